Context: an optimization exercise on an open-source flow, tuned for small area. The choices shown serve that exercise and are no tape-out recipe. RTL that was checked went through simulation tests only; none was proved equivalent to the original. Runs are listed by start time; runs that overlapped did not see each other's results, and the first one shown may already differ from the original design. The series may have gaps, and a smaller design here may also do less where the tests do not look. For run 3, only the layout was checked, not whether the RTL still works. In runs 5 to 7 the design's own scripts or RTL, not TritonCTS, make the clock network. The flow treats the clock pin as an ideal source. Dropping or thinning the clock tree relies on that and would not hold on a real chip. Power figures rest on the tool's default switching activity, not on a simulated workload.

File: flow/design.v
module ALU(
	input [7:0] A,
	input [7:0] B,
	input [2:0] ALUOp,
	output reg [7:0] resultado,
	output zero,
	output eq
);
		always @(*) begin
			case(ALUOp)
				3'b000: resultado = A + B;
				3'b001: resultado = A - B;	
				3'b010: resultado = A & B; 
				3'b011: resultado = A | B;
				3'b100: resultado = A;
				default: resultado = 8'b0000_0000;
			endcase
		end
		assign zero = (resultado == 8'b0000_0000);
		assign eq = (A == B);
endmodule
module BancoRegistrador(
	input clk,
	input write,
	input reset,
	input	[1:0] reg_dest,  
	input [7:0] wrData,
	output [7:0] regA_out,
	output [7:0] regB_out
);
	reg [7:0] regA;
	reg [7:0] regB;
	assign regA_out = regA;
	assign regB_out = regB;
	always @(posedge clk) begin
		if(reset)begin
			regA <= 8'b0000_0000;
			regB <= 8'b0000_0000;
		end else begin
			if(write)begin
				case (reg_dest)
                2'b00: regA <= wrData;   
                2'b01: regB <= wrData;   
                default: ;  
            endcase
			end
		end
	end
endmodule 
module Controle(
	input [3:0] opcode,
	output reg [2:0] ALUOp,
	output reg LoadA,
	output reg LoadB,
	output reg MemRead,
	output reg MemWrite,
	output reg BranchZero,
	output reg BranchEQ,
	output reg UseImmediate
);
	always @(*)begin 
		 LoadA = 0;
		 LoadB = 0;
		 MemRead = 0;
		 MemWrite = 0;
		 BranchZero = 0;
		 BranchEQ   = 0;
		 UseImmediate = 0;
		 ALUOp = 3'b000;
		case(opcode)
			4'b0000: begin  
				ALUOp = 3'b000;
				LoadA = 1;
			end
			4'b0001: begin  
				ALUOp = 3'b001;
				LoadA = 1;
			end
			4'b0010: begin  
            MemRead = 1;
            LoadA = 1;
        end
		  4'b0011: begin  
            MemWrite = 1;
        end
		  4'b0100: begin  
				MemRead = 1;
				LoadB = 1;
		  end
		  4'b0101: begin  
			MemWrite = 1;
		  end
			4'b0110: begin  
            UseImmediate = 1;
            LoadA = 1;
            ALUOp = 3'b100; 
        end
		  4'b0111: begin  
            BranchZero = 1;
        end
		  4'b1000: begin  
            ALUOp = 3'b010;
				LoadA = 1;
        end
			4'b1001: begin  
            ALUOp = 3'b011;
            LoadA = 1;
        end
		  4'b1010: begin  
            BranchEQ = 1;
        end
		endcase	
	end 
endmodule 
module Mux2x1(
	input [7:0] in_0, 
	input [7:0] in_1,
	input sel,
	output reg [7:0] out
);
	always @(*) begin 
		out = (sel) ? in_1 : in_0;
	end
endmodule 
module ProgramCounter(
	input clk,
	input reset,
	input [7:0] data_in,
	output reg [7:0] data_out
);
	always @(posedge clk) begin
		if(reset) begin 
			data_out <= 8'b0000_0000;
		end else begin 
			data_out <= data_in;
		end
	end
endmodule 
module Ram ( 
	input clk,
	input reset,
	input MemWrite,
	input MemRead,
	input [7:0] Address,
	input [7:0] WriteData,
	output reg [7:0] MemData_out
);
	integer k;
	reg [7:0] memoria_dados[0:32];
	always @(posedge clk) begin
        if (reset) begin
            for (k = 0; k < 33; k = k + 1) begin
                memoria_dados[k] <= 8'b0000_0000;
            end
        end else begin
            if (MemWrite) begin
                memoria_dados[Address] <= WriteData;
            end
        end
    end
	 always @(*) begin
        if (MemRead) begin
            if (Address <= 8'd32)
                MemData_out = memoria_dados[Address];
            else
                MemData_out = 8'b0000_0000;
        end else begin
            MemData_out = 8'b0000_0000;
        end
    end
endmodule 
module SomadorPC(
	input [7:0] PC_endereco,
	output reg [7:0] next_endereco
);
	always @(*) begin
		next_endereco = PC_endereco + 8'b0000_0001;
	end
endmodule 
module mux_write_reg_data (
    input UseImmediate,
    input [7:0] immediate_ext,
    input MemRead,
    input [7:0]ram_data_out,
    input [7:0] alu_result,
    output reg [7:0] write_reg_data
);
    always @(*) begin
        if(UseImmediate)begin 
            write_reg_data = immediate_ext;
        end else if(MemRead) begin
            write_reg_data = ram_data_out;
        end else 
            write_reg_data = alu_result;
    end
endmodule
module cpu_top(
	input clk,
	input reset,
	input [7:0] instr,  
	output [7:0] debug_alu_result,
	output [7:0] debug_PC
);
	wire [7:0] PC_out;
	wire [7:0] PC_next;
	wire [7:0] PC_incremented;
	wire [7:0] instrucao;
	wire [7:0] immediate_ext;
	wire [3:0] opcode;
	wire [3:0] imediato;
	wire [2:0] ALUOp;
	wire LoadA, LoadB;
	wire MemRead, MemWrite;
	wire UseImmediate;
	wire BranchZero;
	wire BranchEQ;
	wire [7:0] regA;
	wire [7:0] regB;
	wire [7:0] alu_result;
	wire alu_zero;
	wire alu_eq;
	wire [7:0] ram_data_out;
	wire write_enable;
	wire [1:0] reg_dest;
	wire [7:0] write_reg_data;
	wire [7:0] ram_write_data;
	wire branch_taken;
	assign opcode = instrucao[7:4];
	assign imediato = instrucao[3:0];
	assign immediate_ext = {4'b0000, imediato};  
	assign debug_alu_result = alu_result;
	assign debug_PC = PC_out;
	Controle UC (
		.opcode(opcode),
		.ALUOp(ALUOp),
		.LoadA(LoadA),
		.LoadB(LoadB),
		.MemRead(MemRead),
		.MemWrite(MemWrite),
		.BranchZero(BranchZero),
		.BranchEQ(BranchEQ),
		.UseImmediate(UseImmediate)
	);
	assign instrucao = instr;
	assign write_enable = LoadA | LoadB;
	assign reg_dest = (LoadA) ? 2'b00 :
                     (LoadB) ? 2'b01 : 2'b00;
	mux_write_reg_data mux_reg_data(
		.UseImmediate(UseImmediate),
		.immediate_ext(immediate_ext),
		.MemRead(MemRead),
		.ram_data_out(ram_data_out),
		.alu_result(alu_result),
		.write_reg_data(write_reg_data)
	);
	BancoRegistrador registradores (
		.clk(clk),
      .write(write_enable),
      .reset(reset),
      .reg_dest(reg_dest),	
      .wrData(write_reg_data),
      .regA_out(regA),
      .regB_out(regB)
	);
	ALU alu (
		.A(regA),
		.B(regB),
		.ALUOp(ALUOp),
		.resultado(alu_result),
		.zero(alu_zero),
		.eq(alu_eq)
	);
   assign ram_write_data = alu_result;
	Ram RAM (
        .clk(clk),
        .reset(reset),
        .MemWrite(MemWrite), 
        .MemRead(MemRead),
        .Address(immediate_ext),    
        .WriteData(ram_write_data),
        .MemData_out(ram_data_out)
    );
	 assign branch_taken =
        (BranchZero && alu_zero) ||
        (BranchEQ   && alu_eq);
    Mux2x1 mux_pc (
        .in_0(PC_incremented),
        .in_1(immediate_ext),
        .sel(branch_taken),
        .out(PC_next)
    );
    SomadorPC ADD_PC (
        .PC_endereco(PC_out),
        .next_endereco(PC_incremented)
    );
    ProgramCounter PC (
        .clk(clk),
        .reset(reset),
        .data_in(PC_next),
        .data_out(PC_out)
    );
endmodule 
File: flow/run.sh
#!/bin/bash
# synth_recipe.tcl (not shown) runs the flow's synth.tcl, then flattens the netlist and writes it again
# the make line also repeats each setting of config.mk as NAME=value (left out here)
make -C /OpenROAD-flow-scripts/flow DESIGN_CONFIG=/design/flow/config.mk WORK_HOME=/design/flow/orfs CLKGATE_MAP_FILE= SYNTH_SCRIPT=/design/flow/synth_recipe.tcl finish
File: flow/config.mk
export PLATFORM = sky130hd
export DESIGN_NAME = cpu_top
export DESIGN_NICKNAME = cpu_top
export VERILOG_FILES = /design/flow/design.v
export SDC_FILE = /design/flow/constraint.sdc
export NUM_CORES = 4
export LEC_CHECK = 0
export ABC_AREA = 1
export CAP_MARGIN = 20
export CORE_MARGIN = 2
export CORE_UTILIZATION = 40
export SLEW_MARGIN = 20
File: flow/constraint.sdc
create_clock -name core_clock -period 10.0 [get_ports {clk}]
set_input_delay 2.0000 -clock core_clock [delete_from_list [all_inputs] [get_ports {clk}]]
set_output_delay 2.0000 -clock core_clock [all_outputs]
set_load 0.01 [all_outputs]
==> summary.txt, run 1 <==
Power and ir drop
  • Net Sw Frac: approximately 28%
  • LEAKAGE: 4.005 nW
  • Comb pwr share: between 10% and 20%
  • Psw: 0.4348 mW
  • Reg power frac: a little under half
  • Worst VDD drop: approximately 0.00012 V
  • Clock share of power: between 40% and 50%
  • Cell-internal power: between 1 and 1.5 mW
  • Pwr dens: ~170 mW/mm2

Critical path
  • Critical Path End Type: primary output
  • RR Endpoint: PC.data_out[3]
  • Critical path class: in2out
  • Critical-path top delay cell: clkdlybuf4s50_1
  • Crit path max-delay family: buffers and inverters
  • CP Cell Sequence: clkdlybuf4s50_1, inv_2, nand2_1, nor2_4, nor2_4, nand3_1, nand3_2, clkdlybuf4s50_1
  • CP Launch Type: input pin
  • Critical path depth: 8
  • Max Fanout on Critical Path: 19
  • Critical path arrival: 4.71 ns
  • Crit path from: instr[4]
  • Worst flop-to-flop path startpoint: registradores.regA[2]
  • Critical path data required time: approximately 8.0 ns
  • Worst-case reg-to-reg path depth: 15
  • R2r setup slk: roughly 7 ns
  • CP Buf/Inv Count: 3
  • CP max stage delay: between 0.6 and 0.7 ns

Min path
  • Type of the tightest min-delay check: reg2reg
  • Worst Hold Launch: PC.data_out[4]
  • WHS Endpoint: PC.data_out[4]
  • Hold path depth: 2

Clocking
  • Post-cts resize count: 0
  • CTS tree: done
  • CTS buffer count: 17
  • Clock Sinks: ~150
  • Setup bufs post-CTS: 0
  • Clock Latency Late Sink: about 0.44 ns
  • # hold bufs at CTS: 0
  • Clk buf depth: 2
  • H-tree depth: 4
  • CTS root buf: clkbuf_16
  • Clock Pin Slew Worst Setup and Hold Paths: 0.06 ns

Floorplanning
  • Core footprint: approximately 0.020 mm2
  • Die ar.: roughly 0.021 mm2
  • Top-level I/O count: 26
  • Width of the die: approximately 150 um
  • Initial core utilization: between 40% and 50%
  • Die Height: 145.9 um
  • Rows: 51

GRT
  • Largest net degree at the start of global routing: 36
  • First-pass GRT wire length: ~35 mm
  • Total gr overflow: 0
  • Total Routing Usage GR: 21.80%
  • Initial antenna violation count: 0
  • Vias in the first global route: between 6000 and 7000

Yosys
  • Yosys cell types: 40
  • Synth Instances: roughly 930
  • Number of flops mapped to enable cells by yosys: between 100 and 150
  • Ys flop type: edfxtp_1
  • Cell area after synthesis: between 0.008 and 0.009 mm2
  • Synthesized net count: just under 1000
  • Synth Warn #: 8
  • Sequential area share after synthesis: a little over half
  • Synth Area per Inst: slightly below 9 um2
  • Yosys reg bits: around 150
  • Async SR Flop Fraction: 0%

Detailed routing
  • Initial DRC count: about 600
  • Vias: 6407
  • Routed WL: 22.43 mm
  • DRC viols: 0
  • 1st-pass router iterations: 6
  • Routed Antenna Nets: 0
  • Via/cell ratio: about 5.3
  • WL/cell: 18.42 um

Placement
  • Placer Congestion: between 0.9 and 1
  • Number of I/O port buffers: 25
  • DP HPWL: roughly 16 mm
  • Cell Area, Placed: roughly 0.0085 mm2
  • # placed instances: 1187

Cells and area
  • Nets@finish: about 980
  • Commonest non-fill, non-tap cells in the layout: 190 x nand2_1, 149 x nor2_1, 147 x inv_1
  • Share of layout cells above drive strength 1: under 10%
  • Area Growth Syn to Fin: 12.78%
  • Commonest non-fill, non-tap cell in the layout: nand2_1
  • Post-route insts no fill: between 1000 and 1500
  • Final Instance Area: a little over 0.009 mm2
  • # diodes: 0

Timing
  • Clock Skews: 0.01619 ns
  • Worst rel slew slack: between 50% and 60%
  • Max Clock Freq: around 0.15 GHz
  • Worst hold-check slack: a little over 0.5 ns
  • Unrepaired setup endpoints after global routing: false
  • TNS Setup: 0 ns
  • Endpoints failing hold: 0
  • Worst-Margin Slew: about 0.75 ns
  • Tmin final: between 6 and 7 ns
  • Pins over their slew limit: 0
  • Final period util: between 60% and 70%
  • # setup viols final: 0

Job
  • Max-cap violation count: 0

Outcome
  • Status: no timing/DRC/antenna violations
[per-stage QoR]
step           worst slack, ns  util (%)  total power [mW]
2_1_floorplan            4.896         -            0.8598
3_3_place_gp             3.380     43.39            0.9352
3_5_place_dp             3.318     43.39            0.9355
4_1_cts                  3.300     46.32             1.572
5_1_grt                  3.137     46.34             1.620
6_report                 3.291     46.34             1.570
[metal layers]
layer	track usage, %	vias to the layer above	part of all wire [%]
met4	8.824	0	2.9
met5	0	-	0
li1	-	3074	-
met3	3.354	41	6.7
met1	29.03	3058	43
met2	35.73	234	47
[cell families after synthesis]
group                    synth area share [%]
XOR/XNOR                               0.6529
AO/OA/AOI/OAI                           8.875
adder cells (fa/ha/maj)                 4.228
AND/OR/NAND/NOR                         23.38
buffers and inverters                   9.154
flip-flops                              53.71
[how the worst max path moves through the flow]
stage	endpoint	slack (ns)
after global placement	debug_alu_result[5]	3.38
after floorplan	debug_alu_result[7]	4.90
after global routing	debug_alu_result[7]	3.14
final	debug_alu_result[5]	3.29
after CTS	debug_alu_result[5]	3.30
after detailed placement	debug_alu_result[5]	3.32
[cell type report]
class / count / area [um2]
inverter: 155 / 581.8
tap: 265 / 331.6
clock buffer: 17 / 425.4
multi-input combinational: 587 / 2993
clock inverter: 14 / 150.1
fill: 1936 / 10510
sequential: 152 / 4324
timing repair buffer: 28 / 272.8
[flip-flops by register name, summed over array words and instances, names as in the netlist]
register,count
registradores.regA,8
PC.data_out,8
registradores.regB,8
RAM.memoria_dados,128
[synth_stat cells, types with 8 or more instances]
cell       count  area [um2]
nor2_1       149       559.3
a21oi_1       38       190.2
o21ai_0       20       100.1
ha_1          24       300.3
nand3_1       54       270.3
buf_2         13       65.06
dfxtp_1       24       480.5
nand2_1      190       713.2
edfxtp_1     128        3844
clkbuf_1      14       52.55
nand4_1       14       87.58
inv_1        147       551.8
o22ai_1       27       168.9
o2111ai_1      8       70.07
[power groups by stage]
stage / sequential (mW) / combinational (mW) / clock [mW]
detailed placement: 0.735 / 0.201 / 0
global route: 0.724 / 0.222 / 0.674
floorplan: 0.731 / 0.129 / 0
finish: 0.721 / 0.202 / 0.646
CTS: 0.722 / 0.201 / 0.649
global placement: 0.734 / 0.201 / 0
[tightest hold or removal path, cell delays in order (launching register included)]
cell     delay [ns]
dfxtp_1        0.33
nand2_1        0.07
a21oi_1        0.06
==> inputs of run 2 (changes only) <==
==> flow/design.v (replaced) <==
module cpu_top(
	input clk,
	input reset,
	input [7:0] instr,
	output [7:0] debug_alu_result,
	output [7:0] debug_PC
);
	reg [7:0] pc, ra, rb;
	reg [7:0] mem [0:15];
	wire [3:0] op  = instr[7:4];
	wire [3:0] imm = instr[3:0];
	wire is_sub = (op == 4'd1);
	wire is_ldc = (op == 4'd6);
	wire is_and = (op == 4'd8);
	wire is_or  = (op == 4'd9);
	wire [7:0] sum = ra + rb;
	reg  [7:0] alu;
	always @(*) begin
		if (is_sub)      alu = ra - rb;
		else if (is_ldc) alu = ra;
		else if (is_and) alu = ra & rb;
		else if (is_or)  alu = ra | rb;
		else             alu = sum;
	end
	assign debug_alu_result = alu;
	assign debug_PC = pc;
	wire [7:0] rd = mem[imm];
	wire load_a = (op == 4'd0) | is_sub | (op == 4'd2) | is_ldc | is_and | is_or;
	wire load_b = (op == 4'd4);
	wire store  = (op == 4'd3) | (op == 4'd5);
	wire taken  = ((op == 4'd7) & (sum == 8'd0)) | ((op == 4'd10) & (ra == rb));
	wire [7:0] wa = (op == 4'd2) ? rd : is_ldc ? {4'd0, imm} : alu;
	integer k;
	always @(posedge clk) begin
		if (reset) begin
			pc <= 8'd0;
			ra <= 8'd0;
			rb <= 8'd0;
			for (k = 0; k < 16; k = k + 1) mem[k] <= 8'd0;
		end else begin
			pc <= taken ? {4'd0, imm} : pc + 8'd1;
			if (load_a) ra <= wa;
			if (load_b) rb <= rd;
			if (store) mem[imm] <= sum;
		end
	end
endmodule
==> run 2 against run 1 <==
Against the previous run:
- non-clock buffer count unchanged
- area after synthesis decreased by 1.2%
- register-to-register slack about the same
- critical path depth increased by 2
- critical path type unchanged
- largest cell class unchanged
- highest routed layer unchanged
==> summary.txt, run 2 <==
Outcome
  • Status: no timing/DRC/antenna violations

GRT
  • First-pass GRT wire length: 32.12 mm (-8.6%)
  • Vias in the first global route: 5894 (-6.3%)
  • Initial antenna violation count: 0 (unchanged)
  • Total Routing Usage GR: 19.82% (-2.0 points)
  • Largest net degree at the start of global routing: 37 (+2.8%)
  • Total gr overflow: 0 (unchanged)

Critical path
  • CP Buf/Inv Count: 4 (+1)
  • Critical path data required time: 8.00 ns (about the same)
  • Max Fanout on Critical Path: 14 (-5)
  • CP Cell Sequence: clkdlybuf4s50_1, nand2_1, nor2_1, inv_1, o21ai_0, inv_1, nand2_1, nand2_1, nand2_1, clkdlybuf4s50_1
  • Critical path class: in2out
  • Critical Path End Type: primary output
  • Critical Path Most Common Cell: nand2_1
  • CP Launch Type: input pin
  • Critical path arrival: 4.50 ns (-0.21 ns)
  • CP max stage delay: 0.68 ns (+0.02 ns)
  • Critical-path top delay cell: nor2_1
  • Crit path max-delay family: buffers and inverters
  • R2r setup slk: 7.04 ns (about the same)

Yosys
  • Post-Synth XOR/XNOR Area: 1.541% (+0.89 points)
  • Cell area after synthesis: 0.007956 mm2 (-1.2%)
  • Sequential area share after synthesis: 54.35% (+0.63 points)
  • Synth area leaders: edfxtp_1 48%, nand2_1 9.6%, nor2_1 8.4%
  • Synth Area per Inst: 9.198 um2 (+5.8%)
  • Largest family of logic cells by synthesized area: simple AND/OR/NAND/NOR gates
  • Mux contribution to synthesized area: 0% (unchanged)
  • Synth Instances: 865 (-6.6%)
  • Leading area contributor after synthesis: edfxtp_1
  • Ys flop type: edfxtp_1
  • Synth Warn #: 1 (-7)
  • Adder-cell area share of the yosys netlist: 4.277% (+0.050 points)
  • Synth top cells by count: 204 x nand2_1, 179 x nor2_1, 128 x edfxtp_1
  • Number of flops mapped to enable cells by yosys: 128 (unchanged)
  • Yosys cell types: 46 (+15%)
  • Yosys reg bits: 152 (unchanged)
  • Top-area cell type share of the netlist area: 48.31% (+0.56 points)
  • Top-count cell post-synth: nand2_1
  • Synth Area in Compound Gates: 10.57% (+1.7 points)
  • Synthesized net count: 901 (-6.3%)
  • Synth Area in Simple Gates: 22.90% (-0.48 points)
  • Async SR Flop Fraction: 0% (unchanged)

Timing
  • # setup viols final: 0 (unchanged)
  • Pins over their slew limit: 0 (unchanged)
  • TNS Setup: 0 ns (unchanged)
  • Worst hold-check slack: 0.5418 ns (+0.03381 ns)
  • Min setup slack post-route: 3.503 ns (+0.2121 ns)
  • Tmin final: 6.497 ns (-0.2120 ns)
  • Unrepaired setup endpoints after global routing: false
  • Clock Skews: 0.008114 ns (-0.008072 ns)
  • Final period util: 64.97% (-2.1 points)
  • Worst rel slew slack: 30.01% (-20 points)
  • Worst-Margin Slew: 1.050 ns (+0.3030 ns)
  • Max Clock Freq: 0.1539 GHz (+3.3%)
  • Endpoints failing hold: 0 (unchanged)

Cells and area
  • Commonest non-fill, non-tap cell in the layout: nand2_1
  • Max reg flops: 128 (unchanged)
  • Final Instance Area: 0.008920 mm2 (-1.8%)
  • Top reg by flops: mem
  • Commonest non-fill, non-tap cells in the layout: 204 x nand2_1, 179 x nor2_1, 128 x edfxtp_1
  • Post-route insts no fill: 1157 (-5.0%)
  • # diodes: 0 (unchanged)
  • Nets@finish: 915 (-6.3%)
  • Share of layout cells above drive strength 1: 6.726% (+0.12 points)
  • Area Growth Syn to Fin: 12.11%

Clocking
  • CTS tree: done
  • Clock Sinks: 152 (unchanged)
  • CTS root buf: clkbuf_16
  • Clock Pin Slew Worst Setup and Hold Paths: 0.06 ns (about the same)
  • # hold bufs at CTS: 0 (unchanged)
  • Clock Latency Late Sink: 0.42 ns (-0.02 ns)
  • Clk buf depth: 2 (unchanged)
  • Setup bufs post-CTS: 0 (unchanged)
  • H-tree depth: 4 (unchanged)
  • CTS buffer count: 17 (unchanged)
  • Post-cts resize count: 0 (unchanged)

Placement
  • # placed instances: 1125 (-5.2%)
  • Placement Setup Slack: 3.514 ns (+0.1967 ns)
  • DP HPWL: 13.31 mm (-17%)
  • Number of I/O port buffers: 25 (unchanged)
  • Placer Congestion: 0.9024 (-0.15%)
  • Cell Area, Placed: 0.008328 mm2 (-2.0%)

Floorplanning
  • Rows: 51 (unchanged)
  • Top-level I/O count: 26 (unchanged)
  • Die ar.: 0.02104 mm2 (-1.1%)
  • Die Height: 145.0 um (-0.57%)
  • Initial core utilization: 40.88% (-0.21 points)
  • Width of the die: 145.0 um (-0.57%)
  • Core footprint: 0.01946 mm2 (-0.65%)

Detailed routing
  • WL/cell: 17.52 um (-4.9%)
  • Initial DRC count: 499 (-18%)
  • DRC viols: 0 (unchanged)
  • Routed Antenna Nets: 0 (unchanged)
  • Via/cell ratio: 5.199 (-1.2%)
  • Vias: 6015 (-6.1%)
  • Routed WL: 20.27 mm (-9.6%)
  • 1st-pass router iterations: 5 (-1)

Power and ir drop
  • LEAKAGE: 3.561 nW (-11%)
  • Pwr dens: 175.9 mW/mm2 (+1.7%)
  • Worst VDD drop: 0.0001445 V (+24%)

Job
  • Max-cap violation count: 0 (unchanged)

Min path
  • Type of the tightest min-delay check: reg2reg
run 2: cell types whose count changed after synthesis, sizes merged, moves of 8 or more:
cell,before,now
inv,154,70
a22oi,7,64
nor2,158,187
nand3,60,32
o22ai,27,1
a21oi,39,28
nand2,195,205
nand4,14,5
o2111ai,8,0
o21ai,22,30
run 2: worst paths after layout:
check | startpoint | to | cells after the start
min | pc[7] | pc[7] | 2
max reg2reg | ra[2] | pc[2] | 13
max | instr[7] | debug_alu_result[6] | 10
min reg2reg | pc[7] | pc[7] | 2
run 2: kinds of logic (layout without fill, tap and decap cells):
kind of cell	Yosys count	count (layout)
XOR/XNOR	11	11
flip-flops	152	152
adder cells (fa/ha/maj)	26	26
AND/OR/NAND/NOR	441	441
buffers and inverters	106	133
AO/OA/AOI/OAI	129	129
run 2: area by class of cell:
type                            instances  area (um2)
Fill cell                            1869       10540
Multi-Input combinational cell        607        3126
Inverter                               73       274.0
Clock buffer                           22       474.2
Clock inverter                         10       117.6
Sequential cell                       152        4324
Tap cell                              265       331.6
Timing Repair Buffer                   28       272.8
run 2: power by group:
part	internal (mW)	switching, mW	total [mW]
clock network	0.389	0.259	0.648
registers	0.709	0.0121	0.721
logic	0.0595	0.140	0.199
run 2: worst reg2reg max path, cell delays in order (launching register included):
cell and delay [ns]:
dfxtp_1 0.45, inv_1 0.07, ha_1 0.44, nand3_1 0.16, nand3_2 0.13, nand2_1 0.11
nand2_1 0.05, nand2_1 0.06, and2_1 0.81, nand3_4 0.23, nand2_1 0.16, nand2_1 0.07
nand2_1 0.06, nor2_1 0.04
run 2: metal layers:
metal  up-vias  global-route usage [%]  part of all wire (%)
met1      2896                   26.54                    45
li1       2935                       -                     -
met2       157                   33.29                    49
met5         -                       0                     0
met4         0                   5.297                   1.6
met3        27                   3.491                   4.7
run 2: metrics by stage:
stage               utilization, %  power (mW)
floorplan                        -      0.8631
global placement             42.79      0.9323
detailed placement           42.79      0.9336
CTS                          45.83       1.575
global route                 45.83       1.624
finish                       45.83       1.569
==> inputs of run 3 (changes only) <==
==> flow/design.v (replaced) <==
module cpu_top(
	input clk,
	input reset,
	input [7:0] instr,
	output [7:0] debug_alu_result,
	output [7:0] debug_PC
);
	reg [7:0] pc, ra, rb;
	reg [7:0] mem [0:15];
	wire [3:0] op  = instr[7:4];
	wire [3:0] imm = instr[3:0];
	wire is_sub = (op == 4'd1);
	wire is_lda = (op == 4'd2);
	wire is_ldb = (op == 4'd4);
	wire is_ldc = (op == 4'd6);
	wire is_jmp = (op == 4'd7);
	wire is_and = (op == 4'd8);
	wire is_or  = (op == 4'd9);
	wire is_beq = (op == 4'd10);
	wire store  = (op == 4'd3) | (op == 4'd5);
	wire arith  = (op == 4'd0) | is_sub | is_and | is_or;
	wire [7:0] bx = rb ^ {8{is_sub}};
	wire [7:0] s = ra + bx + {7'd0, is_sub};
	wire [7:0] lg = is_ldc ? ra : is_and ? (ra & rb) : (ra | rb);
	wire [7:0] alu = (is_ldc | is_and | is_or) ? lg : s;
	assign debug_alu_result = alu;
	assign debug_PC = pc;
	wire taken = (is_jmp & (s == 8'd0)) | (is_beq & (ra == rb));
	wire sel_rd  = ~reset & (is_lda | is_ldb);
	wire sel_alu = ~reset & (arith | store);
	wire sel_imm = ~reset & is_ldc;
	wire [7:0] rd = mem[imm];
	wire [7:0] wd = ({8{sel_rd}} & rd) | ({8{sel_alu}} & alu) | ({8{sel_imm}} & {4'd0, imm});
	integer k;
	always @(posedge clk) begin
		for (k = 0; k < 16; k = k + 1)
			if (reset | (store & (imm == k))) mem[k] <= wd;
		if (reset | arith | is_lda | is_ldc) ra <= wd;
		if (reset | is_ldb) rb <= wd;
		if (reset) pc <= 8'd0;
		else pc <= taken ? {4'd0, imm} : pc + 8'd1;
	end
endmodule
==> flow/flow/run.sh (new file) <==
#!/bin/bash
# Own flow: the standard layout (standard.sh) with
#  - synthesis: abc mapping script area.abc instead of abc_area.script, and no
#    adder extraction (abc maps the adders itself)
#  - port buffers: buf_1
#  - CTS: no dummy loads, small clock buffers, larger sink clusters
set -euo pipefail
W=$(pwd)
F=$W/flow
export FLOW_SYNTH_TCL=$W/synth_recipe.tcl
export MY_ABC_SCRIPT=$F/area.abc
bash standard.sh \
  SYNTH_SCRIPT=$F/my_synth.tcl \
  ADDER_MAP_FILE= \
  "BUFFER_PORTS_ARGS=-buffer_cell sky130_fd_sc_hd__buf_1" \
  "CTS_ARGS=-sink_clustering_enable -repair_clock_nets -dont_use_dummy_load -buf_list {sky130_fd_sc_hd__clkbuf_4 sky130_fd_sc_hd__clkbuf_8} -sink_clustering_size 30 -sink_clustering_max_diameter 100" \
  finish > $W/make.log 2>&1
==> flow/flow/area.abc (new file) <==
strash; dch -f; amap; topo
==> flow/flow/my_synth.tcl (new file) <==
proc abc {args} {
  set i [lsearch -exact $args -script]
  if {$i >= 0} {
    lset args [expr {$i + 1}] $::env(MY_ABC_SCRIPT)
  }
  yosys abc {*}$args
}
source $::env(FLOW_SYNTH_TCL)
==> flow/standard.sh (new file) <==
#!/bin/bash
# synth_recipe.tcl (not shown) runs the flow's synth.tcl, then flattens the netlist and writes it again
# the make line also repeats each setting of config.mk as NAME=value (left out here)
make -C /OpenROAD-flow-scripts/flow DESIGN_CONFIG=/design/flow/config.mk WORK_HOME=/design/flow/orfs CLKGATE_MAP_FILE= SYNTH_SCRIPT=/design/flow/synth_recipe.tcl "${@:-finish}"
removed: flow/run.sh
==> run 3 against run 2 <==
Against the previous run:
- power fell by 19%
- global-route usage decreased by 1.3 points
- largest power group unchanged
- still clean
- largest cell class unchanged
- core utilization grew 0.47 points
- clock skew is 0.018 ns higher
- setup slack worse by 0.86 ns
- critical path depth is 5 higher
==> summary.txt, run 3 <==
Outcome
  • Status: no timing/DRC/antenna violations

Cells and area
  • Commonest non-fill, non-tap cell in the layout: edfxtp_1
  • # diodes: 0 (unchanged)
  • Top reg by flops: mem
  • Area Growth Syn to Fin: 12.58%
  • Max reg flops: 128 (unchanged)
  • Nets@finish: 560 (-39%)
  • Commonest non-fill, non-tap cells in the layout: 144 x edfxtp_1, 55 x nand2_1, 41 x nor2_1
  • Final Instance Area: 0.007064 mm2 (-21%)
  • FILL cells: 1377 (-26%)
  • Share of layout cells above drive strength 1: 8.029% (+1.3 points)
  • Post-route insts no fill: 759 (-34%)

Placement
  • Placer Congestion: 0.8809 (-2.4%)
  • Number of I/O port buffers: 25 (unchanged)
  • Cell Area, Placed: 0.006820 mm2 (-18%)
  • DP HPWL: 10.10 mm (-24%)
  • # placed instances: 742 (-34%)
  • Placement Setup Slack: 2.778 ns (-0.7359 ns)

Detailed routing
  • Vias: 4319 (-28%)
  • 1st-pass router iterations: 5 (unchanged)
  • DRC viols: 0 (unchanged)
  • Initial DRC count: 409 (-18%)
  • Via/cell ratio: 5.690 (+9.5%)
  • Routed Antenna Nets: 0 (unchanged)
  • WL/cell: 19.53 um (+11%)
  • Routed WL: 14.82 mm (-27%)

Floorplanning
  • Die Height: 129.2 um (-11%)
  • Rows: 45 (-12%)
  • Initial core utilization: 41.12% (+0.24 points)
  • Core footprint: 0.01526 mm2 (-22%)
  • Die ar.: 0.01670 mm2 (-21%)
  • Width of the die: 129.2 um (-11%)
  • Top-level I/O count: 26 (unchanged)

Timing
  • TNS Setup: 0 ns (unchanged)
  • Min setup slack post-route: 2.647 ns (-0.8554 ns)
  • Tmin final: 7.353 ns (+0.8554 ns)
  • Unrepaired setup endpoints after global routing: false
  • # setup viols final: 0 (unchanged)
  • Pins over their slew limit: 0 (unchanged)
  • Final period util: 73.53% (+8.6 points)
  • Endpoints failing hold: 0 (unchanged)
  • Worst-Margin Slew: 0.9893 ns (-0.06055 ns)
  • Worst rel slew slack: 34.05% (+4.0 points)
  • Clock Skews: 0.02566 ns (+0.01754 ns)
  • Max Clock Freq: 0.1360 GHz (-12%)

Clocking
  • CTS buffer count: 17 (unchanged)
  • # hold bufs at CTS: 0 (unchanged)
  • Clock Latency Late Sink: 0.44 ns (+0.02 ns)
  • H-tree depth: 4 (unchanged)
  • Clock Sinks: 152 (unchanged)
  • Post-cts resize count: 0 (unchanged)
  • Clock Pin Slew Worst Setup and Hold Paths: 0.07 ns (about the same)
  • Clk buf depth: 2 (unchanged)
  • CTS root buf: clkbuf_8
  • CTS tree: done
  • Setup bufs post-CTS: 0 (unchanged)

Power and ir drop
  • Worst VDD drop: 0.00007677 V (-47%)
  • LEAKAGE: 2.370 nW (-33%)
  • Pwr dens: 179.6 mW/mm2 (+2.1%)

Yosys
  • Synth Area per Inst: 13.05 um2 (+42%)
  • Yosys reg bits: 152 (unchanged)
  • Number of flops mapped to enable cells by yosys: 144 (+13%)
  • Synth Warn #: 2 (+1)
  • Synth top cells by count: 144 x edfxtp_1, 55 x nand2_1, 41 x nor2_1
  • Top-area cell type share of the netlist area: 68.91% (+21 points)
  • Leading area contributor after synthesis: edfxtp_1
  • Ys flop type: edfxtp_1
  • Synth area leaders: edfxtp_1 69%, a22oi_1 3.6%, nand2_1 3.3%
  • Yosys cell types: 30 (-35%)
  • Async SR Flop Fraction: 0% (unchanged)
  • Cell area after synthesis: 0.006275 mm2 (-21%)
  • Top-count cell post-synth: edfxtp_1
  • Synth Instances: 481 (-44%)
  • Synthesized net count: 491 (-46%)
  • Sequential area share after synthesis: 71.47% (+17 points)

GRT
  • First-pass GRT wire length: 22.51 mm (-30%)
  • Total Routing Usage GR: 18.53% (-1.3 points)
  • Largest net degree at the start of global routing: 22 (-41%)
  • Vias in the first global route: 4102 (-30%)
  • Initial antenna violation count: 0 (unchanged)
  • Total gr overflow: 0 (unchanged)

Critical path
  • Critical path class: in2out
  • Critical Path End Type: primary output
  • CP Launch Type: input pin
  • Critical path data required time: 8.00 ns (about the same)
  • R2r setup slk: 6.74 ns (-0.30 ns)
  • Max Fanout on Critical Path: 11 (-3)
  • Critical path arrival: 5.35 ns (+0.85 ns)

Job
  • Max-cap violation count: 0 (unchanged)

Min path
  • Type of the tightest min-delay check: reg2reg
==> run 3: cell count changes after synthesis, sizes merged, moves of 24 or more <==
| cell | before | now |
|---|---|---|
| nand3 | 32 | 7 |
| a22oi | 64 | 30 |
| clkinv | 3 | 38 |
| ha | 24 | 0 |
| nor2 | 187 | 41 |
| inv | 70 | 0 |
| nand2 | 205 | 55 |
==> run 3: worst max-delay path: stages <==
cell and delay, ns:
buf_1 0.10, or2_0 0.27, nor2_1 0.32, clkinv_1 0.33, o21ai_0 0.34, nand2_1 0.11, o21ai_0 0.11, nor2_1 0.11
o22ai_1 0.27, nor4_1 0.08, a2111oi_0 0.53, o21ai_0 0.23, o22ai_1 0.26, clkinv_1 0.13, buf_1 0.14
==> run 3: kinds of logic after synthesis <==
logic type	share of synthesized area, %
AND/OR/NAND/NOR	10.31
flip-flops	71.47
buffers and inverters	2.273
AO/OA/AOI/OAI	15.95
==> run 3: layout make-up <==
| class | count | area [um2] | area share [%] |
|---|---|---|---|
| inverter | 38 | 142.6 | 2.019 |
| tap | 211 | 264.0 | 3.737 |
| sequential | 152 | 4484 | 63.48 |
| clock buffer | 17 | 234.0 | 3.312 |
| timing repair buffer | 50 | 281.5 | 3.985 |
| multi-input combinational | 291 | 1658 | 23.47 |
==> run 3: metrics by stage <==
step           total power [mW]  hold slack, ns  utilization, %
2_1_floorplan            0.8847          0.5048               -
3_3_place_gp             0.9447          0.4566           44.70
3_5_place_dp             0.9493          0.4769           44.70
4_1_cts                   1.274          0.4907           46.23
5_1_grt                   1.317          0.5260           46.30
6_report                  1.269          0.4819           46.30
==> run 3: per-layer routing <==
metal | global-route usage, % | routed length, um
met1 | 25.16 | 6623
met2 | 29.75 | 7012
met3 | 4.170 | 926
met4 | 6.202 | 258
met5 | 0 | 0
==> run 3: final timing paths <==
check,to,from,cells after the start
max,debug_alu_result[7],instr[6],15
min reg2reg,pc[7],pc[7],1
max reg2reg,pc[3],rb[4],15
min,pc[7],pc[7],1
==> run 3: where the power goes <==
part	leakage (nW)	internal, mW	switching [mW]
clock network	0.122	0.150	0.181
registers	1.55	0.763	0.0200
logic	0.694	0.0447	0.110
==> inputs of run 4 (changes only) <==
==> flow/design.v (replaced) <==
module cpu_top(
	input clk,
	input reset,
	input [7:0] instr,
	output [7:0] debug_alu_result,
	output [7:0] debug_PC
);
	reg [7:0] pc, ra, rb;
	reg [127:0] mem;
	wire [3:0] op  = instr[7:4];
	wire [3:0] imm = instr[3:0];
	wire is_sub = (op == 4'd1);
	wire is_lda = (op == 4'd2);
	wire is_ldb = (op == 4'd4);
	wire is_ldc = (op == 4'd6);
	wire is_jmp = (op == 4'd7);
	wire is_and = (op == 4'd8);
	wire is_or  = (op == 4'd9);
	wire is_beq = (op == 4'd10);
	wire store  = (op == 4'd3) | (op == 4'd5);
	wire arith  = (op == 4'd0) | is_sub | is_and | is_or;
	wire [7:0] bx = rb ^ {8{is_sub}};
	wire [7:0] p = ra ^ bx;
	wire [7:0] g = ra & bx;
	wire [8:0] c;
	assign c[0] = is_sub;
	genvar i;
	generate for (i = 0; i < 8; i = i + 1) begin : carry
		assign c[i+1] = g[i] | (p[i] & c[i]);
	end endgenerate
	wire [7:0] s = p ^ c[7:0];
	wire [7:0] lg = is_ldc ? ra : is_and ? (ra & rb) : (ra | rb);
	wire [7:0] alu = (is_ldc | is_and | is_or) ? lg : s;
	assign debug_alu_result = alu;
	assign debug_PC = pc;
	wire taken = (is_jmp & ~|s) | (is_beq & ~|p);
	wire [3:0] lo = 4'd1 << imm[1:0];
	wire [3:0] hi = 4'd1 << imm[3:2];
	wire [3:0] hi_rd = hi & {4{~reset & (is_lda | is_ldb)}};
	wire [3:0] hi_st = hi & {4{store}};
	wire sel_alu = ~reset & (arith | store);
	wire sel_imm = ~reset & is_ldc;
	reg [7:0] wd;
	integer k;
	always @(*) begin
		wd = ({8{sel_alu}} & alu) | ({8{sel_imm}} & {4'd0, imm});
		for (k = 0; k < 16; k = k + 1)
			wd = wd | ({8{lo[k % 4] & hi_rd[k / 4]}} & mem[k*8 +: 8]);
	end
	always @(posedge clk) begin
		for (k = 0; k < 16; k = k + 1)
			if (reset | (lo[k % 4] & hi_st[k / 4])) mem[k*8 +: 8] <= wd;
		if (reset | arith | is_lda | is_ldc) ra <= wd;
		if (reset | is_ldb) rb <= wd;
		if (reset) pc <= 8'd0;
		else pc <= taken ? {4'd0, imm} : pc + 8'd1;
	end
endmodule
==> flow/flow/run.sh (replaced) <==
#!/bin/bash
# Own flow: the standard layout (standard.sh) with
#  - synthesis: abc mapping script area.abc (area-only mapping) instead of
#    abc_area.script, and no adder extraction (abc maps the adders itself);
#    registers are mapped before abc and are the same as the standard synthesis's
#  - port buffers: buf_1
#  - CTS: no dummy loads, clkbuf_8 clock buffers
# All tool output goes to make.log in the work folder (ORFS also keeps per-step
# logs under orfs/logs).
set -euo pipefail
W=$(pwd)
F=$W/flow
export FLOW_SYNTH_TCL=$W/synth_recipe.tcl
export MY_ABC_SCRIPT=$F/area.abc
bash standard.sh \
  SYNTH_SCRIPT=$F/my_synth.tcl \
  ADDER_MAP_FILE= \
  "BUFFER_PORTS_ARGS=-buffer_cell sky130_fd_sc_hd__buf_1" \
  "CTS_ARGS=-sink_clustering_enable -repair_clock_nets -dont_use_dummy_load -buf_list sky130_fd_sc_hd__clkbuf_8" \
  finish > $W/make.log 2>&1
==> flow/flow/area.abc (replaced) <==
strash; dc2; dch -f; amap; topo
--- a/flow/config.mk
+++ b/flow/config.mk
@@ -6,7 +6,8 @@
 export NUM_CORES = 4
 export LEC_CHECK = 0
 export ABC_AREA = 1
-export CAP_MARGIN = 20
+export CAP_MARGIN = 0
 export CORE_MARGIN = 2
 export CORE_UTILIZATION = 40
-export SLEW_MARGIN = 20
+export GPL_TIMING_DRIVEN = 0
+export SLEW_MARGIN = 0
==> run 4 against run 3 <==
Against the previous run:
- synthesized cell count decreased by 9.1%
- core utilization shrank 1.6 points
- first-iteration DRC count is 24% higher
- sequential share of layout area grew 3.2 points
- non-clock buffer count down 17
- hold slack got worse by 0.0035 ns
- critical endpoint unchanged
- largest cell class unchanged
- largest power group unchanged
- highest routed layer unchanged
==> summary.txt, run 4 <==
Power and ir drop
  • Net Sw Frac: 23.89% (-0.62 points)
  • Worst VDD drop: 0.00009882 V (+29%)
  • Clock share of power: 27.3% (+1.3 points)
  • Psw: 0.2956 mW (-4.9%)
  • Reg power frac: 63.1% (+1.3 points)
  • Comb pwr share: 9.6% (-2.6 points)
  • Cell-internal power: 0.9417 mW (-1.7%)
  • LEAKAGE: 2.231 nW (-5.9%)
  • Pwr dens: 184.0 mW/mm2 (+2.5%)

Clocking
  • Setup bufs post-CTS: 0 (unchanged)
  • H-tree depth: 4 (unchanged)
  • CTS buffer count: 17 (unchanged)
  • Post-cts resize count: 0 (unchanged)
  • Clock Latency Late Sink: 0.45 ns (about the same)
  • # hold bufs at CTS: 0 (unchanged)
  • Clock Pin Slew Worst Setup and Hold Paths: 0.06 ns (about the same)
  • CTS tree: done
  • Clock Sinks: 152 (unchanged)
  • Clk buf depth: 2 (unchanged)
  • CTS root buf: clkbuf_8

Yosys
  • Sequential area share after synthesis: 73.74% (+2.3 points)
  • Synthesized net count: 447 (-9.0%)
  • Leading area contributor after synthesis: edfxtp_1
  • Yosys cell types: 28 (-6.7%)
  • Top-area cell type share of the netlist area: 71.11% (+2.2 points)
  • Cell area after synthesis: 0.006081 mm2 (-3.1%)
  • Async SR Flop Fraction: 0% (unchanged)
  • Synth top cells by count: 144 x edfxtp_1, 49 x nor2_1, 44 x o21ai_0
  • Synth area leaders: edfxtp_1 71%, a222oi_1 4.3%, o21ai_0 3.6%
  • Number of flops mapped to enable cells by yosys: 144 (unchanged)
  • Yosys reg bits: 152 (unchanged)
  • Top-count cell post-synth: edfxtp_1
  • Synth Instances: 437 (-9.1%)
  • Ys flop type: edfxtp_1
  • Synth Area per Inst: 13.91 um2 (+6.7%)
  • Synth Warn #: 1 (-1)

Detailed routing
  • WL/cell: 23.21 um (+19%)
  • 1st-pass router iterations: 7 (+2)
  • Initial DRC count: 507 (+24%)
  • Routed WL: 15.67 mm (+5.7%)
  • Via/cell ratio: 6.233 (+9.5%)
  • Routed Antenna Nets: 0 (unchanged)
  • DRC viols: 0 (unchanged)
  • Vias: 4207 (-2.6%)

Placement
  • Placement Setup Slack: 2.108 ns (-0.6702 ns)
  • Placer Congestion: 0.9039 (+2.6%)
  • DP HPWL: 10.83 mm (+7.2%)
  • Number of I/O port buffers: 25 (unchanged)
  • # placed instances: 658 (-11%)

Timing
  • Worst rel slew slack: 9.366% (-25 points)
  • Clock Skews: 0.01820 ns (-0.007453 ns)
  • Pins over their slew limit: 0 (unchanged)
  • Worst hold-check slack: 0.4784 ns (-0.003535 ns)
  • # setup viols final: 0 (unchanged)
  • Tmin final: 8.048 ns (+0.6959 ns)
  • Unrepaired setup endpoints after global routing: false
  • Final period util: 80.48% (+7.0 points)
  • Max Clock Freq: 0.1242 GHz (-8.6%)
  • TNS Setup: 0 ns (unchanged)
  • Min setup slack post-route: 1.952 ns (-0.6959 ns)
  • Worst-Margin Slew: 1.345 ns (+0.3560 ns)
  • Endpoints failing hold: 0 (unchanged)

Cells and area
  • Post-route insts no fill: 675 (-11%)
  • Commonest non-fill, non-tap cell in the layout: edfxtp_1
  • Post-Route Utilization: 44.73% (-1.6 points)
  • # diodes: 0 (unchanged)
  • Commonest non-fill, non-tap cells in the layout: 144 x edfxtp_1, 49 x nor2_1, 30 x clkinv_1, 30 x nand2_1, 30 x o21ai_0
  • Nets@finish: 499 (-11%)
  • Top reg by flops: mem
  • Max reg flops: 128 (unchanged)
  • Area Growth Syn to Fin: 10.58%
  • Share of layout cells above drive strength 1: 5.749% (-2.3 points)
  • FILL cells: 1360 (-1.2%)

Job
  • Max-cap violation count: 0 (unchanged)

Critical path
  • Critical-path top delay cell: nor2_1
  • Critical Path End Type: primary output
  • Critical path arrival: 6.05 ns (+0.70 ns)
  • CP Buf/Inv Count: 3 (-1)
  • CP Launch Type: input pin
  • Critical path data required time: 8.00 ns (about the same)
  • Crit path max-delay family: compound AO/OA/AOI/OAI gates
  • CP max stage delay: 0.49 ns (-0.04 ns)
  • Max Fanout on Critical Path: 9 (-2)
  • CP Cell Sequence: buf_1, or2_0, nor2_1, clkinv_1, o22ai_1, nor2_1, a21oi_1, nand2_1, o21ai_0, nand2_1, o21ai_0, nand2_1, o21ai_0, nand2_1, o21ai_0, nand2_1, o21ai_0, nand2_1, o21ai_0, nor2_1, a21oi_1, o32a_1, buf_1
  • Critical path class: in2out

Floorplanning
  • Top-level I/O count: 26 (unchanged)
  • Die ar.: 0.01620 mm2 (-3.0%)
  • Core footprint: 0.01503 mm2 (-1.5%)
  • Die Height: 127.3 um (-1.5%)
  • Initial core utilization: 40.45% (-0.67 points)
  • Rows: 45 (unchanged)
  • Width of the die: 127.3 um (-1.5%)

GRT
  • Total gr overflow: 0 (unchanged)
  • Initial antenna violation count: 0 (unchanged)
  • Total Routing Usage GR: 20.05% (+1.5 points)
  • Vias in the first global route: 4046 (-1.4%)
  • Largest net degree at the start of global routing: 21 (-4.5%)
  • First-pass GRT wire length: 23.42 mm (+4.0%)

Outcome
  • Status: no timing/DRC/antenna violations

Min path
  • Type of the tightest min-delay check: reg2reg
[run 4: final timing paths]
| kind | from | end | slack, ns | cells past startpoint |
|---|---|---|---|---|
| max | instr[6] | debug_alu_result[7] | 1.95 | 23 |
| min | pc[7] | pc[7] | 0.48 | 1 |
| max reg2reg | rb[1] | ra[7] | 5.89 | 19 |
| min reg2reg | pc[7] | pc[7] | 0.48 | 1 |
[run 4: logic make-up (layout without fill, tap and decap cells)]
logic type	after synthesis	count (layout)	share of synthesized area, %
AO/OA/AOI/OAI	134	134	15.35
AND/OR/NAND/NOR	121	121	9.053
buffers and inverters	30	80	1.852
flip-flops	152	152	73.74
[run 4: power groups by stage]
stage,Sequential (mW),Combinational [mW],Clock (mW)
floorplan,0.789,0.0698,0
CTS,0.781,0.116,0.344
global route,0.785,0.131,0.369
detailed placement,0.794,0.116,0
global placement,0.793,0.109,0
finish,0.781,0.119,0.338
[run 4: metrics by stage]
step / total power [mW] / area, um2
finish: 1.237 / 6724
global route: 1.285 / 6724
CTS: 1.241 / 6710
detailed placement: 0.9100 / 6476
global placement: 0.9017 / 6410
floorplan: 0.8584 / 6081
[run 4: layout make-up]
| cell class | count | area (um2) | area share (%) |
|---|---|---|---|
| clock buffers | 17 | 234.0 | 3.480 |
| well taps | 188 | 235.2 | 3.498 |
| multi-input cells | 255 | 1504 | 22.37 |
| repair buffers | 33 | 153.9 | 2.289 |
| flip-flops and latches | 152 | 4484 | 66.69 |
| inverters | 30 | 112.6 | 1.675 |
[run 4: routing by layer]
layer	share of wire, %	global-route usage [%]
met1	41	26.00
met2	48	31.87
met3	8.4	5.946
met4	2.4	8.016
met5	0	0
==> inputs of run 5 (changes only) <==
--- a/flow/design.v
+++ b/flow/design.v
@@ -19,6 +19,7 @@
 	wire is_beq = (op == 4'd10);
 	wire store  = (op == 4'd3) | (op == 4'd5);
 	wire arith  = (op == 4'd0) | is_sub | is_and | is_or;
+	wire load_a = arith | is_lda | is_ldc;
 	wire [7:0] bx = rb ^ {8{is_sub}};
 	wire [7:0] p = ra ^ bx;
 	wire [7:0] g = ra & bx;
@@ -49,9 +50,10 @@
 	end
 	always @(posedge clk) begin
 		for (k = 0; k < 16; k = k + 1)
-			if (reset | (lo[k % 4] & hi_st[k / 4])) mem[k*8 +: 8] <= wd;
-		if (reset | arith | is_lda | is_ldc) ra <= wd;
-		if (reset | is_ldb) rb <= wd;
+			mem[k*8 +: 8] <= ({8{lo[k % 4] & hi_st[k / 4]}} & wd) |
+			                  ({8{~reset & ~(lo[k % 4] & hi_st[k / 4])}} & mem[k*8 +: 8]);
+		ra <= ({8{load_a}} & wd) | ({8{~reset & ~load_a}} & ra);
+		rb <= ({8{is_ldb}} & wd) | ({8{~reset & ~is_ldb}} & rb);
 		if (reset) pc <= 8'd0;
 		else pc <= taken ? {4'd0, imm} : pc + 8'd1;
 	end
==> flow/flow/run.sh (replaced) <==
#!/bin/bash
# Own flow: the standard layout (standard.sh) with
#  - synthesis (my_synth.tcl): abc maps the logic with each area-oriented script
#    in abc_scripts.txt and the smallest result is kept; no adder extraction.
#    Registers are mapped before abc, so they are the standard synthesis's.
#  - port buffers: buf_1
#  - clock tree: a two-level inverter tree built by pre_cts.tcl / mycts.tcl
#    instead of TritonCTS
# All tool output goes to make.log in the work folder (ORFS also keeps per-step
# logs under orfs/logs).
set -euo pipefail
W=$(pwd)
F=$W/flow
export FLOW_SYNTH_TCL=$W/synth_recipe.tcl
export MY_ABC_SCRIPTS=$F/abc_scripts.txt
export MY_FLOW_DIR=$F
export MY_CTS_NLEAF=5
export MY_CTS_BUF=sky130_fd_sc_hd__inv_16
export MY_CTS_ROOT=sky130_fd_sc_hd__inv_8
bash standard.sh \
  SYNTH_SCRIPT=$F/my_synth.tcl \
  ADDER_MAP_FILE= \
  "BUFFER_PORTS_ARGS=-buffer_cell sky130_fd_sc_hd__buf_1" \
  PRE_CTS_TCL=$F/pre_cts.tcl \
  finish > $W/make.log 2>&1
==> flow/flow/abc_scripts.txt (new file) <==
strash; dc2; dch -f; amap; topo
strash; dch -f; amap; topo
strash; ifraig; dch -f; amap; topo
strash; dc2; dch -f; amap -F 2 -A 20; topo
strash; &get -n; &nf -a; &put; topo
strash; dc2; &get -n; &nf -a; &put; topo
strash; &get -n; &dch; &nf -a; &put; topo
strash; &get -n; &dc2; &nf -a; &put; topo
strash; dc2; dc2; &get -n; &nf -a; &put; topo
strash; dc2; &get -n; &dch; &nf -a; &put; topo
strash; &get -n; &dch -f; &nf -a; &put; topo
strash; dc2; &get -n; &dch -f; &nf -a; &put; topo
strash; &get -n; &dc2; &dch; &nf -a; &put; topo
strash; &get -n; &syn2; &nf -a; &put; topo
strash; &get -n; &synch2; &nf -a; &put; topo
strash; dc2; dch -f; amap; topo; strash; &get -n; &nf -a; &put; topo
==> flow/flow/my_synth.tcl (replaced) <==
proc abc {args} {
  set i [lsearch -exact $args -script]
  set lib [lindex $args [expr {[lsearch -exact $args -liberty] + 1}]]
  set fh [open $::env(MY_ABC_SCRIPTS)]; set lines [split [read $fh] "\n"]; close $fh
  yosys design -save my_pre_abc
  set best ""; set besta 1e18; set n 0
  foreach line $lines {
    if {[string trim $line] eq ""} continue
    incr n
    set s $::env(OBJECTS_DIR)/my_abc_$n.abc
    set fh [open $s w]; puts $fh $line; close $fh
    yosys design -load my_pre_abc
    lset args [expr {$i + 1}] $s
    if {[catch {yosys abc {*}$args} err]} { puts "MYABC $n failed: $line"; continue }
    set f $::env(OBJECTS_DIR)/my_abc_stat.txt
    yosys tee -q -o $f stat -liberty $lib
    set fh [open $f]; set txt [read $fh]; close $fh
    if {[regexp {Chip area for module '[^']*': ([0-9.]+)} $txt -> a]} {
      puts "MYABC $n area $a: $line"
      if {$a < $besta} { set besta $a; set best $s }
    }
  }
  puts "MYABC best [file tail $best] area $besta"
  yosys design -load my_pre_abc
  lset args [expr {$i + 1}] $best
  yosys abc {*}$args
}
source $::env(FLOW_SYNTH_TCL)
==> flow/flow/mycts.tcl (new file) <==
proc my_out_iterm {inst} {
  foreach it [$inst getITerms] {
    if {[$it isOutputSignal]} { return $it }
  }
  error "no output on [$inst getName]"
}
# Manual clock tree: the clock port drives NLEAF clock buffers directly; each
# drives one cluster of flip-flops (k-means on flop positions).
proc my_manual_cts {} {
  set nleaf [expr {[info exists ::env(MY_CTS_NLEAF)] ? $::env(MY_CTS_NLEAF) : 4}]
  set bufname [expr {[info exists ::env(MY_CTS_BUF)] ? $::env(MY_CTS_BUF) : "sky130_fd_sc_hd__clkbuf_16"}]
  set db [ord::get_db]
  set block [[$db getChip] getBlock]
  set master [$db findMaster $bufname]
  set clknet [$block findNet clk]
  set sinks {}
  foreach it [$clknet getITerms] {
    set inst [$it getInst]
    set bb [$inst getBBox]
    set x [expr {([$bb xMin] + [$bb xMax]) / 2.0}]
    set y [expr {([$bb yMin] + [$bb yMax]) / 2.0}]
    lappend sinks [list $it $x $y]
  }
  set n [llength $sinks]
  # init centers: sinks sorted by x, quantiles
  set sorted [lsort -real -index 1 $sinks]
  set cx {}; set cy {}
  for {set k 0} {$k < $nleaf} {incr k} {
    set s [lindex $sorted [expr {int(($k + 0.5) * $n / $nleaf)}]]
    lappend cx [lindex $s 1]; lappend cy [lindex $s 2]
  }
  # balanced k-means: each cluster capped at ceil(n/nleaf)
  set cap [expr {int(ceil(double($n) / $nleaf))}]
  for {set iter 0} {$iter < 30} {incr iter} {
    # all (dist, sink, cluster) pairs, greedy assignment with capacity
    set pairs {}
    for {set i 0} {$i < $n} {incr i} {
      set s [lindex $sinks $i]
      for {set k 0} {$k < $nleaf} {incr k} {
        set d [expr {abs([lindex $s 1] - [lindex $cx $k]) + abs([lindex $s 2] - [lindex $cy $k])}]
        lappend pairs [list $d $i $k]
      }
    }
    set pairs [lsort -real -index 0 $pairs]
    array unset asg; array unset cnt
    for {set k 0} {$k < $nleaf} {incr k} { set cnt($k) 0 }
    set done 0
    foreach p $pairs {
      lassign $p d i k
      if {[info exists asg($i)] || $cnt($k) >= $cap} continue
      set asg($i) $k; incr cnt($k); incr done
      if {$done == $n} break
    }
    set ncx {}; set ncy {}
    for {set k 0} {$k < $nleaf} {incr k} { set sx($k) 0.0; set sy($k) 0.0 }
    for {set i 0} {$i < $n} {incr i} {
      set k $asg($i); set s [lindex $sinks $i]
      set sx($k) [expr {$sx($k) + [lindex $s 1]}]; set sy($k) [expr {$sy($k) + [lindex $s 2]}]
    }
    for {set k 0} {$k < $nleaf} {incr k} {
      lappend ncx [expr {$cnt($k) ? $sx($k) / $cnt($k) : [lindex $cx $k]}]
      lappend ncy [expr {$cnt($k) ? $sy($k) / $cnt($k) : [lindex $cy $k]}]
    }
    set cx $ncx; set cy $ncy
  }
  for {set k 0} {$k < $nleaf} {incr k} {
    set inst [odb::dbInst_create $block $master "mycts_buf_$k"]
    set net [odb::dbNet_create $block "mycts_clk_$k"]
    $net setSigType CLOCK
    $inst setLocation [expr {int([lindex $cx $k])}] [expr {int([lindex $cy $k])}]
    $inst setPlacementStatus PLACED
    [$inst findITerm A] connect $clknet
    [my_out_iterm $inst] connect $net
    set members($k) 0
  }
  for {set i 0} {$i < $n} {incr i} {
    set k $asg($i)
    set it [lindex [lindex $sinks $i] 0]
    $it disconnect
    $it connect [$block findNet "mycts_clk_$k"]
    incr members($k)
  }
  $clknet setSigType CLOCK
  if {[info exists ::env(MY_CTS_ROOT)] && $::env(MY_CTS_ROOT) ne ""} {
    # one root buffer between the port and the leaf buffers, at their centroid
    set rmaster [$db findMaster $::env(MY_CTS_ROOT)]
    set rinst [odb::dbInst_create $block $rmaster "mycts_root"]
    set rnet [odb::dbNet_create $block "mycts_clk_root"]
    $rnet setSigType CLOCK
    set rsx 0.0; set rsy 0.0
    for {set k 0} {$k < $nleaf} {incr k} { set rsx [expr {$rsx + [lindex $cx $k]}]; set rsy [expr {$rsy + [lindex $cy $k]}] }
    $rinst setLocation [expr {int($rsx / $nleaf)}] [expr {int($rsy / $nleaf)}]
    $rinst setPlacementStatus PLACED
    for {set k 0} {$k < $nleaf} {incr k} {
      set it [[$block findInst "mycts_buf_$k"] findITerm A]
      $it disconnect
      $it connect $rnet
    }
    [$rinst findITerm A] connect $clknet
    [my_out_iterm $rinst] connect $rnet
  }
  for {set k 0} {$k < $nleaf} {incr k} { puts "mycts: buffer $k ($bufname) drives $members($k) sinks at [lindex $cx $k] [lindex $cy $k]" }
}
==> flow/flow/pre_cts.tcl (new file) <==
# Sourced by ORFS's cts.tcl before clock tree synthesis (PRE_CTS_TCL).
# Replaces TritonCTS with a small two-level inverter tree (mycts.tcl): the
# clock port drives one root inverter, which drives MY_CTS_NLEAF leaf
# inverters, each driving one cluster of flip-flops (two inversions: every
# flip-flop sees the clock in its true polarity). cts.tcl then legalizes the
# new cells and repairs timing as usual.
source $::env(MY_FLOW_DIR)/mycts.tcl
proc clock_tree_synthesis {args} {
  puts "clock_tree_synthesis replaced by my_manual_cts (args: $args)"
  my_manual_cts
  set_propagated_clock [all_clocks]
}
removed: flow/flow/area.abc
==> run 5 against run 4 <==
Against the previous run:
- power decreased by 24%
- first-iteration DRC count rose by 17%
- clock power down 24%
- critical path depth decreased by 11
- register-to-register slack worse by 0.36 ns
- critical path type unchanged
- critical endpoint unchanged
==> summary.txt, run 5 <==
Placement
  • Placer Congestion: 0.9510 (+5.2%)
  • Number of I/O port buffers: 25 (unchanged)
  • DP HPWL: 12.19 mm (+12%)
  • Cell Area, Placed: 0.006340 mm2 (-2.1%)

Critical path
  • Critical-path top delay cell: nor4b_2
  • CP max stage delay: 0.68 ns (+0.19 ns)
  • Critical path class: in2out
  • CP Buf/Inv Count: 2 (-1)
  • Critical path data required time: 8.00 ns (about the same)
  • CP Launch Type: input pin
  • Critical Path End Type: primary output
  • CP Cell Sequence: buf_1, nor4b_2, xnor3_1, o2bb2ai_1, maj3_1, a21o_1, maj3_1, maj3_1, maj3_1, xnor2_1, a21oi_1, buf_1
  • Critical Path Most Common Cell: maj3_1
  • Max Fanout on Critical Path: 8 (-1)
  • Crit path max-delay family: adder cells
  • Critical path arrival: 5.70 ns (-0.35 ns)

Power and ir drop
  • Pwr dens: 145.0 mW/mm2 (-21%)
  • Worst VDD drop: 0.00009621 V (-2.6%)
  • LEAKAGE: 2.309 nW (+3.5%)

Yosys
  • Top-count cell post-synth: dfxtp_1
  • Top-area cell type share of the netlist area: 50.76% (-20 points)
  • Yosys reg bits: 152 (unchanged)
  • Synth Instances: 571 (+31%)
  • Yosys cell types: 37 (+32%)
  • Ys flop type: dfxtp_1
  • Synth top cells by count: 152 x dfxtp_1, 148 x a22o_1, 75 x nor2_1
  • Number of flops mapped to enable cells by yosys: 0 (-100%)
  • Synth Area per Inst: 10.50 um2 (-25%)
  • Leading area contributor after synthesis: dfxtp_1
  • Sequential area share after synthesis: 50.76% (-23 points)
  • Synthesized net count: 581 (+30%)
  • Async SR Flop Fraction: 0% (unchanged)
  • Synth Warn #: 1 (unchanged)
  • Synth area leaders: dfxtp_1 51%, a22o_1 22%, nor2_1 4.7%
  • Cell area after synthesis: 0.005994 mm2 (-1.4%)

Detailed routing
  • WL/cell: 22.88 um (-1.4%)
  • Initial DRC count: 591 (+17%)
  • Routed WL: 18.03 mm (+15%)
  • Vias: 5162 (+23%)
  • Routed Antenna Nets: 0 (unchanged)
  • 1st-pass router iterations: 8 (+1)
  • DRC viols: 0 (unchanged)
  • Via/cell ratio: 6.551 (+5.1%)

Min path
  • Type of the tightest min-delay check: reg2reg

Outcome
  • Status: no timing/DRC/antenna violations

GRT
  • Total Routing Usage GR: 21.46% (+1.4 points)
  • First-pass GRT wire length: 27.87 mm (+19%)
  • Vias in the first global route: 4899 (+21%)
  • Largest net degree at the start of global routing: 32 (+52%)
  • Total gr overflow: 0 (unchanged)
  • Initial antenna violation count: 0 (unchanged)

Clocking
  • Setup bufs post-CTS: 0 (unchanged)
  • # hold bufs at CTS: 0 (unchanged)
  • Post-cts resize count: 0 (unchanged)
  • Clock Pin Slew Worst Setup and Hold Paths: 0.09 ns (+0.03 ns)
  • Clock Latency Late Sink: 0.23 ns (-0.22 ns)

Cells and area
  • Nets@finish: 616 (+23%)
  • Share of layout cells above drive strength 1: 1.490% (-4.3 points)
  • Commonest non-fill, non-tap cell in the layout: dfxtp_1
  • Final Instance Area: 0.006451 mm2 (-4.1%)
  • FILL cells: 1377 (+1.3%)
  • Max reg flops: 128 (unchanged)
  • # diodes: 0 (unchanged)
  • Area Growth Syn to Fin: 7.619%
  • Top reg by flops: mem
  • Commonest non-fill, non-tap cells in the layout: 152 x dfxtp_1, 148 x a22o_1, 75 x nor2_1

Floorplanning
  • Die ar.: 0.01598 mm2 (-1.4%)
  • Die Height: 126.4 um (-0.69%)
  • Core footprint: 0.01459 mm2 (-3.0%)
  • Initial core utilization: 41.09% (+0.64 points)
  • Top-level I/O count: 26 (unchanged)
  • Width of the die: 126.4 um (-0.69%)
  • Rows: 44 (-2.2%)

Timing
  • Pins over their slew limit: 0 (unchanged)
  • # setup viols final: 0 (unchanged)
  • TNS Setup: 0 ns (unchanged)
  • Worst-Margin Slew: 1.312 ns (-0.03345 ns)
  • Clock Skews: 0.01046 ns (-0.007745 ns)
  • Unrepaired setup endpoints after global routing: false
  • Final period util: 76.98% (-3.5 points)
  • Tmin final: 7.698 ns (-0.3502 ns)
  • Max Clock Freq: 0.1299 GHz (+4.5%)
  • Worst rel slew slack: 11.87% (+2.5 points)
  • Endpoints failing hold: 0 (unchanged)

Job
  • Max-cap violation count: 0 (unchanged)
run 5: changes by cell type in the layout (fill, tap and decap cells not counted), moves of 11 or more:
| cell | before | now |
|---|---|---|
| a22o_1 | 5 | 148 |
| a22oi_1 | 12 | 24 |
| clkbuf_8 | 17 | 0 |
| clkinv_1 | 30 | 0 |
| dfxtp_1 | 8 | 152 |
| edfxtp_1 | 144 | 0 |
| nor2_1 | 49 | 75 |
| o21ai_0 | 30 | 9 |
| o21ai_1 | 14 | 1 |
| o22ai_1 | 15 | 1 |
| xnor2_1 | 0 | 14 |
| xor2_1 | 0 | 11 |
run 5: per-layer routing:
metal  GRT usage (%)  vias to the layer above  part of all wire, %
met5               0                        -                    0
met4           5.430                        0                  3.0
met3           2.573                       44                  6.6
met2           33.31                      221                   44
met1           31.75                     2542                   46
li1                -                     2355                    -
run 5: logic make-up (layout without fill, tap and decap cells):
kind of cell               Yosys count  after routing  share of synthesized area [%]
adders and majority gates            4              4                         0.6679
DFF                                152            152                          50.76
buffers and inverters                0             33                              0
xor gates and xnor gates            26             26                          4.028
and+or+nand+nor                    152            152                          11.54
AOI/OAI and AO/OA                  234            234                          32.46
muxes                                3              3                         0.5427
run 5: power by group:
part           switching, mW  internal (mW)
combinational         0.0493         0.0169
clock                  0.220         0.0365
sequential           0.00360          0.609
total                  0.273          0.662
run 5: cell type report:
class / count / area, um2 / area share (%)
multi-input combinational: 419 / 2958 / 45.85
timing repair buffer: 27 / 108.9 / 1.687
tap: 184 / 230.2 / 3.569
inverter: 6 / 111.4 / 1.726
sequential: 152 / 3043 / 47.17
run 5: worst paths after layout:
check / startpoint / endpoint / slack, ns / depth (start not counted)
setup / recovery: instr[5] / debug_alu_result[7] / 2.30 / 12
hold / removal: mem[54] / mem[54] / 0.49 / 1
setup reg to reg: rb[0] / mem[39] / 5.53 / 11
hold reg to reg: mem[54] / mem[54] / 0.49 / 1
run 5: through the flow:
step / cells / utilization [%] / setup WS (ns) / hold WS (ns) / power (mW)
final: 788 / 44.22 / 2.302 / 0.4860 / 0.9355
after global routing: 788 / 44.22 / 2.185 / 0.4989 / 0.9695
after CTS: 788 / 44.22 / 2.294 / 0.4856 / 0.9397
after detailed placement: 782 / 43.46 / 2.329 / 0.4552 / 0.6907
after global placement: 780 / 43.31 / 1.067 / 0.4565 / 0.6890
after floorplan: 571 / - / 2.161 / 0.4413 / 0.6643
run 5: worst register-to-register path, delay by kind of cell, from the launching register on:
family,cells,cell delay [ns]
adders and majority gates,4,1.59
AOI/OAI and AO/OA,4,1.07
and+or+nand+nor,1,0.74
DFF,1,0.44
muxes,1,0.38
xor gates and xnor gates,1,0.18
==> inputs of run 6 (changes only) <==
--- a/flow/flow/run.sh
+++ b/flow/flow/run.sh
@@ -15,7 +15,7 @@
 export MY_ABC_SCRIPTS=$F/abc_scripts.txt
 export MY_FLOW_DIR=$F
 export MY_CTS_NLEAF=5
-export MY_CTS_BUF=sky130_fd_sc_hd__inv_16
+export MY_CTS_BUF=sky130_fd_sc_hd__inv_12
 export MY_CTS_ROOT=sky130_fd_sc_hd__inv_8
 bash standard.sh \
   SYNTH_SCRIPT=$F/my_synth.tcl \
==> run 6 against run 5 <==
Against the previous run:
- clock power decreased by 7%
- maximum frequency is 0.17% lower
- critical path depth stayed put
- via count increased by 0.29%
- cell area decreased by 0.29%
- register-to-register slack about the same
- largest cell class unchanged
- largest power group unchanged
==> summary.txt, run 6 <==
Clocking
  • Clock Latency Late Sink: 0.22 ns (about the same)
  • Clock Pin Slew Worst Setup and Hold Paths: 0.11 ns (+0.02 ns)
  • # hold bufs at CTS: 0 (unchanged)
  • Post-cts resize count: 0 (unchanged)
  • Setup bufs post-CTS: 0 (unchanged)

Floorplanning
  • Die Height: 126.4 um (unchanged)
  • Width of the die: 126.4 um (unchanged)
  • Die ar.: 0.01598 mm2 (unchanged)
  • Initial core utilization: 41.09% (unchanged)
  • Top-level I/O count: 26 (unchanged)
  • Core footprint: 0.01459 mm2 (unchanged)
  • Rows: 44 (unchanged)

Timing
  • Max Clock Freq: 0.1297 GHz (-0.17%)
  • Final period util: 77.12% (+0.13 points)
  • TNS Setup: 0 ns (unchanged)
  • Worst-Margin Slew: 1.300 ns (-0.01220 ns)
  • Worst hold-check slack: 0.4884 ns (+0.002409 ns)
  • Min setup slack post-route: 2.288 ns (-0.01326 ns)
  • Unrepaired setup endpoints after global routing: false
  • Pins over their slew limit: 0 (unchanged)
  • # setup viols final: 0 (unchanged)
  • Worst rel slew slack: 12.69% (+0.82 points)
  • Tmin final: 7.712 ns (+0.01326 ns)
  • Endpoints failing hold: 0 (unchanged)
  • Clock Skews: 0.01049 ns (+0.00003540 ns)

Placement
  • Placer Congestion: 0.9510 (unchanged)
  • Number of I/O port buffers: 25 (unchanged)
  • Placement Setup Slack: 2.329 ns (unchanged)
  • Cell Area, Placed: 0.006340 mm2 (unchanged)
  • DP HPWL: 12.19 mm (unchanged)
  • # placed instances: 782 (unchanged)

Critical path
  • Critical path class: in2out
  • CP Cell Sequence: buf_1, nor4b_2, xnor3_1, o2bb2ai_1, maj3_1, a21o_1, maj3_1, maj3_1, maj3_1, xnor2_1, a21oi_1, buf_1
  • CP Buf/Inv Count: 2 (unchanged)
  • Worst-case reg-to-reg path depth: 11 (unchanged)
  • Critical Path End Type: primary output
  • Critical path arrival: 5.71 ns (about the same)
  • Setup crit end: debug_alu_result[7]
  • RR Endpoint: mem[23]
  • Crit path from: instr[5]
  • Worst flop-to-flop path startpoint: rb[0]
  • CP Launch Type: input pin
  • Critical path data required time: 8.00 ns (about the same)
  • Critical path depth: 12 (unchanged)
  • Max Fanout on Critical Path: 8 (unchanged)
  • CP max stage delay: 0.69 ns (about the same)
  • R2r setup slk: 5.54 ns (about the same)
  • Critical Path Most Common Cell: maj3_1
  • Critical-path top delay cell: nor4b_2
  • Crit path max-delay family: adder cells

Cells and area
  • Post-Route Utilization: 44.09% (-0.13 points)
  • Top reg by flops: mem
  • Commonest non-fill, non-tap cell in the layout: dfxtp_1
  • # diodes: 0 (unchanged)
  • Area Growth Syn to Fin: 7.305%
  • Nets@finish: 616 (unchanged)
  • Share of layout cells above drive strength 1: 1.490% (unchanged)
  • FILL cells: 1383 (+0.44%)
  • Final Instance Area: 0.006432 mm2 (-0.29%)
  • Commonest non-fill, non-tap cells in the layout: 152 x dfxtp_1, 148 x a22o_1, 75 x nor2_1
  • Post-route insts no fill: 788 (unchanged)
  • Max reg flops: 128 (unchanged)

Power and ir drop
  • Psw: 0.2608 mW (-4.6%)
  • Reg power frac: 66.8% (+1.3 points)
  • Pwr dens: 142.5 mW/mm2 (-1.7%)
  • Cell-internal power: 0.6559 mW (-0.93%)
  • Net Sw Frac: 28.45% (-0.77 points)
  • Clock share of power: 26.0% (-1.5 points)
  • Tot Pwr: 0.9167 mW (-2.0%)
  • Comb pwr share: 7.2% (about the same)
  • LEAKAGE: 2.297 nW (-0.54%)
  • Worst VDD drop: 0.0001074 V (+12%)

Yosys
  • Yosys reg bits: 152 (unchanged)
  • Top-count cell post-synth: dfxtp_1
  • Cell area after synthesis: 0.005994 mm2 (unchanged)
  • Synth Instances: 571 (unchanged)
  • Number of flops mapped to enable cells by yosys: 0 (unchanged)
  • Synth Area per Inst: 10.50 um2 (unchanged)
  • Top-area cell type share of the netlist area: 50.76% (unchanged)
  • Leading area contributor after synthesis: dfxtp_1
  • Synth area leaders: dfxtp_1 51%, a22o_1 22%, nor2_1 4.7%
  • Synth top cells by count: 152 x dfxtp_1, 148 x a22o_1, 75 x nor2_1
  • Ys flop type: dfxtp_1
  • Synthesized net count: 581 (unchanged)
  • Yosys cell types: 37 (unchanged)
  • Synth Warn #: 1 (unchanged)
  • Sequential area share after synthesis: 50.76% (unchanged)
  • Async SR Flop Fraction: 0% (unchanged)

GRT
  • Total Routing Usage GR: 21.43% (-0.029 points)
  • GRT met2 Usage: 33.22% (-0.094 points)
  • Total gr overflow: 0 (unchanged)
  • GR Util met1: 31.90% (+0.15 points)
  • Layer with the highest usage: met2
  • Met3 Use GR: 2.193% (-0.38 points)
  • First-pass GRT wire length: 27.81 mm (-0.20%)
  • Vias in the first global route: 4875 (-0.49%)
  • Largest net degree at the start of global routing: 32 (unchanged)
  • Initial antenna violation count: 0 (unchanged)

Job
  • Max-cap violation count: 0 (unchanged)

Detailed routing
  • Initial DRC count: 588 (-0.51%)
  • 1st-pass router iterations: 8 (unchanged)
  • Via/cell ratio: 6.570 (+0.29%)
  • DRC viols: 0 (unchanged)
  • Vias: 5177 (+0.29%)
  • Routed WL: 18.10 mm (+0.35%)
  • WL/cell: 22.96 um (+0.35%)
  • Routed Antenna Nets: 0 (unchanged)

Outcome
  • Status: no timing/DRC/antenna violations

Min path
  • Hold path depth: 1 (unchanged)
  • Type of the tightest min-delay check: reg2reg
-- run 6: cell counts after synthesis --
No cell type changed its count.
-- run 6: final cells by class --
class	count	area [um2]	area share, %
flip-flops and latches	152	3043	47.31
multi-input cells	419	2958	45.98
well taps	184	230.2	3.579
repair buffers	27	108.9	1.692
inverters	6	92.59	1.439
-- run 6: worst min-delay path by stage --
| stage | to | from | slack [ns] |
|---|---|---|---|
| 2_1_floorplan | mem[0] | mem[0] | 0.44 |
| 3_3_place_gp | mem[43] | mem[43] | 0.46 |
| 3_5_place_dp | mem[83] | mem[83] | 0.46 |
| 4_1_cts | mem[88] | mem[88] | 0.49 |
| 5_1_grt | mem[83] | mem[83] | 0.50 |
| 6_report | mem[123] | mem[123] | 0.49 |
-- run 6: worst reg2reg max path: cells and delay by family, from the launching register on --
| family | cells | cell delay [ns] |
|---|---|---|
| compound gates | 4 | 1.06 |
| xor+xnor | 1 | 0.18 |
| fa+ha+maj | 4 | 1.60 |
| flops | 1 | 0.45 |
| mux | 1 | 0.37 |
| simple gates | 1 | 0.74 |
-- run 6: cells by family (layout without fill, tap and decap cells) --
logic type	count (synthesis)	count (layout)	share of synthesized area, %
buffers and inverters	0	33	0
XOR/XNOR	26	26	4.028
multiplexers	3	3	0.5427
AO/OA/AOI/OAI	234	234	32.46
adder cells (fa/ha/maj)	4	4	0.6679
AND/OR/NAND/NOR	152	152	11.54
flip-flops	152	152	50.76
-- run 6: routing by layer --
metal	vias to the layer above	part of all wire, %	wire, um
met5	-	0	0
met4	0	2.8	507
met3	39	7.3	1322
met2	253	45	8064
met1	2530	45	8202
li1	2355	-	-
-- run 6: power groups by stage --
stage / logic [mW] / registers [mW] / clock network (mW)
3_3_place_gp: 0.0636 / 0.625 / 0
5_1_grt: 0.0708 / 0.613 / 0.266
6_report: 0.0664 / 0.612 / 0.238
2_1_floorplan: 0.0384 / 0.626 / 0
4_1_cts: 0.0652 / 0.612 / 0.243
3_5_place_dp: 0.0650 / 0.626 / 0
==> inputs of run 7 (changes only) <==
--- a/flow/design.v
+++ b/flow/design.v
@@ -38,8 +38,8 @@
 	wire [3:0] lo = 4'd1 << imm[1:0];
 	wire [3:0] hi = 4'd1 << imm[3:2];
 	wire [3:0] hi_rd = hi & {4{~reset & (is_lda | is_ldb)}};
-	wire [3:0] hi_st = hi & {4{store}};
-	wire sel_alu = ~reset & (arith | store);
+	wire [3:0] hi_st = hi & {4{~reset & store}};
+	wire sel_alu = ~reset & arith;
 	wire sel_imm = ~reset & is_ldc;
 	reg [7:0] wd;
 	integer k;
@@ -50,7 +50,7 @@
 	end
 	always @(posedge clk) begin
 		for (k = 0; k < 16; k = k + 1)
-			mem[k*8 +: 8] <= ({8{lo[k % 4] & hi_st[k / 4]}} & wd) |
+			mem[k*8 +: 8] <= ({8{lo[k % 4] & hi_st[k / 4]}} & alu) |
 			                  ({8{~reset & ~(lo[k % 4] & hi_st[k / 4])}} & mem[k*8 +: 8]);
 		ra <= ({8{load_a}} & wd) | ({8{~reset & ~load_a}} & ra);
 		rb <= ({8{is_ldb}} & wd) | ({8{~reset & ~is_ldb}} & rb);
==> run 7 against run 6 <==
Against the previous run:
- still clean
- global-route usage rose by 3.1 points
- wire length increased by 11%
- flip-flop and latch count did not move
- cell area rose by 2.0%
- critical path type unchanged
==> summary.txt, run 7 <==
Yosys
  • Async SR Flop Fraction: 0% (unchanged)
  • Post-Synth XOR/XNOR Area: 3.834% (-0.19 points)
  • Synth top cells by count: 152 x dfxtp_1, 145 x a22o_1, 75 x nor2_1
  • Largest family of logic cells by synthesized area: compound AO/OA/AOI/OAI gates
  • Yosys reg bits: 152 (unchanged)
  • Yosys cell types: 35 (-5.4%)
  • Synth Area per Inst: 10.57 um2 (+0.67%)
  • Synthesized net count: 572 (-1.5%)
  • Synth Instances: 562 (-1.6%)
  • Number of flops mapped to enable cells by yosys: 0 (unchanged)
  • Sequential area share after synthesis: 51.23% (+0.47 points)
  • Cell area after synthesis: 0.005939 mm2 (-0.92%)
  • Ys flop type: dfxtp_1
  • Synth area leaders: dfxtp_1 51%, a22o_1 21%, a222oi_1 5.6%
  • Synth Area in Compound Gates: 32.61% (+0.15 points)
  • Top-count cell post-synth: dfxtp_1
  • Top-area cell type share of the netlist area: 51.23% (+0.47 points)
  • Synth Area in Simple Gates: 10.58% (-0.97 points)
  • Mux contribution to synthesized area: 0.1685% (-0.37 points)
  • Adder-cell area share of the yosys netlist: 1.011% (+0.34 points)
  • Leading area contributor after synthesis: dfxtp_1
  • Synth Warn #: 1 (unchanged)

Cells and area
  • Area Growth Syn to Fin: 10.45%
  • Top reg by flops: mem
  • FF+latch area: 0.003043 mm2 (unchanged)
  • Final Instance Area: 0.006560 mm2 (+2.0%)
  • # diodes: 0 (unchanged)
  • Post-route insts no fill: 784 (-0.51%)
  • Area of the multi-input gates: 0.002973 mm2 (+0.51%)
  • Commonest non-fill, non-tap cells in the layout: 152 x dfxtp_1, 145 x a22o_1, 75 x nor2_1
  • Max reg flops: 128 (unchanged)
  • Post-Route Utilization: 45.14% (+1.0 points)
  • Share of layout cells above drive strength 1: 3.833% (+2.3 points)
  • Nets@finish: 612 (-0.65%)
  • FILL cells: 1383 (unchanged)
  • Commonest non-fill, non-tap cell in the layout: dfxtp_1

Timing
  • Worst rel slew slack: 6.564% (-6.1 points)
  • Min setup slack post-route: 1.670 ns (-0.6182 ns)
  • Final period util: 83.30% (+6.2 points)
  • Pins over their slew limit: 0 (unchanged)
  • TNS Setup: 0 ns (unchanged)
  • Unrepaired setup endpoints after global routing: false
  • # setup viols final: 0 (unchanged)
  • Tmin final: 8.330 ns (+0.6182 ns)
  • Clock Skews: 0.01193 ns (+0.001434 ns)
  • Endpoints failing hold: 0 (unchanged)
  • Worst-Margin Slew: 1.391 ns (+0.09121 ns)
  • Max Clock Freq: 0.1201 GHz (-7.4%)

Outcome
  • Status: no timing/DRC/antenna violations

Detailed routing
  • WL/cell: 25.63 um (+12%)
  • 1st-pass router iterations: 5 (-3)
  • Initial DRC count: 649 (+10%)
  • Routed Antenna Nets: 0 (unchanged)
  • Via/cell ratio: 6.726 (+2.4%)
  • Routed WL: 20.10 mm (+11%)
  • Vias: 5273 (+1.9%)
  • DRC viols: 0 (unchanged)

Min path
  • Type of the tightest min-delay check: reg2reg

Floorplanning
  • Rows: 44 (unchanged)
  • Top-level I/O count: 26 (unchanged)
  • Core footprint: 0.01453 mm2 (-0.38%)
  • Die ar.: 0.01584 mm2 (-0.89%)
  • Initial core utilization: 40.87% (-0.22 points)
  • Width of the die: 125.9 um (-0.45%)
  • Die Height: 125.9 um (-0.45%)

Critical path
  • Critical path class: in2out
  • Critical Path End Type: primary output
  • Max Fanout on Critical Path: 11 (+3)
  • CP Launch Type: input pin
  • Critical path data required time: 8.00 ns (about the same)
  • Critical path arrival: 6.33 ns (+0.62 ns)

GRT
  • Initial antenna violation count: 0 (unchanged)
  • Total gr overflow: 0 (unchanged)
  • Total Routing Usage GR: 24.55% (+3.1 points)
  • Largest net degree at the start of global routing: 32 (unchanged)
  • Vias in the first global route: 4991 (+2.4%)
  • First-pass GRT wire length: 30.88 mm (+11%)

Clocking
  • Clock Latency Late Sink: 0.22 ns (about the same)
  • Post-cts resize count: 0 (unchanged)
  • Setup bufs post-CTS: 0 (unchanged)
  • Clock Pin Slew Worst Setup and Hold Paths: 0.10 ns (about the same)
  • # hold bufs at CTS: 0 (unchanged)

Placement
  • # placed instances: 778 (-0.51%)
  • DP HPWL: 13.80 mm (+13%)
  • Placement Setup Slack: 1.687 ns (-0.6421 ns)
  • Cell Area, Placed: 0.006467 mm2 (+2.0%)
  • Number of I/O port buffers: 25 (unchanged)
  • Placer Congestion: 0.9963 (+4.8%)

Power and ir drop
  • Worst VDD drop: 0.00009236 V (-14%)
  • LEAKAGE: 2.305 nW (+0.36%)
  • Pwr dens: 140.1 mW/mm2 (-1.7%)

Job
  • Max-cap violation count: 0 (unchanged)
-- run 7: cell types whose count changed in the layout (fill, tap and decap cells not counted), sizes merged, moves of 4 or more --
cell and change:
a221oi -6, a222oi +13, a22oi -12, buf +5, clkinv +9, nand2 -4
nand2b -4, o21ai -7, o31ai +6
-- run 7: path summary, 6_finish.rpt --
| kind | endpoint | slack [ns] | start | cells past startpoint |
|---|---|---|---|---|
| max | debug_alu_result[7] | 1.67 | instr[6] | 13 |
| min reg2reg | mem[38] | 0.48 | mem[38] | 1 |
| max reg2reg | pc[5] | 5.71 | ra[0] | 11 |
| min | mem[38] | 0.48 | mem[38] | 1 |
-- run 7: critical path, stage by stage --
cell	delay [ns]
buf_1	0.19
nor4b_2	0.38
buf_4	0.25
mux2i_1	0.14
maj3_1	0.42
maj3_1	0.41
maj3_1	0.40
maj3_1	0.40
maj3_1	0.39
maj3_1	0.35
xnor2_1	0.17
a21oi_2	0.58
buf_1	0.22
-- run 7: cells by family (layout without fill, tap and decap cells) --
family / count (synthesis) / after routing
XOR/XNOR: 26 / 26
adder cells (fa/ha/maj): 6 / 6
AND/OR/NAND/NOR: 141 / 141
multiplexers: 1 / 1
AO/OA/AOI/OAI: 227 / 227
flip-flops: 152 / 152
buffers and inverters: 9 / 47
-- run 7: report_power, final --
| group | total, mW | leakage, nW | internal (mW) | switching (mW) |
|---|---|---|---|---|
| sequential | 0.611 | 1.22 | 0.608 | 0.00262 |
| clock | 0.238 | 0.0425 | 0.0303 | 0.207 |
| combinational | 0.0707 | 1.04 | 0.0180 | 0.0528 |
-- run 7: layer usage --
layer / routed length, um / GRT usage, % / part of all wire [%]
met4: 622 / 6.076 / 3.1
met2: 8621 / 37.74 / 43
met3: 1941 / 4.333 / 9.7
met1: 8911 / 35.92 / 44
met5: 0 / 0 / 0
-- run 7: per-stage QoR --
step,hold WS (ns),power [mW]
2_1_floorplan,0.4375,0.6585
3_3_place_gp,0.4513,0.6834
3_5_place_dp,0.4530,0.6931
4_1_cts,0.4877,0.9230
5_1_grt,0.5024,0.9496
6_report,0.4832,0.9192
-- run 7: area by class of cell --
type | count | area share [%]
tap | 184 | 3.509
inverter | 15 | 1.926
multi-input combinational | 401 | 45.32
sequential | 152 | 46.39
timing repair buffer | 32 | 2.861

==> afterwards: timing with drivers on the ports <==
No port has a modelled driver above. Below, the same layouts with a new extraction and two added sets of constraints. Step 1, drivers: a clkbuf_16 drives clk and a buf_2 each remaining input, both assumed. Step 2 moves the port delays by t, midway between the first and last clock arrival at a register: inputs arrive t later, outputs are due t later. That takes back most of the time a late clock gives input paths. Three values: ideal, step 1, step 2; two values: the first two.
run | t (ns) | setup slack, ns | pins driven straight from the clock port
run 1 | 0.477 | 3.291 / 3.266 / 3.266 | 1
run 2 | 0.464 | 3.503 / 3.478 / 3.478 | 1
run 3 | 0.466 | 2.647 / 2.625 / 2.625 | 1
run 4 | 0.483 | 1.952 / 1.931 / 1.931 | 1
run 5 | 0.281 | 2.302 / 2.276 / 2.276 | 1
run 6 | 0.272 | 2.288 / 2.262 / 2.262 | 1
run 7 | 0.269 | 1.670 / 1.650 / 1.650 | 1
After both steps setup and hold are still met in every run listed.
